From an optimization exercise on the open Yosys and OpenROAD flow, aimed at small area and a short achievable clock period; shortcuts taken in it are not production practice. Where RTL was checked, it was by simulation tests only, not by an equivalence proof against the original. Order is by start time. A run may have started before the one above it ended, and the first run may already hold edits. The series may have gaps, and a smaller design here may also do less where the tests do not look. No functional check of the RTL was part of run 2.

<file path="flow/design.v">
module P_MUL(
	in_1,
	in_2,
	in_3,
	in_valid,
	rst_n,
	clk,
    out_valid,
	out
);
input [46:0] in_1, in_2;
input [47:0] in_3;
input in_valid, rst_n, clk;
output reg out_valid;
output reg [95:0] out;
reg [23:0] A1, A2, B1, B2;
reg [95:0] A1B1, A1B2, A2B1, A2B2;
reg out_start;
integer i;
always @(posedge clk or negedge rst_n) begin
	if (!rst_n) begin
		i <= 0;
		out <= 0;
		out_valid <= 0;
		out_start <= 0;
	end else  begin
		if(i != 5)
			i <= i+1;
		else
			out_start <= 1;
		{A1, A2} <= in_1 + in_2;
		{B1, B2} <= in_3;
		A1B1 <= ((A1 * B1) << 48);
		A1B2 <= ((A1 * B2) << 24);
		A2B1 <= ((A2 * B1) << 24);
		A2B2 <= (A2 * B2);
		out <= A1B1 + A1B2 + A2B1 + A2B2;
		out_valid <= out_start;
	end
end
endmodule
</file>
<file path="flow/run.sh">
#!/bin/bash
# synth_recipe.tcl (not shown) runs the flow's synth.tcl, then flattens the netlist and writes it again
# the make line also repeats each setting of config.mk as NAME=value (left out here)
make -C /OpenROAD-flow-scripts/flow DESIGN_CONFIG=/design/flow/config.mk WORK_HOME=/design/flow/orfs CLKGATE_MAP_FILE= SYNTH_SCRIPT=/design/flow/synth_recipe.tcl finish
</file>
<file path="flow/config.mk">
export PLATFORM = sky130hd
export DESIGN_NAME = P_MUL
export DESIGN_NICKNAME = P_MUL
export VERILOG_FILES = /design/flow/design.v
export SDC_FILE = /design/flow/constraint.sdc
export NUM_CORES = 4
export LEC_CHECK = 0
export CAP_MARGIN = 20
export CORE_MARGIN = 2
export CORE_UTILIZATION = 40
export SLEW_MARGIN = 20
</file>
<file path="flow/constraint.sdc">
create_clock -name core_clock -period 10.0 [get_ports {clk}]
set_input_delay 2.0000 -clock core_clock [delete_from_list [all_inputs] [get_ports {clk}]]
set_output_delay 2.0000 -clock core_clock [all_outputs]
set_load 0.01 [all_outputs]
</file>
==> impl_summary.txt, run 1 <==
----------------------------------------------------
[Route]
  Post-route antenna net violation count ... 0
  Total number of vias ... ~70000
  Wire length on met3 ... ~23000 um
  Final wirelength ... between 200000 and 300000 um
  Top routing layer in use ... met5
  DR WL met2 ... between 100000 and 150000 um
  DRC violations left ... 0
  Met1 routed wirelength after detailed routing ... ~120000 um
  Detailed Route Iter0 Violations ... 5195
  Avg WL per Cell ... ~21 um
  Via density ... a little over 5
  Iteration count of the initial detailed-routing pass ... 6

[STA]
  Part of the cycle the worst path needs ... 0.8638
  TNS Setup ... 0 ps
  Number of setup violations in the final report ... 0
  Unrepaired setup endpoints after global routing ... no
  Max-Slew Margin vs Limit ... 0.2013
  Final Hold Fails ... 0
  Top achievable clock speed ... about 0.12 GHz
  Tightest Pin Transition ... about 1200 ps
  Final Max Slew Viols ... 0
  Largest clock skew in the final design ... 75.51 ps
  Clock period minus worst slack ... between 8000 and 9000 ps

[Clocking]
  Source-to-sink clock delay at the later pin of the worst-skew pair ... between 700 and 800 ps
  CTS tree ... done
  Clock Pin Slew Worst Setup and Hold Paths ... 70 ps
  Clock root buffer ... sky130_fd_sc_hd__clkbuf_16
  Post_cts resized ... 0
  Total clock buffers created by CTS ... 53
  Number of levels in the clock H-tree ... 2
  Number of buffers on the longest clock path ... 3
  Clock tree sinks ... between 400 and 500
  Cts hold-fix bufs ... 0
  Post-CTS Setup Repair Bufs ... 0

[Synthesis]
  Cells after Synth ... approximately 10000
  Yosys top cell area share ... 0.4182
  Leading post-synthesis cells by cell area ... sky130_fd_sc_hd__fa_1, sky130_fd_sc_hd__ha_1, sky130_fd_sc_hd__edfxtp_1, sky130_fd_sc_hd__inv_1, sky130_fd_sc_hd__and2_1
  Total number of yosys warnings ... 1
  Fraction of registers with async set/reset ... 0.3110
  Count of flip-flops with a built-in enable after synthesis ... 288
  Netlist area before placement ... approximately 95000 um^2
  Top_reg_cell synth ... sky130_fd_sc_hd__edfxtp_1
  Post-synth top area cell ... sky130_fd_sc_hd__fa_1
  Netlist cell types ... 71
  Proportion of synthesized chip area in sequential cells ... 0.1257
  Post-synthesis area per instance ... between 9 and 10 um^2
  #FFs+latches synth ... 418

[Cells and area]
  Highest-count cells in the layout ignoring fill and taps ... sky130_fd_sc_hd__inv_1, sky130_fd_sc_hd__fa_1, sky130_fd_sc_hd__nand2_1
  Nets ... 12910
  Count of fill cells added during filler insertion ... between 20000 and 25000
  Area occupied by registers ... roughly 12000 um^2
  Area of the multi-input gates ... 72280 um^2
  Area Overhead vs Synth ... 8.441%
  Ratio of cells with drive above 1 in the final layout ... 0.03068
  Commonest non-fill, non-tap cell in the layout ... sky130_fd_sc_hd__inv_1

[Setup path]
  Setup crit start kind ... flip-flop
  Worst setup path category ... flip-flop to flip-flop
  Critical R2R Capture ... A2B1[65]
  Arrival time worst endpoint ... about 9000 ps
  CP max FO ... 21
  R2r setup slk ... ~1400 ps
  Launching point of the worst reg2reg path ... A2[7]
  R2R cell count ... 24
  Category of the worst setup path capture point ... flip-flop
  Worst endpoint required time ... 10390 ps

[Placement]
  Routability cong. ... approximately 0.90
  DPL Wire Length ... between 200000 and 250000 um
  IO Port Bufs ... 240

[Global route]
  Total global routing overflow ... 0
  Maximum number of pins on one net before global-route repair ... 85
  Global-route wire length before repair ... roughly 430000 um
  All-Layer GR Usage ... 0.2302
  Vias in the first global route ... between 70000 and 80000
  Number of antenna violations at the first check in global routing ... 17

[Worst hold path]
  Worst hold stages ... 0
  Class of the worst hold path ... flip-flop to flip-flop
  Endpoint of the worst hold-timing path ... out[1]
  Min-delay src ... A2B2[1]

[Floorplanning]
  Height of the chip ... around 490 um
  Starting density of the core ... 0.4026
  DIE WIDTH ... roughly 500 um
  IO Count ... between 200 and 250
  Die footprint ... about 240000 um^2
  Core area ... 235200 um^2
  Number of placement rows ... approximately 180

[Run]
  Max-cap violations ... 0

[Outcome]
  Result of the run ... finished clean

----------------------------------------------------
[logic make-up (layout without fill, tap and decap cells)]
kind of cell / Yosys count / count (layout) / share of synthesized area
AO/OA/AOI/OAI: 818 / 818 / 0.05582
flip-flops: 418 / 418 / 0.1257
multiplexers: 2 / 2 / 0.0002115
buffers and inverters: 2792 / 2776 / 0.1109
adder cells (fa/ha/maj): 2771 / 2771 / 0.5230
AND/OR/NAND/NOR: 2937 / 2937 / 0.1549
other: 0 / 7 / 0
XOR/XNOR: 318 / 318 / 0.02942
[registers in the layout, summed over array words and instances, names as in the netlist]
| register | cells |
|---|---|
| out_valid | 1 |
| A2 | 24 |
| A1 | 24 |
| out | 96 |
| i | 32 |
| A2B1 | 48 |
| A2B2 | 48 |
| B2 | 24 |
| B1 | 24 |
| A1B1 | 48 |
| out_start | 1 |
| A1B2 | 48 |
[worst max-delay path: stages (launching register included)]
cell and delay [ps]:
sky130_fd_sc_hd__edfxtp_1 940, sky130_fd_sc_hd__buf_4 500, sky130_fd_sc_hd__buf_4 330, sky130_fd_sc_hd__nand2_1 110
sky130_fd_sc_hd__fa_1 550, sky130_fd_sc_hd__inv_1 50, sky130_fd_sc_hd__fa_1 500, sky130_fd_sc_hd__inv_1 50
sky130_fd_sc_hd__fa_1 520, sky130_fd_sc_hd__inv_1 50, sky130_fd_sc_hd__fa_1 500, sky130_fd_sc_hd__fa_1 440
sky130_fd_sc_hd__fa_1 500, sky130_fd_sc_hd__inv_1 50, sky130_fd_sc_hd__fa_1 500, sky130_fd_sc_hd__inv_1 50
sky130_fd_sc_hd__ha_1 430, sky130_fd_sc_hd__o21a_1 190, sky130_fd_sc_hd__o211a_1 170, sky130_fd_sc_hd__o2111ai_1 300
sky130_fd_sc_hd__a211oi_1 700, sky130_fd_sc_hd__a21oi_1 220, sky130_fd_sc_hd__o21ai_0 370, sky130_fd_sc_hd__a221oi_1 150
sky130_fd_sc_hd__xnor2_1 150
[worst max-delay path by stage]
stage,from,endpoint,slack [ps],cells past startpoint
floorplan,B2[3],A2B2[47],2810,28
global placement,B1[1],A2B1[65],1650,22
detailed placement,A2[7],A2B1[65],1640,24
CTS,A2[7],A2B1[65],1530,24
global route,A2[9],A2B1[65],1050,23
finish,A2[7],A2B1[65],1360,24
[per-stage QoR]
stage / cells / worst slack, ps / util / area (um^2) / hold WS [ps]
final: 13200 / 1362 / 0.4365 / 102700 / 341.0
after global routing: 13190 / 1055 / 0.4365 / 102700 / 354.3
after CTS: 13190 / 1526 / 0.4364 / 102600 / 339.9
after detailed placement: 13090 / 1641 / 0.4282 / 100700 / 336.2
after global placement: 13080 / 1651 / 0.4277 / 100600 / 336.8
after floorplan: 10060 / 2811 / - / 94680 / 330.6
[synthesized netlist by cell type, types with 29 or more instances]
cell type                  number
sky130_fd_sc_hd__nand2_1     1334
sky130_fd_sc_hd__nand2b_1      35
sky130_fd_sc_hd__o21bai_1      47
sky130_fd_sc_hd__fa_1        1978
sky130_fd_sc_hd__nor2_1       142
sky130_fd_sc_hd__inv_1       2254
sky130_fd_sc_hd__ha_1         793
sky130_fd_sc_hd__xnor2_1      211
sky130_fd_sc_hd__xor2_1       107
sky130_fd_sc_hd__dfrtp_1      130
sky130_fd_sc_hd__o21ai_0      114
sky130_fd_sc_hd__and3_1        29
sky130_fd_sc_hd__nand4_1       55
sky130_fd_sc_hd__nand3_1       58
sky130_fd_sc_hd__a21oi_1      270
sky130_fd_sc_hd__a21o_1       169
sky130_fd_sc_hd__edfxtp_1     288
sky130_fd_sc_hd__and2_1      1153
sky130_fd_sc_hd__nor3_1        29
sky130_fd_sc_hd__clkbuf_1     517
[final cells by class]
class                      instances  share of cell area
inverter                        2254             0.08241
timing repair buffer             424             0.04029
clock buffer                      63             0.01439
tap                             3150             0.03839
clock inverter                    35            0.004399
antenna                            7           0.0001706
multi-input combinational       6846              0.7040
sequential                       418              0.1159
[layer usage]
| metal | track usage | vias up |
|---|---|---|
| met5 | 0 | - |
| met3 | 0.04214 | 480 |
| li1 | - | 29890 |
| met1 | 0.3195 | 35120 |
| met4 | 0.06601 | 8 |
| met2 | 0.3678 | 2786 |
Power of run 1 is not shown: default switching activity piles up to over one toggle a cycle in this logic, so the estimate is an artifact.
==> run 2: too many edits to list; what changed since run 1 <==
flow/design.v: 41 -> 6757 lines; modules unchanged: 0
  P_MUL: edited, 41 -> 6749 lines, shown in part
  fa: new, 4 lines
  ha: new, 4 lines
==> module P_MUL, changes in run 2, first 118 of 6777 lines <==
@@ -1,10 +1,10 @@
 module P_MUL(
-	in_1,
-	in_2,
-	in_3,
-	in_valid,
-	rst_n,
-	clk,
+    in_1,
+    in_2,
+    in_3,
+    in_valid,
+    rst_n,
+    clk,
     out_valid,
-	out
+    out
 );
@@ -15,27 +15,6735 @@
 output reg [95:0] out;
-reg [23:0] A1, A2, B1, B2;
-reg [95:0] A1B1, A1B2, A2B1, A2B2;
-reg out_start;
-integer i;
+reg [2:0] cnt;
 always @(posedge clk or negedge rst_n) begin
-	if (!rst_n) begin
-		i <= 0;
-		out <= 0;
-		out_valid <= 0;
-		out_start <= 0;
-	end else  begin
-		if(i != 5)
-			i <= i+1;
-		else
-			out_start <= 1;
-		{A1, A2} <= in_1 + in_2;
-		{B1, B2} <= in_3;
-		A1B1 <= ((A1 * B1) << 48);
-		A1B2 <= ((A1 * B2) << 24);
-		A2B1 <= ((A2 * B1) << 24);
-		A2B2 <= (A2 * B2);
-		out <= A1B1 + A1B2 + A2B1 + A2B2;
-		out_valid <= out_start;
-	end
+    if (!rst_n) begin
+        cnt <= 3'd0;
+        out_valid <= 1'b0;
+    end else begin
+        if (cnt != 3'd6)
+            cnt <= cnt + 3'd1;
+        out_valid <= (cnt == 3'd6);
+    end
 end
+reg [47:0] s_r, b_r;
+always @(posedge clk) begin
+    s_r <= {1'b0, in_1} + {1'b0, in_2};
+    b_r <= in_3;
+end
+reg [331:0] r1;
+wire bo0;
+wire bt0;
+wire bn0;
+wire pp1;
+wire pp2;
+wire pp3;
+wire pp4;
+wire pp5;
+wire pp6;
+wire pp7;
+wire pp8;
+wire pp9;
+wire pp10;
+wire pp11;
+wire pp12;
+wire pp13;
+wire pp14;
+wire pp15;
+wire pp16;
+wire pp17;
+wire pp18;
+wire pp19;
+wire pp20;
+wire pp21;
+wire pp22;
+wire pp23;
+wire pp24;
+wire pp25;
+wire pp26;
+wire pp27;
+wire pp28;
+wire pp29;
+wire pp30;
+wire pp31;
+wire pp32;
+wire pp33;
+wire pp34;
+wire pp35;
+wire pp36;
+wire pp37;
+wire pp38;
+wire pp39;
+wire pp40;
+wire pp41;
+wire pp42;
+wire pp43;
+wire pp44;
+wire pp45;
+wire pp46;
+wire pp47;
+wire pp48;
+wire pp49;
+wire sn50;
+wire bo1;
+wire bt1;
+wire bn1;
+wire pp51;
+wire pp52;
==> module fa as of run 2 <==
module fa(input a, input b, input c, output s, output co);
assign s = a ^ b ^ c;
assign co = (a & b) | (a & c) | (b & c);
endmodule
==> module ha as of run 2 <==
module ha(input a, input b, output s, output co);
assign s = a ^ b;
assign co = a & b;
endmodule
--- a/flow/config.mk
+++ b/flow/config.mk
@@ -7,5 +7,7 @@
 export LEC_CHECK = 0
+export ABC_AREA = 1
 export CAP_MARGIN = 20
 export CORE_MARGIN = 2
-export CORE_UTILIZATION = 40
+export CORE_UTILIZATION = 55
 export SLEW_MARGIN = 20
+export SYNTH_HIERARCHICAL = 1
==> run 2 against run 1 <==
  * Synthesized area fell by 28%
  * Synthesized cell count fell by 23%
  * Critical path depth decreased by 14
  * Via count is 9.2% lower
  * Hold slack improved by 110 ps
  * Setup slack improved by 2700 ps
  * First-iteration DRC count increased by 77%
  * Register-to-register slack better by 2700 ps
  * Critical endpoint is now r1[296]
  * Highest routed layer unchanged
==> impl_summary.txt, run 2 <==
----------------------------------------------------
[Outcome]
  Result of the run ... finished clean

[Clocking]
  Clock Pin Slew Worst Setup and Hold Paths ... 60 ps (about the same)
  Source-to-sink clock delay at the later pin of the worst-skew pair ... 730 ps (+20 ps)
  Post-CTS Setup Repair Bufs ... 0 (unchanged)
  Post_cts resized ... 0 (unchanged)
  Clock tree sinks ... 528 (+26%)
  Number of buffers on the longest clock path ... 3 (unchanged)
  Total clock buffers created by CTS ... 67 (+26%)
  Number of levels in the clock H-tree ... 3 (+1)
  CTS tree ... done
  Cts hold-fix bufs ... 0 (unchanged)
  Clock root buffer ... sky130_fd_sc_hd__clkbuf_16

[Synthesis]
  Cells after Synth ... 7777 (-23%)
  Proportion of synthesized chip area in sequential cells ... 0.1557 (+0.02996)
  Netlist cell types ... 41 (-42%)
  Most common cell in the synthesized netlist ... sky130_fd_sc_hd__nand2_1
  Top_reg_cell synth ... sky130_fd_sc_hd__dfxtp_1
  Post-synth top area cell ... sky130_fd_sc_hd__fa_1
  Count of flip-flops with a built-in enable after synthesis ... 0 (-100%)
  Leading post-synthesis cells by cell area ... sky130_fd_sc_hd__fa_1, sky130_fd_sc_hd__xor2_1, sky130_fd_sc_hd__dfxtp_1, sky130_fd_sc_hd__o22ai_1, sky130_fd_sc_hd__nand2_1
  Post-synthesis area per instance ... 8.748 um^2 (-7.1%)
  Fraction of registers with async set/reset ... 0.007576 (-0.3034)
  Most numerous cell types in the synthesized netlist ... sky130_fd_sc_hd__nand2_1, sky130_fd_sc_hd__xor2_1, sky130_fd_sc_hd__o22ai_1
  Yosys top cell area share ... 0.3202 (-0.09807)
  #FFs+latches synth ... 528 (+26%)
  Netlist area before placement ... 68030 um^2 (-28%)
  Total number of yosys warnings ... 7 (+6)

[Placement]
  Pre-CTS setup slack ... 4464 ps (+2823 ps)
  DPL Wire Length ... 200300 um (-5.1%)
  Routability cong. ... 1.007 (+11%)
  IO Port Bufs ... 240 (unchanged)

[Setup path]
  Arrival time worst endpoint ... 6460 ps (-2570 ps)
  Chain of cells forming the critical path ... buf_4 -> nor2_1 -> a21oi_4 -> buf_4 -> o22ai_1 -> xor2_1 -> fa_1 -> fa_1 -> fa_1 -> fa_1
  Worst endpoint required time ... 10560 ps (+170 ps)
  Cell with the most instances on the worst path ... sky130_fd_sc_hd__fa_1
  CP max FO ... 33 (+57%)
  Cell with the largest stage delay on the worst path ... sky130_fd_sc_hd__dfxtp_2
  Largest incremental delay on the critical path ... 1000 ps (+60 ps)
  Setup crit start kind ... flip-flop
  Worst setup path category ... flip-flop to flip-flop
  Category of the worst setup path capture point ... flip-flop

[Global route]
  All-Layer GR Usage ... 0.4824 (+0.2522)
  Vias in the first global route ... 63690 (-15%)
  Maximum number of pins on one net before global-route repair ... 50 (-41%)
  Number of antenna violations at the first check in global routing ... 13 (-4)
  Global-route wire length before repair ... 436600 um (+1.2%)
  Total global routing overflow ... 0 (unchanged)
  Met2 track utilization from global routing ... 0.6836 (+0.3159)
  Met1 demand-to-capacity share in global routing ... 0.5649 (+0.2454)
  Global-route track usage on met3 ... 0.2413 (+0.1992)
  GR peak layer ... met2

[Floorplanning]
  IO Count ... 242 (unchanged)
  Height of the chip ... 355.7 um (-27%)
  Core area ... 123200 um^2 (-48%)
  Number of placement rows ... 129 (-28%)
  Die footprint ... 126500 um^2 (-47%)
  Starting density of the core ... 0.5524 (+0.1498)
  DIE WIDTH ... 355.7 um (-27%)

[STA]
  Tightest Pin Transition ... 1208 ps (+9.707 ps)
  Largest clock skew in the final design ... 91.69 ps (+16.18 ps)
  Number of setup violations in the final report ... 0 (unchanged)
  Part of the cycle the worst path needs ... 0.5902 (-0.2736)
  TNS Setup ... 0 ps (unchanged)
  Final WS setup ... 4098 ps (+2736 ps)
  Final Max Slew Viols ... 0 (unchanged)
  Unrepaired setup endpoints after global routing ... no
  Clock period minus worst slack ... 5902 ps (-2736 ps)
  Final Hold Fails ... 0 (unchanged)
  Max-Slew Margin vs Limit ... 0.1948 (-0.006471)
  Top achievable clock speed ... 0.1694 GHz (+46%)

[Route]
  Iteration count of the initial detailed-routing pass ... 13 (+7)
  Detailed Route Iter0 Violations ... 9194 (+77%)
  Avg WL per Cell ... 33.16 um (+61%)
  DRC violations left ... 0 (unchanged)
  Via density ... 6.684 (+29%)
  Total number of vias ... 62020 (-9.2%)
  Post-route antenna net violation count ... 0 (unchanged)
  Final wirelength ... 307700 um (+13%)

[Worst hold path]
  Class of the worst hold path ... flip-flop to flip-flop

[Cells and area]
  Commonest non-fill, non-tap cell in the layout ... sky130_fd_sc_hd__nand2_1
  Largest registers ... r1 (332), out (96)
  Register bank with the most flops ... r1
  Flip-flop count of the largest register, all copies and words added ... 332 (+250%)
  Nets ... 9036 (-30%)
  Highest-count cells in the layout ignoring fill and taps ... sky130_fd_sc_hd__nand2_1, sky130_fd_sc_hd__xor2_1, sky130_fd_sc_hd__o22ai_1
  Ratio of cells with drive above 1 in the final layout ... 0.05240 (+0.02173)
  Area Overhead vs Synth ... 7.392%

[Run]
  Max-cap violations ... 0 (unchanged)

----------------------------------------------------
-- run 2: changes by cell type in the layout (fill, tap and decap cells not counted), moves of 126 or more --
cell / delta
sky130_fd_sc_hd__and2_1: -1141
sky130_fd_sc_hd__a21o_1: -165
sky130_fd_sc_hd__xnor2_1: -203
sky130_fd_sc_hd__fa_1: -890
sky130_fd_sc_hd__a21oi_1: -145
sky130_fd_sc_hd__dfrtp_1: -126
sky130_fd_sc_hd__o22ai_1: +1125
sky130_fd_sc_hd__inv_1: -1513
sky130_fd_sc_hd__xor2_1: +1125
sky130_fd_sc_hd__edfxtp_1: -288
sky130_fd_sc_hd__dfxtp_1: +500
sky130_fd_sc_hd__nor2_1: +181
sky130_fd_sc_hd__ha_1: -569
-- run 2: through the flow --
stage / cell area, um^2 / std cells / util / hold slack [ps]
CTS: 73030 / 9270 / 0.5930 / 457.1
global route: 73040 / 9270 / 0.5931 / 464.3
finish: 73060 / 9279 / 0.5932 / 453.5
detailed placement: 70810 / 9147 / 0.5750 / 444.5
floorplan: 68030 / 7777 / - / 406.6
global placement: 70810 / 9147 / 0.5750 / 436.1
-- run 2: layer usage --
metal	part of all wire	wire length, um
met5	0.0016	498
met4	0.090	27840
met3	0.16	49990
met2	0.40	123800
met1	0.34	105600
-- run 2: cells by family after synthesis --
family	after synthesis	share of synthesized area
xor+xnor	1241	0.1598
buf+inv	1435	0.08782
fa+ha+maj	1312	0.3614
compound gates	1372	0.1226
simple gates	1889	0.1127
flops	528	0.1557
-- run 2: cell type report --
cell class,count,area (um^2)
Multi-Input combinational cell,5814,51750
Fill cell,11070,50090
Sequential cell,528,10680
Timing Repair Buffer,363,3326
Inverter,805,3022
Tap cell,1637,2048
Clock buffer,89,1819
Clock inverter,34,396.6
Antenna cell,9,22.52
-- run 2: worst paths after layout --
kind                          from        end  slack [ps]  depth (start not counted)
setup / recovery           b_r[41]    r1[296]        4100                         10
hold / removal               r1[1]     out[0]         450                          1
setup reg to reg           b_r[41]    r1[296]        4100                         10
hold reg to reg              r1[1]     out[0]         450                          1
max in group asynchronous    rst_n     cnt[2]        8330                          1
min in group asynchronous    rst_n  out_valid        1490                          1
-- run 2: critical path, delay by kind of cell, from the launching register on --
kind	cells	cell delay, ps
XOR/XNOR	1	220
adder cells (fa/ha/maj)	4	2040
buffers and inverters	2	1370
flip-flops	1	1000
AO/OA/AOI/OAI	2	840
AND/OR/NAND/NOR	1	200
-- run 2: Yosys stat by module (local to each module, per instance) --
module | cells inside | area [um^2]
ha | 1 | 12.51
fa | 1 | 20.02
P_MUL | 6627 | 45480
Power of run 2 is left out for the same reason.
## Run 3: large edit since run 2, in outline
flow/design.v: 6757 -> 9187 lines; modules unchanged: 2
  P_MUL: edited, 6749 -> 9179 lines, shown in part
==> module P_MUL, changes in run 3, first 44 of 5431 lines <==
@@ -26,11 +26,87 @@
 end
-reg [47:0] s_r, b_r;
+reg [47:0] s_r;
+reg [23:0] eo_r, et_r, en_r;
+reg e47_r;
+wire [23:0] eo_d, et_d, en_d;
 always @(posedge clk) begin
-    s_r <= {1'b0, in_1} + {1'b0, in_2};
-    b_r <= in_3;
+    s_r <= s_d;
+    eo_r <= eo_d;
+    et_r <= et_d;
+    en_r <= en_d;
+    e47_r <= in_3[47];
 end
+assign eo_d[0] = in_3[0] ^ 1'b0;
+assign et_d[0] = (in_3[1] & ~in_3[0] & ~1'b0) | (~in_3[1] & in_3[0] & 1'b0);
+assign en_d[0] = in_3[1];
+assign eo_d[1] = in_3[2] ^ in_3[1];
+assign et_d[1] = (in_3[3] & ~in_3[2] & ~in_3[1]) | (~in_3[3] & in_3[2] & in_3[1]);
+assign en_d[1] = in_3[3];
+assign eo_d[2] = in_3[4] ^ in_3[3];
+assign et_d[2] = (in_3[5] & ~in_3[4] & ~in_3[3]) | (~in_3[5] & in_3[4] & in_3[3]);
+assign en_d[2] = in_3[5];
+assign eo_d[3] = in_3[6] ^ in_3[5];
+assign et_d[3] = (in_3[7] & ~in_3[6] & ~in_3[5]) | (~in_3[7] & in_3[6] & in_3[5]);
+assign en_d[3] = in_3[7];
+assign eo_d[4] = in_3[8] ^ in_3[7];
+assign et_d[4] = (in_3[9] & ~in_3[8] & ~in_3[7]) | (~in_3[9] & in_3[8] & in_3[7]);
+assign en_d[4] = in_3[9];
+assign eo_d[5] = in_3[10] ^ in_3[9];
+assign et_d[5] = (in_3[11] & ~in_3[10] & ~in_3[9]) | (~in_3[11] & in_3[10] & in_3[9]);
+assign en_d[5] = in_3[11];
+assign eo_d[6] = in_3[12] ^ in_3[11];
+assign et_d[6] = (in_3[13] & ~in_3[12] & ~in_3[11]) | (~in_3[13] & in_3[12] & in_3[11]);
+assign en_d[6] = in_3[13];
+assign eo_d[7] = in_3[14] ^ in_3[13];
+assign et_d[7] = (in_3[15] & ~in_3[14] & ~in_3[13]) | (~in_3[15] & in_3[14] & in_3[13]);
+assign en_d[7] = in_3[15];
+assign eo_d[8] = in_3[16] ^ in_3[15];
+assign et_d[8] = (in_3[17] & ~in_3[16] & ~in_3[15]) | (~in_3[17] & in_3[16] & in_3[15]);
+assign en_d[8] = in_3[17];
+assign eo_d[9] = in_3[18] ^ in_3[17];
removed: flow/run.sh
==> flow/flow/run.sh (new file) <==
#!/bin/bash
set -euo pipefail
MARGIN=6.4
bash standard.sh SETUP_SLACK_MARGIN=$MARGIN finish > standard.log 2>&1
==> flow/standard.sh (new file) <==
#!/bin/bash
# synth_recipe.tcl (not shown) runs the flow's synth.tcl, then flattens the netlist and writes it again
# the make line also repeats each setting of config.mk as NAME=value (left out here)
make -C /OpenROAD-flow-scripts/flow DESIGN_CONFIG=/design/flow/config.mk WORK_HOME=/design/flow/orfs CLKGATE_MAP_FILE= SYNTH_SCRIPT=/design/flow/synth_recipe.tcl "${@:-finish}"
--- a/flow/config.mk
+++ b/flow/config.mk
@@ -11,2 +11,3 @@
 export CORE_UTILIZATION = 55
+export SETUP_SLACK_MARGIN = 5
 export SLEW_MARGIN = 20
==> run 3 against run 2 <==
  * Global-route usage down 2.0 points
  * Routed wire length is 8.7% lower
  * Via count is 12% lower
  * Cell count fell by 14%
  * Maximum frequency grew 50%
  * Hold slack got worse by 8.1 ps
  * Critical path type unchanged
==> impl_summary.txt, run 3 <==
----------------------------------------------------
[Outcome]
  Result of the run ... finished clean

[STA]
  Max-Slew Margin vs Limit ... 0.2252 (+0.03044)
  TNS Setup ... 0 ps (unchanged)
  Top achievable clock speed ... 0.2542 GHz (+50%)
  Clock period minus worst slack ... 3933 ps (-1969 ps)
  Part of the cycle the worst path needs ... 0.3933 (-0.1969)
  Tightest Pin Transition ... 1158 ps (-49.58 ps)
  Largest clock skew in the final design ... 37.05 ps (-54.64 ps)
  Final Hold Fails ... 0 (unchanged)
  Unrepaired setup endpoints after global routing ... yes
  Final Max Slew Viols ... 0 (unchanged)
  Number of setup violations in the final report ... 0 (unchanged)

[Floorplanning]
  Starting density of the core ... 0.5529 (about the same)
  Number of placement rows ... 125 (-3.1%)
  IO Count ... 242 (unchanged)
  Core area ... 115700 um^2 (-6.0%)
  DIE WIDTH ... 345.1 um (-3.0%)
  Die footprint ... 119100 um^2 (-5.9%)
  Height of the chip ... 345.1 um (-3.0%)

[Placement]
  IO Port Bufs ... 240 (unchanged)
  DPL Wire Length ... 175900 um (-12%)
  Routability cong. ... 0.9774 (-2.9%)

[Clocking]
  CTS tree ... done
  Clock tree sinks ... 552 (+4.5%)
  Clock Pin Slew Worst Setup and Hold Paths ... 60 ps (about the same)
  Clock root buffer ... sky130_fd_sc_hd__clkbuf_16
  Source-to-sink clock delay at the later pin of the worst-skew pair ... 690 ps (-40 ps)
  Number of buffers on the longest clock path ... 3 (unchanged)
  Number of levels in the clock H-tree ... 3 (unchanged)
  Total clock buffers created by CTS ... 69 (+3.0%)

[Worst hold path]
  Class of the worst hold path ... flip-flop to flip-flop

[Cells and area]
  Ratio of cells with drive above 1 in the final layout ... 0.1345 (+0.08205)
  Area occupied by registers ... 11170 um^2 (+4.6%)
  Nets ... 7956 (-12%)
  Register bank with the most flops ... r1
  Area of the multi-input gates ... 50700 um^2 (-2.0%)
  Highest-count cells in the layout ignoring fill and taps ... sky130_fd_sc_hd__xor2_1, sky130_fd_sc_hd__o22ai_1, sky130_fd_sc_hd__fa_1
  Count of fill cells added during filler insertion ... 9576 (-13%)
  Commonest non-fill, non-tap cell in the layout ... sky130_fd_sc_hd__xor2_1
  Flip-flop count of the largest register, all copies and words added ... 332 (unchanged)
  Area Overhead vs Synth ... 13.84%
  Largest registers ... r1 (332), out (96), s_r (48)

[Synthesis]
  Post-synthesis area per instance ... 9.802 um^2 (+12%)
  Netlist cell types ... 38 (-7.3%)
  Total number of yosys warnings ... 7 (unchanged)
  Netlist area before placement ... 63990 um^2 (-5.9%)
  Fraction of registers with async set/reset ... 0.007246 (-0.0003294)
  Post-synth top area cell ... sky130_fd_sc_hd__fa_1
  #FFs+latches synth ... 552 (+4.5%)
  Count of flip-flops with a built-in enable after synthesis ... 0 (unchanged)
  Top_reg_cell synth ... sky130_fd_sc_hd__dfxtp_1
  Yosys top cell area share ... 0.3401 (+0.01990)
  Cells after Synth ... 6528 (-16%)
  Leading post-synthesis cells by cell area ... sky130_fd_sc_hd__fa_1, sky130_fd_sc_hd__dfxtp_1, sky130_fd_sc_hd__xor2_1, sky130_fd_sc_hd__o22ai_1, sky130_fd_sc_hd__ha_1
  Most numerous cell types in the synthesized netlist ... sky130_fd_sc_hd__xor2_1, sky130_fd_sc_hd__o22ai_1, sky130_fd_sc_hd__fa_1
  Most common cell in the synthesized netlist ... sky130_fd_sc_hd__xor2_1
  Proportion of synthesized chip area in sequential cells ... 0.1730 (+0.01734)

[Global route]
  Maximum number of pins on one net before global-route repair ... 51 (+2.0%)
  Global-route wire length before repair ... 395400 um (-9.4%)
  Number of antenna violations at the first check in global routing ... 12 (-1)
  Vias in the first global route ... 57030 (-10%)
  All-Layer GR Usage ... 0.4621 (-0.02026)
  Total global routing overflow ... 0 (unchanged)

[Setup path]
  Worst endpoint required time ... 10550 ps (about the same)
  Worst setup path category ... flip-flop to flip-flop
  Arrival time worst endpoint ... 4480 ps (-1980 ps)
  Setup crit start kind ... flip-flop
  Category of the worst setup path capture point ... flip-flop
  CP max FO ... 3 (-91%)

[Route]
  Via density ... 6.822 (+2.1%)
  Total number of vias ... 54630 (-12%)
  Detailed Route Iter0 Violations ... 8443 (-8.2%)
  Final wirelength ... 280900 um (-8.7%)
  DRC violations left ... 0 (unchanged)
  Post-route antenna net violation count ... 0 (unchanged)
  Avg WL per Cell ... 35.08 um (+5.8%)
  Iteration count of the initial detailed-routing pass ... 10 (-3)

[Run]
  Max-cap violations ... 0 (unchanged)

----------------------------------------------------
[run 3: cell types whose count changed in the layout (fill, tap and decap cells not counted), moves of 78 or more]
| cell | before | now |
|---|---|---|
| sky130_fd_sc_hd__a21oi_1 | 124 | 25 |
| sky130_fd_sc_hd__inv_1 | 741 | 436 |
| sky130_fd_sc_hd__nand2_1 | 1297 | 509 |
| sky130_fd_sc_hd__nand3_1 | 122 | 18 |
| sky130_fd_sc_hd__buf_6 | 0 | 78 |
| sky130_fd_sc_hd__nor2_1 | 323 | 160 |
[run 3: cells by family after synthesis]
kind of cell / after synthesis / synth area share
AOI/OAI and AO/OA: 1242 / 0.1202
xor gates and xnor gates: 1246 / 0.1705
adders and majority gates: 1383 / 0.3979
buffers and inverters: 1121 / 0.07186
DFF: 552 / 0.1730
muxes: 23 / 0.004047
and+or+nand+nor: 961 / 0.06245
[run 3: repair_timing]
action                     in CTS  in global routing
setup endpoints to repair     362                206
hold buffers                    0                  0
pin swaps                     101                101
setup buffers                  41                 38
resized for setup             410                370
gates cloned                    5                  0
[run 3: Yosys stat by module, one instance, submodules excluded]
| module | cells | area [um^2] |
|---|---|---|
| P_MUL | 5241 | 39730 |
| fa | 1 | 20.02 |
| ha | 1 | 12.51 |
[run 3: area by class of cell]
type,count,area share
Antenna cell,5,0.0001718
Clock buffer,93,0.02676
Clock inverter,28,0.003985
Inverter,492,0.02650
Multi-Input combinational cell,4855,0.6959
Sequential cell,552,0.1533
Tap cell,1524,0.02618
Timing Repair Buffer,453,0.06662
Timing Repair inverter,5,0.0005153
[run 3: layer usage]
| layer | vias to the layer above | wire length (um) | GRT usage |
|---|---|---|---|
| li1 | 21230 | - | - |
| met1 | 26570 | 96990 | 0.5522 |
| met5 | - | 891 | 0.02921 |
| met2 | 5255 | 111200 | 0.6414 |
| met3 | 1546 | 50430 | 0.2702 |
| met4 | 32 | 21320 | 0.2616 |
[run 3: worst max-delay path, cell delays in order (launching register included)]
cell,delay [ps]
sky130_fd_sc_hd__dfxtp_1,320
sky130_fd_sc_hd__fa_1,460
sky130_fd_sc_hd__fa_2,700
sky130_fd_sc_hd__fa_1,470
sky130_fd_sc_hd__ha_4,340
sky130_fd_sc_hd__nand2_2,110
sky130_fd_sc_hd__nor2_4,190
sky130_fd_sc_hd__nand2_1,130
sky130_fd_sc_hd__inv_1,90
sky130_fd_sc_hd__nand2_1,180
sky130_fd_sc_hd__nor2_4,180
sky130_fd_sc_hd__nand3_2,110
sky130_fd_sc_hd__nand3_4,200
sky130_fd_sc_hd__ha_4,170
sky130_fd_sc_hd__nor2_4,30
sky130_fd_sc_hd__xnor2_1,120
[run 3: stage by stage]
step                std cells  cell area, um^2  setup WS, ps  utilization  hold WS, ps
finish                   8007            72850          6067       0.6294        445.4
detailed placement       7796            66610          5407       0.5755        433.9
global route             8002            72830          5961       0.6293        467.5
CTS                      7963            71010          6047       0.6136        448.0
floorplan                6528            64020          6414            -        408.5
global placement         7796            66610          5374       0.5755        442.9
[run 3: path summary, 6_finish.rpt]
kind | from | endpoint | slack, ps | depth (start not counted)
max in group asynchronous | rst_n | cnt[2] | 8300 | 1
min in group asynchronous | rst_n | cnt[1] | 1540 | 1
worst min-delay path | r1[1] | out[0] | 450 | 1
worst max-delay path | r1[204] | out[91] | 6070 | 15
worst min register to register | r1[1] | out[0] | 450 | 1
worst max register to register | r1[204] | out[91] | 6070 | 15
Power of run 3 is left out for the same reason.
==> run 4, diff against run 3 <==
==> flow/flow/run.sh (replaced) <==
#!/bin/bash
set -euo pipefail
MARGIN=6.4
bash standard.sh SETUP_SLACK_MARGIN=$MARGIN "BUFFER_PORTS_ARGS=-buffer_cell sky130_fd_sc_hd__buf_2" finish > standard.log 2>&1
--- a/flow/config.mk
+++ b/flow/config.mk
@@ -14 +14,2 @@
 export SYNTH_HIERARCHICAL = 1
+export TNS_END_PERCENT = 30
==> run 4 against run 3 <==
  * Maximum frequency shrank 1.1%
  * Routed wire length fell by 0.76%
  * Non-clock buffer count fell by 25
  * Core utilization shrank 1.8 points
  * Synthesized area is the same
  * Critical path depth is 3 higher
  * Critical endpoint unchanged
  * Highest routed layer unchanged
==> impl_summary.txt, run 4 <==
----------------------------------------------------
[Worst hold path]
  Worst hold stages ... 1 (unchanged)
  Class of the worst hold path ... flip-flop to flip-flop
  Min-delay src ... r1[2]
  Endpoint of the worst hold-timing path ... out[1]

[Floorplanning]
  Starting density of the core ... 0.5529 (unchanged)
  Number of placement rows ... 125 (unchanged)
  Core area ... 115700 um^2 (unchanged)
  Height of the chip ... 345.1 um (unchanged)
  IO Count ... 242 (unchanged)
  DIE WIDTH ... 345.1 um (unchanged)
  Die footprint ... 119100 um^2 (unchanged)

[Synthesis]
  Leading post-synthesis cells by cell area ... sky130_fd_sc_hd__fa_1, sky130_fd_sc_hd__dfxtp_1, sky130_fd_sc_hd__xor2_1, sky130_fd_sc_hd__o22ai_1, sky130_fd_sc_hd__ha_1
  Most common cell in the synthesized netlist ... sky130_fd_sc_hd__xor2_1
  Cells after Synth ... 6528 (unchanged)
  Netlist area before placement ... 63990 um^2 (unchanged)
  Post-synthesis area per instance ... 9.802 um^2 (unchanged)
  Yosys top cell area share ... 0.3401 (unchanged)
  Proportion of synthesized chip area in sequential cells ... 0.1730 (unchanged)
  Fraction of registers with async set/reset ... 0.007246 (unchanged)
  Netlist cell types ... 38 (unchanged)
  #FFs+latches synth ... 552 (unchanged)
  Top_reg_cell synth ... sky130_fd_sc_hd__dfxtp_1
  Count of flip-flops with a built-in enable after synthesis ... 0 (unchanged)
  Most numerous cell types in the synthesized netlist ... sky130_fd_sc_hd__xor2_1, sky130_fd_sc_hd__o22ai_1, sky130_fd_sc_hd__fa_1
  Total number of yosys warnings ... 7 (unchanged)
  Post-synth top area cell ... sky130_fd_sc_hd__fa_1

[Route]
  DRC violations left ... 0 (unchanged)
  Post-route antenna net violation count ... 0 (unchanged)
  Via density ... 6.867 (+0.66%)
  Final wirelength ... 278700 um (-0.76%)
  Total number of vias ... 54920 (+0.54%)
  Avg WL per Cell ... 34.86 um (-0.64%)
  Detailed Route Iter0 Violations ... 9100 (+7.8%)
  Iteration count of the initial detailed-routing pass ... 10 (unchanged)

[Cells and area]
  Flip-flop count of the largest register, all copies and words added ... 332 (unchanged)
  Register bank with the most flops ... r1
  Largest registers ... r1 (332), out (96), s_r (48)
  Area Overhead vs Synth ... 10.58%
  Final standard cell count with taps included and fillers excluded ... 7997 (-0.12%)
  Area of the multi-input gates ... 49950 um^2 (-1.5%)
  Nets ... 7933 (-0.29%)
  Commonest non-fill, non-tap cell in the layout ... sky130_fd_sc_hd__xor2_1
  Ratio of cells with drive above 1 in the final layout ... 0.1531 (+0.01869)
  Count of fill cells added during filler insertion ... 9764 (+2.0%)
  Highest-count cells in the layout ignoring fill and taps ... sky130_fd_sc_hd__xor2_1, sky130_fd_sc_hd__o22ai_1, sky130_fd_sc_hd__fa_1
  Area occupied by registers ... 11160 um^2 (about the same)

[Clocking]
  Number of buffers on the longest clock path ... 3 (unchanged)
  Clock Pin Slew Worst Setup and Hold Paths ... 60 ps (about the same)
  Source-to-sink clock delay at the later pin of the worst-skew pair ... 710 ps (+20 ps)
  CTS tree ... done
  Clock root buffer ... sky130_fd_sc_hd__clkbuf_16
  Total clock buffers created by CTS ... 69 (unchanged)
  Number of levels in the clock H-tree ... 3 (unchanged)
  Clock tree sinks ... 552 (unchanged)

[STA]
  Worst hold slack after final layout ... 460.0 ps (+14.59 ps)
  Final Max Slew Viols ... 0 (unchanged)
  Tightest Pin Transition ... 1324 ps (+165.8 ps)
  Number of setup violations in the final report ... 0 (unchanged)
  Final WS setup ... 6024 ps (-42.08 ps)
  Part of the cycle the worst path needs ... 0.3976 (+0.004208)
  Top achievable clock speed ... 0.2515 GHz (-1.1%)
  Max-Slew Margin vs Limit ... 0.1144 (-0.1109)
  Clock period minus worst slack ... 3976 ps (+42.08 ps)
  Final Hold Fails ... 0 (unchanged)
  TNS Setup ... 0 ps (unchanged)
  Largest clock skew in the final design ... 49.42 ps (+12.37 ps)
  Unrepaired setup endpoints after global routing ... yes

[Outcome]
  Result of the run ... finished clean

[Setup path]
  Setup crit start kind ... flip-flop
  R2R cell count ... 18 (+3)
  Worst setup path category ... flip-flop to flip-flop
  Chain of cells forming the critical path ... fa_1 -> fa_2 -> fa_2 -> ha_4 -> nand2_4 -> nor2_4 -> inv_2 -> nor2_4 -> buf_12 -> nand2_4 -> inv_2 -> nand2_1 -> nand2_1 -> nand2_2 -> nand3_4 -> ha_4 -> nor2_4 -> xnor2_2
  Launching point of the worst reg2reg path ... r1[150]
  R2r setup slk ... 6020 ps (-40 ps)
  Cell with the largest stage delay on the worst path ... sky130_fd_sc_hd__fa_2
  Largest incremental delay on the critical path ... 680 ps (-20 ps)
  Category of the worst setup path capture point ... flip-flop
  Critical R2R Capture ... out[91]
  Cell with the most instances on the worst path ... sky130_fd_sc_hd__nor2_4
  Arrival time worst endpoint ... 4550 ps (+70 ps)
  CP max FO ... 3 (unchanged)
  Worst endpoint required time ... 10570 ps (+20 ps)

[Global route]
  Maximum number of pins on one net before global-route repair ... 59 (+16%)
  Number of antenna violations at the first check in global routing ... 17 (+5)
  All-Layer GR Usage ... 0.4603 (-0.001835)
  Vias in the first global route ... 56900 (-0.24%)
  Global-route wire length before repair ... 393700 um (-0.42%)
  Total global routing overflow ... 0 (unchanged)

[Placement]
  Instance count after placement with tap cells included ... 7791 (-0.064%)
  Pre-CTS setup slack ... 5440 ps (+33.71 ps)
  Routability cong. ... 0.9732 (-0.43%)
  DPL Wire Length ... 172800 um (-1.8%)
  IO Port Bufs ... 240 (unchanged)

[Run]
  Max-cap violations ... 0 (unchanged)

----------------------------------------------------
[run 4: cell types whose count changed in the layout (fill, tap and decap cells not counted), moves of 11 or more]
cell | before | now
sky130_fd_sc_hd__a21oi_1 | 25 | 49
sky130_fd_sc_hd__a21oi_2 | 28 | 9
sky130_fd_sc_hd__buf_2 | 0 | 240
sky130_fd_sc_hd__buf_4 | 77 | 61
sky130_fd_sc_hd__clkbuf_8 | 20 | 31
sky130_fd_sc_hd__clkdlybuf4s50_1 | 232 | 0
sky130_fd_sc_hd__ha_1 | 232 | 256
sky130_fd_sc_hd__ha_4 | 62 | 37
sky130_fd_sc_hd__nor2_1 | 160 | 184
sky130_fd_sc_hd__nor2_2 | 50 | 36
sky130_fd_sc_hd__o21ai_0 | 13 | 27
[run 4: area by class of cell]
class	instances	share of cell area
Multi-Input combinational cell	4855	0.7059
Inverter	492	0.02727
Clock buffer	95	0.02778
Antenna cell	15	0.0005305
Timing Repair inverter	7	0.0007073
Sequential cell	552	0.1578
Tap cell	1524	0.02695
Clock inverter	29	0.005499
Timing Repair Buffer	428	0.04755
[run 4: worst max-delay path by stage]
stage,start,end,slack (ps),cells after the start
2_1_floorplan,in_1[3],s_r[47],6410,11
3_3_place_gp,r1[159],out[91],5440,17
3_5_place_dp,r1[159],out[91],5440,17
4_1_cts,r1[147],out[91],6020,18
5_1_grt,r1[151],out[83],5940,17
6_report,r1[150],out[91],6020,18
[run 4: metal layers]
metal	vias to the layer above	global-route usage	routed length [um]	part of all wire
met4	32	0.2863	22510	0.081
met2	5466	0.6339	110300	0.40
li1	21180	-	-	-
met1	26590	0.5433	94690	0.34
met3	1653	0.2692	50080	0.18
met5	-	0.03721	1142	0.0041
[run 4: cell families (layout without fill, tap and decap cells)]
logic type               count (synthesis)  count (layout)  synth area share
multiplexers                            23              23          0.004047
buffers and inverters                 1121            1051           0.07186
adder cells (fa/ha/maj)               1383            1383            0.3979
AO/OA/AOI/OAI                         1242            1242            0.1202
XOR/XNOR                              1246            1246            0.1705
AND/OR/NAND/NOR                        961             961           0.06245
flip-flops                             552             552            0.1730
other                                    0              15                 0
[run 4: per-module statistics from Yosys (local to each module, per instance)]
module,copies in the design,area [um^2],flip-flops and latches
fa,1087,20.02,0
ha,200,12.51,0
P_MUL,1,39730,552
[run 4: per-stage QoR]
stage          instance area [um^2]    util
2_1_floorplan                 64020       -
3_3_place_gp                  65370  0.5648
3_5_place_dp                  65370  0.5648
4_1_cts                       68990  0.5961
5_1_grt                       70730  0.6111
6_report                      70760  0.6114
[run 4: what timing repair did]
item,4_1_cts,5_1_grt
gates cloned,7,1
gates resized for setup,241,363
hold buffers,0,0
buffers inserted,27,32
setup endpoints to repair,334,231
pin swaps,41,102
hold endpoints to repair,0,0
[run 4: worst max-delay path, delay by kind of cell (launching register included)]
family                   cells  cell delay, ps
flip-flops                   1             340
XOR/XNOR                     1             130
AND/OR/NAND/NOR              9             920
buffers and inverters        3             250
adder cells (fa/ha/maj)      5            2200
Power of run 4 is left out for the same reason.
## Run 5: large edit since run 4, in outline
flow/design.v: 9187 -> 10402 lines; modules unchanged: 2
  P_MUL: edited, 9179 -> 10389 lines, shown in part
  benc: new, 5 lines
==> module P_MUL, changes in run 5, first 43 of 4740 lines <==
@@ -27,5 +27,6 @@
 reg [47:0] s_r;
-reg [23:0] eo_r, et_r, en_r;
-reg e47_r;
-wire [23:0] eo_d, et_d, en_d;
+reg [24-1:0] eo_r, et_r, en_r;
+reg [1-1:0] e47_r;
+wire [24-1:0] eo_d, et_d, en_d;
+wire [1-1:0] e47_d;
 always @(posedge clk) begin
@@ -35,76 +36,29 @@
     en_r <= en_d;
-    e47_r <= in_3[47];
+    e47_r <= e47_d;
 end
-assign eo_d[0] = in_3[0] ^ 1'b0;
-assign et_d[0] = (in_3[1] & ~in_3[0] & ~1'b0) | (~in_3[1] & in_3[0] & 1'b0);
-assign en_d[0] = in_3[1];
-assign eo_d[1] = in_3[2] ^ in_3[1];
-assign et_d[1] = (in_3[3] & ~in_3[2] & ~in_3[1]) | (~in_3[3] & in_3[2] & in_3[1]);
-assign en_d[1] = in_3[3];
-assign eo_d[2] = in_3[4] ^ in_3[3];
-assign et_d[2] = (in_3[5] & ~in_3[4] & ~in_3[3]) | (~in_3[5] & in_3[4] & in_3[3]);
-assign en_d[2] = in_3[5];
-assign eo_d[3] = in_3[6] ^ in_3[5];
-assign et_d[3] = (in_3[7] & ~in_3[6] & ~in_3[5]) | (~in_3[7] & in_3[6] & in_3[5]);
-assign en_d[3] = in_3[7];
-assign eo_d[4] = in_3[8] ^ in_3[7];
-assign et_d[4] = (in_3[9] & ~in_3[8] & ~in_3[7]) | (~in_3[9] & in_3[8] & in_3[7]);
-assign en_d[4] = in_3[9];
-assign eo_d[5] = in_3[10] ^ in_3[9];
-assign et_d[5] = (in_3[11] & ~in_3[10] & ~in_3[9]) | (~in_3[11] & in_3[10] & in_3[9]);
-assign en_d[5] = in_3[11];
-assign eo_d[6] = in_3[12] ^ in_3[11];
-assign et_d[6] = (in_3[13] & ~in_3[12] & ~in_3[11]) | (~in_3[13] & in_3[12] & in_3[11]);
-assign en_d[6] = in_3[13];
-assign eo_d[7] = in_3[14] ^ in_3[13];
-assign et_d[7] = (in_3[15] & ~in_3[14] & ~in_3[13]) | (~in_3[15] & in_3[14] & in_3[13]);
-assign en_d[7] = in_3[15];
-assign eo_d[8] = in_3[16] ^ in_3[15];
-assign et_d[8] = (in_3[17] & ~in_3[16] & ~in_3[15]) | (~in_3[17] & in_3[16] & in_3[15]);
-assign en_d[8] = in_3[17];
-assign eo_d[9] = in_3[18] ^ in_3[17];
==> module benc as of run 5 <==
module benc(input b2, input b1, input b0, output one, output two, output neg);
assign one = b1 ^ b0;
assign two = (b2 & ~b1 & ~b0) | (~b2 & b1 & b0);
assign neg = b2;
endmodule
==> run 5 against run 4 <==
  * Sequential share of layout area is 1.1 points lower
  * Register-to-register slack better by 220 ps
  * Synthesized cell count rose by 21%
  * Core utilization grew 0.28 points
  * Non-clock buffer count unchanged
  * Flip-flop and latch count up 1
  * Die area increased by 7.7%
  * Global-route usage rose by 2.6 points
==> impl_summary.txt, run 5 <==
----------------------------------------------------
[Outcome]
  Result of the run ... finished clean

[Cells and area]
  Flip-flop count of the largest register, all copies and words added ... 332 (unchanged)
  Final standard cell count with taps included and fillers excluded ... 9455 (+18%)
  Highest-count cells in the layout ignoring fill and taps ... sky130_fd_sc_hd__xor2_1, sky130_fd_sc_hd__nand2_1, sky130_fd_sc_hd__o22ai_1
  Nets ... 9211 (+16%)
  Ratio of cells with drive above 1 in the final layout ... 0.1314 (-0.02171)
  Area Overhead vs Synth ... 10.49% (about the same)
  Register bank with the most flops ... r1
  Commonest non-fill, non-tap cell in the layout ... sky130_fd_sc_hd__xor2_1
  Largest registers ... r1 (332), out (96), s_r (48)

[Placement]
  Pre-CTS setup slack ... 5663 ps (+222.9 ps)
  Routability cong. ... 0.9915 (+1.9%)
  IO Port Bufs ... 240 (unchanged)
  Instance count after placement with tap cells included ... 9254 (+19%)
  DPL Wire Length ... 198100 um (+15%)

[Synthesis]
  Total number of yosys warnings ... 7 (unchanged)
  Netlist area before placement ... 68990 um^2 (+7.8%)
  Cells after Synth ... 7900 (+21%)
  Post-synthesis area per instance ... 8.733 um^2 (-11%)

[Floorplanning]
  Core area ... 124100 um^2 (+7.2%)
  DIE WIDTH ... 358.2 um (+3.8%)
  Height of the chip ... 358.2 um (+3.8%)
  IO Count ... 242 (unchanged)
  Die footprint ... 128300 um^2 (+7.7%)
  Starting density of the core ... 0.5558 (+0.002934)
  Number of placement rows ... 129 (+3.2%)

[STA]
  Number of setup violations in the final report ... 0 (unchanged)
  Unrepaired setup endpoints after global routing ... yes
  Final WS setup ... 6244 ps (+219.7 ps)
  Final Hold Fails ... 0 (unchanged)
  Final Max Slew Viols ... 0 (unchanged)
  Part of the cycle the worst path needs ... 0.3756 (-0.02197)
  Clock period minus worst slack ... 3756 ps (-219.7 ps)
  Tightest Pin Transition ... 1344 ps (+20.25 ps)
  Max-Slew Margin vs Limit ... 0.1008 (-0.01355)
  Largest clock skew in the final design ... 56.02 ps (+6.604 ps)
  Top achievable clock speed ... 0.2663 GHz (+5.9%)
  TNS Setup ... 0 ps (unchanged)

[Setup path]
  Worst setup path category ... flip-flop to flip-flop
  R2R cell count ... 8 (-10)
  Critical R2R Capture ... r1[55]
  Setup crit start kind ... flip-flop
  Critical Path Source ... s_r[24]
  Crit-path leading delay family ... adder cells
  Launching point of the worst reg2reg path ... s_r[24]
  Timing endpoint of the critical path ... r1[55]
  Cell with the most instances on the worst path ... sky130_fd_sc_hd__fa_1
  CP max FO ... 48 (+45)
  Worst endpoint required time ... 10560 ps (about the same)
  Number of cells on the critical path ... 8 (-10)
  Critical path buffer and inverter count ... 2 (-1)
  Category of the worst setup path capture point ... flip-flop
  R2r setup slk ... 6240 ps (+220 ps)
  Largest incremental delay on the critical path ... 720 ps (+40 ps)
  Cell with the largest stage delay on the worst path ... sky130_fd_sc_hd__buf_4
  Arrival time worst endpoint ... 4320 ps (-230 ps)
  Chain of cells forming the critical path ... clkinv_1 -> buf_4 -> o22ai_1 -> xor2_1 -> fa_1 -> fa_1 -> fa_1 -> fa_1

[Clocking]
  CTS tree ... done
  Source-to-sink clock delay at the later pin of the worst-skew pair ... 710 ps (about the same)
  Number of levels in the clock H-tree ... 3 (unchanged)
  Clock Pin Slew Worst Setup and Hold Paths ... 60 ps (about the same)
  Total clock buffers created by CTS ... 71 (+2.9%)
  Cts hold-fix bufs ... 0 (unchanged)
  Clock tree sinks ... 553 (+0.18%)
  Clock root buffer ... sky130_fd_sc_hd__clkbuf_16
  Number of buffers on the longest clock path ... 3 (unchanged)

[Global route]
  Vias in the first global route ... 64820 (+14%)
  GR peak layer ... met2
  Met1 demand-to-capacity share in global routing ... 0.5639 (+0.02058)
  All-Layer GR Usage ... 0.4866 (+0.02630)
  Global-route track usage on met3 ... 0.2781 (+0.008949)
  Total global routing overflow ... 0 (unchanged)
  Global-route wire length before repair ... 443700 um (+13%)
  Maximum number of pins on one net before global-route repair ... 49 (-17%)
  Number of antenna violations at the first check in global routing ... 15 (-2)
  Met2 track utilization from global routing ... 0.6831 (+0.04924)

[Route]
  Total number of vias ... 62960 (+15%)
  Final wirelength ... 314100 um (+13%)
  Post-route antenna net violation count ... 0 (unchanged)
  Iteration count of the initial detailed-routing pass ... 12 (+2)
  Detailed Route Iter0 Violations ... 10140 (+11%)
  Avg WL per Cell ... 33.22 um (-4.7%)
  DRC violations left ... 0 (unchanged)
  Via density ... 6.659 (-3.0%)

[Run]
  Max-cap violations ... 0 (unchanged)

[Worst hold path]
  Class of the worst hold path ... flip-flop to flip-flop

----------------------------------------------------
run 5: worst min-delay path by stage:
stage,start,end,slack [ps],depth (start not counted)
global route,r1[0],out[0],480,1
floorplan,en_r[0],r1[0],410,0
finish,r1[1],out[0],460,1
detailed placement,r1[0],out[0],440,1
global placement,r1[0],out[0],440,1
CTS,r1[0],out[0],460,1
run 5: worst register-to-register path: stages (launching register included):
cell and delay [ps]:
sky130_fd_sc_hd__dfxtp_1 320, sky130_fd_sc_hd__clkinv_1 40, sky130_fd_sc_hd__buf_4 720, sky130_fd_sc_hd__o22ai_1 370
sky130_fd_sc_hd__xor2_1 230, sky130_fd_sc_hd__fa_1 520, sky130_fd_sc_hd__fa_1 560, sky130_fd_sc_hd__fa_1 450
sky130_fd_sc_hd__fa_1 450
run 5: what timing repair did:
action,CTS,global route
gates cloned,2,4
pin swaps,14,124
buffers inserted,13,44
endpoints found under the setup margin,314,139
gates resized for setup,271,394
hold endpoints to repair,0,0
run 5: final cells by class:
class / instances / area (um^2)
multi-input combinational: 5806 / 53580
fill: 10840 / 47890
sequential: 553 / 11170
timing repair buffer: 428 / 3546
inverter: 891 / 3398
tap: 1637 / 2048
clock buffer: 96 / 2034
clock inverter: 30 / 407.9
antenna: 12 / 30.03
timing repair inverter: 2 / 15.01
run 5: per-layer routing:
metal,share of wire,wire [um],up-vias
met3,0.18,55590,1835
li1,-,-,25090
met2,0.40,124300,6099
met5,0.0030,957,-
met4,0.087,27380,24
met1,0.34,105900,29910
run 5: through the flow:
step           utilization  area (um^2)  hold WS [ps]
2_1_floorplan            -        69000         408.5
3_3_place_gp        0.5687        70590         444.7
3_5_place_dp        0.5687        70590         441.9
4_1_cts             0.5986        74300         461.1
5_1_grt             0.6140        76210         480.9
6_report            0.6141        76230         460.5
Power of run 5 is left out for the same reason.
## Run 6: large edit since run 5, in outline
flow/design.v: 10402 -> 10046 lines; modules unchanged: 3
  P_MUL: edited, 10389 -> 10033 lines, shown in part
==> module P_MUL, changes in run 6, first 123 of 4513 lines <==
@@ -4145,406 +4145,406 @@
 wire pp_4080;
-wire pg4081;
-wire pp_4082;
-wire pg4083;
-wire pp_4084;
-wire pg4085;
-wire pp_4086;
-wire pg4087;
-wire pp_4088;
-wire pg4089;
-wire pp_4090;
-wire pg4091;
-wire pp_4092;
-wire pg4093;
-wire pp_4094;
-wire pg4095;
-wire pp_4096;
-wire pg4097;
-wire pp_4098;
-wire pg4099;
-wire pp_4100;
-wire pg4101;
-wire pp_4102;
-wire pg4103;
-wire pp_4104;
-wire pg4105;
-wire pp_4106;
-wire pg4107;
-wire pp_4108;
-wire pg4109;
-wire pp_4110;
-wire pg4111;
-wire pp_4112;
-wire pg4113;
-wire pp_4114;
-wire pg4115;
-wire pp_4116;
-wire pg4117;
-wire pp_4118;
-wire pg4119;
-wire pp_4120;
-wire pg4121;
-wire pp_4122;
-wire pg4123;
-wire pp_4124;
-wire pg4125;
-wire pp_4126;
-wire pg4127;
-wire pp_4128;
-wire pg4129;
-wire pp_4130;
-wire pg4131;
-wire pp_4132;
-wire pg4133;
-wire pp_4134;
-wire pg4135;
-wire pp_4136;
-wire pg4137;
-wire pp_4138;
-wire pg4139;
-wire pp_4140;
-wire pg4141;
-wire pp_4142;
-wire pg4143;
-wire pp_4144;
-wire pg4145;
-wire pp_4146;
-wire pg4147;
-wire pp_4148;
-wire pg4149;
-wire pp_4150;
-wire pg4151;
-wire pp_4152;
-wire pg4153;
-wire pp_4154;
-wire pg4155;
-wire pp_4156;
-wire pg4157;
-wire pp_4158;
-wire pg4159;
-wire pp_4160;
-wire pg4161;
-wire pp_4162;
-wire pg4163;
-wire pp_4164;
-wire pg4165;
-wire pp_4166;
-wire pg4167;
-wire pp_4168;
-wire pg4169;
-wire pp_4170;
-wire pg4171;
-wire pp_4172;
-wire pg4173;
-wire pp_4174;
-wire pg4175;
-wire pp_4176;
-wire pg4177;
-wire pp_4178;
-wire pg4179;
-wire pp_4180;
-wire pg4181;
-wire pp_4182;
-wire pg4183;
-wire pp_4184;
-wire pg4185;
-wire pp_4186;
-wire pg4187;
-wire pp_4188;
-wire pg4189;
-wire pp_4190;
-wire pg4191;
-wire pp_4192;
-wire pg4193;
-wire pp_4194;
-wire pg4195;
-wire pp_4196;
-wire pg4197;
-wire pp_4198;
-wire pg4199;
-wire pp_4200;
-wire pg4201;
==> run 6 against run 5 <==
  * Sequential share of layout area increased by 0.38 points
  * Clock skew decreased by 5.1 ps
  * Synthesized cell count decreased by 4.6%
  * Core utilization decreased by 0.40 points
  * Cell area decreased by 2.4%
  * First-iteration DRC count decreased by 9.0%
  * Global-route usage decreased by 0.66 points
  * Setup slack got worse by 43 ps
  * Flip-flop and latch count unchanged
  * Hold slack got worse by 13 ps
  * Via count decreased by 4.0%
==> impl_summary.txt, run 6 <==
----------------------------------------------------
[Outcome]
  Result of the run ... finished clean

[Cells and area]
  Largest registers ... r1 (332), out (96), s_r (48)
  Highest-count cells in the layout ignoring fill and taps ... sky130_fd_sc_hd__xor2_1, sky130_fd_sc_hd__o22ai_1, sky130_fd_sc_hd__fa_1
  Nets ... 8859 (-3.8%)
  Count of fill cells added during filler insertion ... 10700 (-1.3%)
  Commonest non-fill, non-tap cell in the layout ... sky130_fd_sc_hd__xor2_1
  Flip-flop count of the largest register, all copies and words added ... 332 (unchanged)
  Area Overhead vs Synth ... 9.947%
  Register bank with the most flops ... r1
  Ratio of cells with drive above 1 in the final layout ... 0.1343 (+0.002883)

[STA]
  Final Max Slew Viols ... 0 (unchanged)
  Max-Slew Margin vs Limit ... 0.1624 (+0.06160)
  Number of setup violations in the final report ... 0 (unchanged)
  Part of the cycle the worst path needs ... 0.3798 (+0.004255)
  TNS Setup ... 0 ps (unchanged)
  Unrepaired setup endpoints after global routing ... yes
  Tightest Pin Transition ... 1252 ps (-92.08 ps)
  Clock period minus worst slack ... 3798 ps (+42.55 ps)
  Final Hold Fails ... 0 (unchanged)
  Top achievable clock speed ... 0.2633 GHz (-1.1%)
  Largest clock skew in the final design ... 50.97 ps (-5.057 ps)

[Route]
  Iteration count of the initial detailed-routing pass ... 10 (-2)
  Detailed Route Iter0 Violations ... 9227 (-9.0%)
  Via density ... 6.672 (+0.19%)
  DRC violations left ... 0 (unchanged)
  Final wirelength ... 305200 um (-2.8%)
  Total number of vias ... 60450 (-4.0%)
  Post-route antenna net violation count ... 0 (unchanged)
  Avg WL per Cell ... 33.69 um (+1.4%)

[Floorplanning]
  Die footprint ... 125800 um^2 (-1.9%)
  DIE WIDTH ... 354.7 um (-0.98%)
  IO Count ... 242 (unchanged)
  Number of placement rows ... 128 (-0.78%)
  Starting density of the core ... 0.5550 (-0.0008767)
  Height of the chip ... 354.7 um (-0.98%)
  Core area ... 121900 um^2 (-1.8%)

[Clocking]
  Number of buffers on the longest clock path ... 3 (unchanged)
  Clock Pin Slew Worst Setup and Hold Paths ... 60 ps (about the same)
  Clock tree sinks ... 553 (unchanged)
  Total clock buffers created by CTS ... 69 (-2.8%)
  Cts hold-fix bufs ... 0 (unchanged)
  Source-to-sink clock delay at the later pin of the worst-skew pair ... 700 ps (about the same)
  Number of levels in the clock H-tree ... 3 (unchanged)
  Clock root buffer ... sky130_fd_sc_hd__clkbuf_16
  CTS tree ... done

[Setup path]
  Setup crit start kind ... flip-flop
  Arrival time worst endpoint ... 4370 ps (+50 ps)
  Worst endpoint required time ... 10570 ps (about the same)
  Category of the worst setup path capture point ... flip-flop
  CP max FO ... 19 (-60%)
  Worst setup path category ... flip-flop to flip-flop

[Placement]
  DPL Wire Length ... 191100 um (-3.5%)
  Routability cong. ... 0.9650 (-2.7%)
  IO Port Bufs ... 240 (unchanged)

[Synthesis]
  Netlist area before placement ... 67640 um^2 (-2.0%)
  Post-synthesis area per instance ... 8.974 um^2 (+2.8%)
  Cells after Synth ... 7537 (-4.6%)
  Total number of yosys warnings ... 7 (unchanged)

[Run]
  Max-cap violations ... 0 (unchanged)

[Global route]
  Maximum number of pins on one net before global-route repair ... 49 (unchanged)
  Vias in the first global route ... 62620 (-3.4%)
  All-Layer GR Usage ... 0.4800 (-0.006567)
  Number of antenna violations at the first check in global routing ... 9 (-6)
  Total global routing overflow ... 0 (unchanged)
  Global-route wire length before repair ... 429800 um (-3.1%)

[Worst hold path]
  Class of the worst hold path ... flip-flop to flip-flop

----------------------------------------------------
[run 6: what timing repair did]
action | 4_1_cts | 5_1_grt
cloned | 2 | 0
buffers inserted | 18 | 31
pin swaps | 10 | 85
resized for setup | 260 | 341
setup endpoints to repair | 332 | 172
[run 6: worst paths after layout]
kind / startpoint / end / slack [ps] / cells past startpoint
setup / recovery: en_r[14] / r1[74] / 6200 / 6
hold / removal: r1[1] / out[0] / 450 / 1
setup reg to reg: en_r[14] / r1[74] / 6200 / 6
hold reg to reg: r1[1] / out[0] / 450 / 1
max in group asynchronous: rst_n / cnt[2] / 8740 / 1
min in group asynchronous: rst_n / out_valid / 1130 / 1
[run 6: through the flow]
step / area [um^2] / setup WS (ps) / util / hold slack (ps) / std cells
floorplan: 67680 / 6213 / - / 408.5 / 7540
global placement: 69270 / 5653 / 0.5684 / 437.3 / 8880
detailed placement: 69270 / 5676 / 0.5684 / 434.9 / 8880
CTS: 72810 / 6325 / 0.5974 / 453.2 / 9023
global route: 74350 / 6256 / 0.6101 / 468.4 / 9055
finish: 74360 / 6202 / 0.6102 / 447.1 / 9060
[run 6: cell type report]
type	count	area, um^2	share of cell area
Clock buffer	98	2028	0.02727
Inverter	829	3151	0.04237
Sequential cell	553	11180	0.1503
Tap cell	1625	2033	0.02734
Timing Repair inverter	1	7.507	0.0001010
Multi-Input combinational cell	5505	52180	0.7017
Clock inverter	25	285.3	0.003836
Antenna cell	5	12.51	0.0001683
Timing Repair Buffer	419	3490	0.04693
[run 6: metal layers]
metal  vias to the layer above  global-route usage  wire, um
met2                      5912              0.6729    121100
li1                      23900                   -         -
met3                      1815              0.2788     54620
met1                     28800              0.5563    102700
met4                        22              0.3033     25930
met5                         -             0.02906       868
[run 6: worst max-delay path, stage by stage (launching register included)]
cell and delay (ps):
sky130_fd_sc_hd__dfxtp_4 610, sky130_fd_sc_hd__inv_1 210, sky130_fd_sc_hd__xor2_1 1010, sky130_fd_sc_hd__fa_1 390, sky130_fd_sc_hd__fa_1 460, sky130_fd_sc_hd__fa_1 510, sky130_fd_sc_hd__fa_1 450
Power of run 6 is left out for the same reason.
==> run 7, diff against run 6 <==
==> flow/design.v: back to that of run 3 <==
--- a/flow/config.mk
+++ b/flow/config.mk
@@ -11,2 +11,3 @@
 export CORE_UTILIZATION = 55
+export CTS_BUF_LIST = sky130_fd_sc_hd__clkbuf_8
 export SETUP_SLACK_MARGIN = 5
==> run 7 against run 6 <==
  * Setup slack got worse by 180 ps
  * Sequential share of layout area increased by 0.76 points
  * Via count decreased by 8.7%
  * Count of clock-buffer cells in the layout increased by 17
  * Critical path type unchanged
  * Synthesized cell count decreased by 13%
  * Critical path depth increased by 13
  * Clock skew increased by 34 ps
  * Maximum frequency decreased by 4.5%
  * First-iteration DRC count decreased by 6.1%
  * Die area decreased by 5.3%
  * Hold slack improved by 16 ps
==> impl_summary.txt, run 7 <==
----------------------------------------------------
[Setup path]
  Worst setup path category ... flip-flop to flip-flop
  Arrival time worst endpoint ... 4750 ps (+380 ps)
  Chain of cells forming the critical path ... ha_4 -> fa_1 -> fa_2 -> fa_2 -> ha_4 -> nand2_4 -> nor2_4 -> inv_2 -> nor2_4 -> buf_12 -> nand2_8 -> inv_2 -> nand2_1 -> nand2_1 -> nand2_2 -> nand3_4 -> ha_4 -> nor2_2 -> xnor2_1
  Largest incremental delay on the critical path ... 560 ps (-450 ps)
  CP max FO ... 3 (-16)
  Setup crit start kind ... flip-flop
  Cell with the most instances on the worst path ... sky130_fd_sc_hd__ha_4
  Category of the worst setup path capture point ... flip-flop
  Cell with the largest stage delay on the worst path ... sky130_fd_sc_hd__fa_2
  Worst endpoint required time ... 10780 ps (+210 ps)

[Floorplanning]
  Number of placement rows ... 125 (-2.3%)
  IO Count ... 242 (unchanged)
  Core area ... 115700 um^2 (-5.0%)
  Starting density of the core ... 0.5529 (-0.002057)
  Die footprint ... 119100 um^2 (-5.3%)
  DIE WIDTH ... 345.1 um (-2.7%)
  Height of the chip ... 345.1 um (-2.7%)

[Clocking]
  Clock Pin Slew Worst Setup and Hold Paths ... 70 ps (about the same)
  Cts hold-fix bufs ... 0 (unchanged)
  Total clock buffers created by CTS ... 98 (+42%)
  Source-to-sink clock delay at the later pin of the worst-skew pair ... 870 ps (+170 ps)
  Clock root buffer ... sky130_fd_sc_hd__clkbuf_8
  Number of levels in the clock H-tree ... 3 (unchanged)
  Number of buffers on the longest clock path ... 3 (unchanged)
  Clock tree sinks ... 552 (-0.18%)
  CTS tree ... done

[Synthesis]
  Proportion of synthesized chip area in sequential cells ... 0.1730
  Total number of yosys warnings ... 7 (unchanged)
  Most common cell in the synthesized netlist ... sky130_fd_sc_hd__xor2_1
  Post-synthesis area per instance ... 9.802 um^2 (+9.2%)
  Compound-Gate Fraction of Synth Area ... 0.1202
  Fraction of registers with async set/reset ... 0.007246
  Simple-Gate Fraction of Synth Area ... 0.06245
  Mux share of post-synthesis cell area ... 0.004047
  Most numerous cell types in the synthesized netlist ... sky130_fd_sc_hd__xor2_1, sky130_fd_sc_hd__o22ai_1, sky130_fd_sc_hd__fa_1
  Netlist area before placement ... 63990 um^2 (-5.4%)
  Post-synth top area cell ... sky130_fd_sc_hd__fa_1
  Xor/xnor share of the synthesized area ... 0.1705
  Dominant combinational cell family by area after synthesis ... adder cells
  Leading post-synthesis cells by cell area ... sky130_fd_sc_hd__fa_1, sky130_fd_sc_hd__dfxtp_1, sky130_fd_sc_hd__xor2_1, sky130_fd_sc_hd__o22ai_1, sky130_fd_sc_hd__ha_1
  Top_reg_cell synth ... sky130_fd_sc_hd__dfxtp_1
  Share of synthesized cell area in full adder, half adder and majority cells ... 0.3979
  Count of flip-flops with a built-in enable after synthesis ... 0
  #FFs+latches synth ... ~550
  Cells after Synth ... 6528 (-13%)
  Netlist cell types ... 38
  Yosys top cell area share ... 0.3401

[Global route]
  Total global routing overflow ... 0 (unchanged)
  Vias in the first global route ... 57000 (-9.0%)
  Number of antenna violations at the first check in global routing ... 22 (+13)
  Maximum number of pins on one net before global-route repair ... 59 (+20%)
  All-Layer GR Usage ... 0.4597 (-0.02026)
  Global-route wire length before repair ... 393200 um (-8.5%)

[STA]
  Tightest Pin Transition ... 1335 ps (+82.53 ps)
  Final Hold Fails ... 0 (unchanged)
  Clock period minus worst slack ... 3977 ps (+178.4 ps)
  Unrepaired setup endpoints after global routing ... yes
  Final WS setup ... 6023 ps (-178.4 ps)
  Part of the cycle the worst path needs ... 0.3977 (+0.01784)
  TNS Setup ... 0 ps (unchanged)
  Number of setup violations in the final report ... 0 (unchanged)
  Max-Slew Margin vs Limit ... 0.1072 (-0.05521)
  Final Max Slew Viols ... 0 (unchanged)
  Largest clock skew in the final design ... 84.52 ps (+33.56 ps)
  Top achievable clock speed ... 0.2515 GHz (-4.5%)

[Placement]
  Pre-CTS setup slack ... 5440 ps (-235.7 ps)
  Instance count after placement with tap cells included ... 7791 (-12%)
  DPL Wire Length ... 172800 um (-9.6%)
  IO Port Bufs ... 240 (unchanged)
  Area after DPL ... 65370 um^2 (-5.6%)
  Routability cong. ... 0.9732 (+0.85%)

[Worst hold path]
  Class of the worst hold path ... flip-flop to flip-flop

[Outcome]
  Result of the run ... finished clean

[Cells and area]
  Post-layout instance area ... 70750 um^2 (-4.9%)
  Register bank with the most flops ... r1
  Nets ... 7965 (-10%)
  Flip-flop count of the largest register, all copies and words added ... 332 (unchanged)
  Largest registers ... r1 (332), out (96), s_r (48)
  Area Overhead vs Synth ... 10.56%
  Highest-count cells in the layout ignoring fill and taps ... sky130_fd_sc_hd__xor2_1, sky130_fd_sc_hd__o22ai_1, sky130_fd_sc_hd__fa_1
  Ratio of cells with drive above 1 in the final layout ... 0.1615 (+0.02718)
  Final standard cell count with taps included and fillers excluded ... 8055 (-11%)
  Commonest non-fill, non-tap cell in the layout ... sky130_fd_sc_hd__xor2_1

[Route]
  Post-route antenna net violation count ... 0 (unchanged)
  DRC violations left ... 0 (unchanged)
  Via density ... 6.850 (+2.7%)
  Iteration count of the initial detailed-routing pass ... 12 (+2)
  Avg WL per Cell ... 34.65 um (+2.8%)
  Detailed Route Iter0 Violations ... 8664 (-6.1%)
  Final wirelength ... 279100 um (-8.6%)
  Total number of vias ... 55180 (-8.7%)

[Run]
  Max-cap violations ... 0 (unchanged)

----------------------------------------------------
-- run 7: Yosys stat by module, one instance, submodules excluded --
| module | flops+latches | cells |
|---|---|---|
| ha | 0 | 1 |
| fa | 0 | 1 |
| P_MUL | 552 | 5241 |
-- run 7: cells by family (layout without fill, tap and decap cells) --
group           after synthesis  in the layout
other cells                   0             11
buf+inv                    1121           1113
simple gates                961            961
mux                          23             23
flops                       552            552
xor+xnor                   1246           1246
compound gates             1242           1242
fa+ha+maj                  1383           1383
-- run 7: layer usage --
layer  global-route usage  share of wire  vias up
li1                     -              -    21270
met1               0.5393           0.34    26750
met2               0.6333           0.40     5422
met3               0.2705           0.18     1696
met4               0.2958          0.082       40
met5              0.01841         0.0031        -
-- run 7: timing repair --
| item | 4_1_cts | 5_1_grt |
|---|---|---|
| setup buffers | 28 | 34 |
| gates resized for setup | 261 | 388 |
| setup endpoints to repair | 334 | 217 |
| pin swaps | 34 | 125 |
| cloned | 7 | 1 |
-- run 7: cell type report --
class / instances / area [um^2]
Fill cell: 9820 / 44990
Sequential cell: 552 / 11170
Inverter: 492 / 1932
Clock buffer: 115 / 1583
Tap cell: 1524 / 1907
Clock inverter: 68 / 603.1
Multi-Input combinational cell: 4855 / 49980
Antenna cell: 11 / 27.53
Timing Repair inverter: 7 / 47.55
Timing Repair Buffer: 431 / 3501
-- run 7: metrics by stage --
step                        util  hold WS [ps]
after floorplan                -         408.5
after global placement    0.5648         448.1
after detailed placement  0.5648         439.1
after CTS                 0.5957         464.8
after global routing      0.6112         486.5
final                     0.6113         463.5
-- run 7: final timing paths --
kind,startpoint,to,slack (ps),cells past startpoint
min reg2reg,r1[0],out[0],460,1
max,r1[147],out[91],6020,19
min in group asynchronous,rst_n,cnt[1],950,1
max reg2reg,r1[147],out[91],6020,19
min,r1[0],out[0],460,1
max in group asynchronous,rst_n,cnt[2],8920,1
-- run 7: critical path: cells and delay by family (launching register included) --
| kind | cells | cell delay (ps) |
|---|---|---|
| fa+ha+maj | 6 | 2190 |
| simple gates | 9 | 910 |
| flops | 1 | 330 |
| buf+inv | 3 | 240 |
| xor+xnor | 1 | 170 |
Power of run 7 is left out for the same reason.

==> re-timing with driven ports <==
The flow's constraints put no driver on any port. The routed layouts listed below were extracted and timed again, unchanged, in two steps. Step 1 assumes that a clkbuf_16 drives the clock port and a buf_2 every other input. Step 2 adds t to the input delays and takes it off the output delays; t is the mean of the earliest and latest rising clock arrival at the registers after step 1. Input paths then give back, and output paths get back, about the clock's delay inside the block. Slacks: ideal ports / drivers / drivers and shift; pairs: ideal ports / drivers.
| run | t (ns) | slack for setup (ns) | worst setup path after step 2 | worst data-port slew with drivers (ns) | cell pins on the clock port's net |
|---|---|---|---|---|---|
| run 1 | 0.764 | 1.362 / 1.362 / 1.362 | register to register | 0.06 | 1 |
| run 2 | 0.767 | 4.098 / 4.098 / 4.098 | register to register | 0.10 | 1 |
| run 3 | 0.754 | 6.067 / 6.067 / 5.761 | input to register | 0.13 | 1 |
| run 4 | 0.762 | 6.024 / 6.024 / 5.816 | input to register | 0.13 | 1 |
| run 5 | 0.773 | 6.244 / 6.244 / 5.796 | input to register | 0.10 | 1 |
| run 6 | 0.762 | 6.202 / 6.202 / 5.582 | input to register | 0.08 | 1 |
| run 7 | 0.916 | 6.023 / 6.023 / 5.816 | input to register | 0.13 | 1 |
After both steps every run listed still meets setup and hold. For run 6, which loses most, drivers alone change the setup slack by 0.000 ns; drivers and shift together by -0.620 ns.
